Source: an optimization exercise on an open RTL-to-GDS flow (aim: small area). Production flows keep margins and buffers that such runs may drop. Where RTL was checked, it was by simulation tests only, not by an equivalence proof against the original. Order is by start time. A run may have started before the one above it ended, and the first run may already hold edits. The series may have gaps, and a smaller design here may also do less where the tests do not look. The RTL of run 3 was laid out without a check of its function. Power and IR drop assume default switching activity.

### config.mk
export PLATFORM = sky130hd
export DESIGN_NAME = ram_top
export DESIGN_NICKNAME = ram_top
export VERILOG_FILES = /design/flow/design.v
export SDC_FILE = /design/flow/constraint.sdc
export NUM_CORES = 4
export LEC_CHECK = 0
export CAP_MARGIN = 20
export CORE_MARGIN = 2
export CORE_UTILIZATION = 40
export SLEW_MARGIN = 20
### constraint.sdc
create_clock -name core_clock -period 5.0 [get_ports {clk}]
set_input_delay 1.0000 -clock core_clock [delete_from_list [all_inputs] [get_ports {clk}]]
set_output_delay 1.0000 -clock core_clock [all_outputs]
set_load 0.01 [all_outputs]
### design.v
module dual_port_ram #(
	parameter ADDR_WIDTH = 3,
	parameter DATA_WIDTH = 8
)(
	input  logic 		      clk,
	input  logic 		      rsta,
	input  logic 		      ena,
	input  logic 		      wea,
	input  logic [ADDR_WIDTH-1:0] addra,
	input  logic [DATA_WIDTH-1:0] dina,
	output logic [DATA_WIDTH-1:0] douta,
	input  logic 		      rstb,
	input  logic 		      enb,
	input  logic 		      web,
	input  logic [ADDR_WIDTH-1:0] addrb,
	input  logic [DATA_WIDTH-1:0] dinb,
	output logic [DATA_WIDTH-1:0] doutb
);
	logic [DATA_WIDTH-1:0] mem [(2**ADDR_WIDTH)-1:0];
	integer i;
	always_ff @(posedge clk) begin
		if(rsta || rstb) begin
			for(i = 0; i < (2**ADDR_WIDTH); i++) begin
				mem[i] <= '0;
			end
		end
		else begin
			if(ena && wea) begin
				mem[addra] <= dina;
			end
			if(enb && web) begin
				mem[addrb] <= dinb;
			end
		end
	end
	always_ff @(posedge clk) begin
		if(rsta) begin
			douta <= '0;
		end
		else begin
			if(ena && !wea) begin
				douta <= mem[addra];
			end
			else
				douta <= douta;
		end
	end
	always_ff @(posedge clk) begin
		if(rstb) begin
			doutb <= '0;
		end
		else begin
			if(enb && !web) begin
				doutb <= mem[addrb];
			end
			else
				doutb <= doutb;
		end
	end
endmodule
module ram_top(
	input  logic 	   clk,
	input  logic 	   rsta,
	input  logic 	   ena,
	input  logic       wea,
	input  logic [4:0] addra,
	input  logic [7:0] dina,
	output logic [7:0] douta,
	input  logic 	   rstb,
	input  logic 	   enb,
	input  logic 	   web,
	input  logic [4:0] addrb,
	input  logic [7:0] dinb,
	output logic [7:0] doutb
);
	logic [1:0] bank_a;
	logic [2:0] row_a;
	logic [1:0] bank_b;
	logic [2:0] row_b;
	assign bank_a = addra[4:3];	 
	assign row_a  = addra[2:0];	 
	assign bank_b = addrb[4:3];
	assign row_b  = addrb[2:0];
	logic [7:0] douta_bank[3:0];
	logic [7:0] doutb_bank[3:0];
	logic [1:0] rd_bank_a;
	logic [1:0] rd_bank_b;
	genvar i;
	generate
	for( i = 0; i < 4; i++) begin : banks
		dual_port_ram #(
			.ADDR_WIDTH(3),		 
			.DATA_WIDTH(8)		 
		)u_bank (
			.clk(clk),
			.rsta(rsta),
			.ena(ena && (bank_a == i)),
			.wea(wea),
			.addra(row_a),
			.dina(dina),
			.douta(douta_bank[i]),
			.rstb(rstb),
			.enb(enb && bank_b == i),
			.web(web),
			.addrb(row_b),
			.dinb(dinb),
			.doutb(doutb_bank[i])
		);
	end
	endgenerate
	always_ff @(posedge clk) begin
		if(rsta)
			rd_bank_a <= 2'd0;
		else if(ena && !wea)
			rd_bank_a <= bank_a;
	end
	always_ff @(posedge clk) begin
		if(rstb)
			rd_bank_b <= 2'd0;
		else if(enb && !web)
			rd_bank_b <= bank_b;
	end
	assign douta = douta_bank[rd_bank_a];
	assign doutb = doutb_bank[rd_bank_b];
endmodule
### run.sh
#!/bin/bash
# synth_recipe.tcl (not shown) runs the flow's synth.tcl, then flattens the netlist and writes it again
# the make line also repeats each setting of config.mk as NAME=value (left out here)
make -C /OpenROAD-flow-scripts/flow DESIGN_CONFIG=/design/flow/config.mk WORK_HOME=/design/flow/orfs CLKGATE_MAP_FILE= SYNTH_SCRIPT=/design/flow/synth_recipe.tcl finish
==> run notes, run 1 <==
status=no timing/DRC/antenna violations; Worst Tran Pin Value=1.30 ns; number of global-route vias before repair=15.2k; Seq/Total Area, Yosys=0.471; reg2reg setup slack=2.94 ns; slowest CP cell=nor3_1; Syn Inst Count=between 1.5k and 2k; Die Area=49800 µm²; cells along the critical path=clkdlybuf4s50_1, nand4bb_4, buf_4, nor3_1, nand2b_1, o21ai_1; Clk Latency, worst-skew pair=about 0.58 ns; 1st-iter DRT viols=roughly 3.5k; Tmin final=between 3 and 4 ns; largest net degree at the start of global routing=65; postcts setup bufs=0; number of synthesized flops with an enable pin=around 260; Synth async-reset ratio=0; clk slew on worst S/H paths=around 0.06 ns; Critical Path Max Stage Delay=between 0.8 and 0.9 ns; CP required=5.32 ns; wire length per cell=~37 µm; Cell Pwr Density=roughly 320 nW/µm²; Most used DFF post-synth=edfxtp_1; RSZ-0062 raised after global routing=false; cts hold-fix bufs=0; dpl hpwl=approximately 67000 µm; Placeable Area=47500 µm²; Clock Tree Buf Depth=3; Congestion Overflow GR=0; count of pins over their slew limit=0; first-pass GRT wire length=126000 µm; Root Buffer=clkbuf_16; headroom to the max-slew limit=0.134; Port-buffer cells=48; row count=80; top-count cell post-synth=nand2_1; Worst setup SP type=primary input; synth cell count leaders=nand2_1, edfxtp_1, o31ai_1; Layout Cells excl Fill=2463; placed cells=2390; all-layer global routing usage=0.366; Peak Freq=roughly 270 MHz; Lkg Pwr=between 7 and 8 nW; crit path kind=primary input to register; endpoint class of the critical path=register; Setup Skew=between 0.02 and 0.03 ns; crit-path max FO=15; GPL Wtd Cong=~1; max cap viols=0; final period utilization=0.729; crit path DAT=between 3 and 4 ns; vias=~17k; post-synth top area share=0.400; die width=223 µm; TritonCTS clock tree=yes; setup TNS=0 ns; worst vdd rail ir drop=0.000223 V; initial antenna violation count=4; drc violations=0; IO Pins=slightly below 50; layout cell share with drive strength beyond 1=0.133; synthesized area per cell=between 10 and 15 µm²; Tightest Hold Check Type=register to register; Final ANT Viol Nets=0; Avg Vias per Cell=approximately 7; Post-Syn Area=around 19000 µm²; initial core utilization=0.404; Pre-Repair DR Iteration Count=10; Final Hold Vio Count=0; Final #Nets=approximately 1.8k; top cells by area, synth=edfxtp_1, nand2_1, dfxtp_1; synthesis-stage register bit count=~320; H-Tree Depth=2; Synth Warn #=4; # setup viols final=0; chip height=between 200 and 250 µm; Yosys cell types=73; Syn-to-layout area delta=10.2%; Post-Syn Nets=about 1.9k; Sink Count=324; CTS Buf Count=39; post-CTS resize count=0; area leader, netlist=edfxtp_1; drt total wl=roughly 92000 µm
[report_power, final]
group | switching, W | internal, W | total (W) | leakage, nW
logic | 0.000577 | 0.000239 | 0.000816 | 3.23
clock network | 0.00122 | 0.00163 | 0.00285 | 0.611
registers | 0.000170 | 0.00304 | 0.00321 | 3.34
[critical path: cells and delay by family]
kind | cells | cell delay (ns)
buf+inv | 2 | 0.95
simple gates | 3 | 1.86
compound gates | 1 | 0.12
[cell usage in the layout (no fill, tap or decap), types with 40 or more instances in the layout]
cell type        synthesis  routed
clkbuf_16                0      40
mux2i_1                 96      96
o31ai_1                164     164
mux2_2                  46      46
nand2_1                368     368
o21ai_1                 49      49
edfxtp_1               256     256
o21ai_0                 70      70
nor2_1                  80      79
buf_4                   37      60
a221oi_1                41      41
a21oi_1                 59      59
dfxtp_1                 68      68
clkdlybuf4s50_1          0      42
[final cells by class]
class | instances | area (µm²)
antenna | 1 | 2.50
clock buffer | 48 | 1070
clock inverter | 24 | 184
fill | 4467 | 26400
inverter | 7 | 26.3
multi-input combinational | 1339 | 9180
sequential | 324 | 9050
tap | 615 | 769
timing repair buffer | 105 | 901
[logic make-up after synthesis]
logic type,after synthesis,share of synthesized area
AOI/OAI and AO/OA,566,0.211
buffers and inverters,205,0.0538
DFF,324,0.471
muxes,170,0.109
and+or+nand+nor,603,0.156
[routing by layer]
metal,track usage,vias up,wire length (µm),share of wire
met5,0,-,25,0.00027
met4,0.166,4,4910,0.053
met3,0.127,204,14200,0.15
met2,0.508,1538,36900,0.40
met1,0.512,8296,36100,0.39
li1,-,7069,-,-
[path summary, 6_finish.rpt]
kind                                           startpoint  cells after the start                         to
worst min register to register   banks[0].u_bank.doutb[2]                      2   banks[0].u_bank.doutb[2]
worst max-delay path                                 rstb                      6  banks[1].u_bank.mem[1][7]
worst min-delay path             banks[0].u_bank.doutb[2]                      2   banks[0].u_bank.doutb[2]
worst max register to register  banks[3].u_bank.mem[5][1]                      4   banks[3].u_bank.douta[1]
[stage by stage]
step | setup slack, ns | util | hold slack, ns | power [W] | area (µm²)
5_1_grt | 1.29 | 0.446 | 0.478 | 0.00699 | 21200
3_5_place_dp | 0.777 | 0.419 | 0.451 | 0.00402 | 19900
6_report | 1.36 | 0.446 | 0.462 | 0.00688 | 21200
3_3_place_gp | 0.824 | 0.419 | 0.452 | 0.00402 | 19900
4_1_cts | 1.37 | 0.445 | 0.459 | 0.00681 | 21200
2_1_floorplan | 2.24 | - | 0.433 | 0.00360 | 19200
[registers in the layout, indices dropped and copies added (netlist names)]
| register | count |
|---|---|
| banks.u_bank.douta | 32 |
| banks.u_bank.doutb | 32 |
| banks.u_bank.mem | 256 |
| rd_bank_a | 2 |
| rd_bank_b | 2 |
==> inputs of run 2 (changes only) <==
==> design.v (replaced) <==
module dual_port_ram (
	input  logic       clk,
	input  logic       wb,
	input  logic       sa,
	input  logic       hold,
	input  logic [7:0] nda,
	input  logic [7:0] ndb,
	output logic [7:0] q
);
	always_ff @(posedge clk)
		q <= ~(({8{wb}} & ndb) | ({8{sa}} & nda) | ({8{hold}} & ~q));
endmodule
module ram_read_bit (
	input  logic        clk,
	input  logic [31:0] sel,
	input  logic        hold,
	input  logic [31:0] d,
	output logic        q
);
	always_ff @(posedge clk)
		q <= (|(sel & d)) | (hold & q);
endmodule
module ram_top(
	input  logic 	   clk,
	input  logic 	   rsta,
	input  logic 	   ena,
	input  logic       wea,
	input  logic [4:0] addra,
	input  logic [7:0] dina,
	output logic [7:0] douta,
	input  logic 	   rstb,
	input  logic 	   enb,
	input  logic 	   web,
	input  logic [4:0] addrb,
	input  logic [7:0] dinb,
	output logic [7:0] doutb
);
	logic        rst;
	logic [7:0]  nda, ndb;      
	logic [31:0] wb;            
	logic [31:0] xa;            
	logic [31:0] sa;            
	logic [31:0] hold;          
	logic [7:0]  mem [31:0];
	assign rst = rsta | rstb;
	assign nda = ~(dina & {8{~rst}});
	assign ndb = ~(dinb & {8{~rst}});
	always_comb begin
		for (int k = 0; k < 32; k++) begin
			wb[k]   = enb & web & (addrb == k[4:0]);
			xa[k]   = rst | (ena & wea & (addra == k[4:0]));
			sa[k]   = xa[k] & ~wb[k];
			hold[k] = ~xa[k] & ~wb[k];
		end
	end
	genvar k, j;
	generate
	for (k = 0; k < 32; k++) begin : words
		dual_port_ram u_word (
			.clk(clk), .wb(wb[k]), .sa(sa[k]), .hold(hold[k]),
			.nda(nda), .ndb(ndb), .q(mem[k])
		);
	end
	endgenerate
	logic [31:0] ra, rb;
	logic        ha, hb;
	logic [31:0] col [7:0];
	always_comb begin
		ha = ~rsta & ~(ena & ~wea);
		hb = ~rstb & ~(enb & ~web);
		for (int i = 0; i < 32; i++) begin
			ra[i] = ~rsta & ena & ~wea & (addra == i[4:0]);
			rb[i] = ~rstb & enb & ~web & (addrb == i[4:0]);
		end
		for (int b = 0; b < 8; b++)
			for (int i = 0; i < 32; i++)
				col[b][i] = mem[i][b];
	end
	generate
	for (j = 0; j < 8; j++) begin : bits
		ram_read_bit u_ra (.clk(clk), .sel(ra), .hold(ha), .d(col[j]), .q(douta[j]));
		ram_read_bit u_rb (.clk(clk), .sel(rb), .hold(hb), .d(col[j]), .q(doutb[j]));
	end
	endgenerate
endmodule
--- a/config.mk
+++ b/config.mk
@@ -11 +11,2 @@
 export SLEW_MARGIN = 20
+export SYNTH_HIERARCHICAL = 1
==> run notes, run 2 <==
status=no timing/DRC/antenna violations; Die Area=between 30000 and 40000 µm²; largest net degree at the start of global routing=roughly 50; CP required=roughly 5.4 ns; Setup Skew=0.0233 ns; fillers=about 3.3k; Congestion Overflow GR=0; synthesized area per cell=9.13 µm²; crit path DAT=3.97 ns; Synth Warn #=12; endpoint class of the critical path=register; final period utilization=0.718; setup TNS=0 ns; Largest Register=words.u_word.q; Worst Tran Pin Value=roughly 0.98 ns; synth cell count leaders=a222oi_1, dfxtp_1, inv_1; Reg power frac=0.459; Critical Path Max Stage Delay=~0.8 ns; initial core utilization=0.409; chip height=190 µm; dpl hpwl=a little over 40000 µm; Post-Syn Nets=~1.5k; Hold Path Sink=words[19].u_word.q[4]; hold path cells=2; H-Tree Depth=2; Root Buffer=clkbuf_16; Syn-to-layout area delta=13.0%; die width=roughly 190 µm; Logic pwr share=0.103; reg2reg path depth=4; RSZ-0062 raised after global routing=false; headroom to the max-slew limit=0.344; internal power=a little over 0.004 W; Clk Latency, worst-skew pair=between 0.5 and 0.6 ns; Synth async-reset ratio=0; Seq/Total Area, Yosys=0.395; crit-path max FO=16; layout cell share with drive strength beyond 1=0.0940; post-synth top area share=0.395; reg2reg setup slack=approximately 3.4 ns; ANT cells=0; Largest register FFs=around 260; cts hold-fix bufs=0; first-pass GRT wire length=89500 µm; Pre-Repair DR Iteration Count=14; post-layout instance area=approximately 16000 µm²; synthesis-stage register bit count=272; post-CTS resize count=0; hold_sp=words[19].u_word.q[4]; Clock Tree Buf Depth=3; GPL Wtd Cong=~1; count of pins over their slew limit=0; # setup viols final=0; row count=67; Top Registers=words.u_word.q (256), bits.u_ra.q (8), bits.u_rb.q (8); clk slew on worst S/H paths=roughly 0.06 ns; TritonCTS clock tree=yes; Tightest Hold Check Type=register to register; Port-buffer cells=between 40 and 50; Clock power frac=0.438; Final Hold Vio Count=0; slowest CP cell=or4b_1; Post-DP Area=14500 µm²; Syn Inst Count=1508; top cells by area, synth=dfxtp_1, a222oi_1, a22oi_1; worst vdd rail ir drop=between 0.0002 and 0.00025 V; drc violations=0; Worst setup SP type=primary input; Placeable Area=around 34000 µm²; Tmin final=around 3.6 ns; Critical R2R Capture=bits[0].u_ra.q; Sink Count=between 200 and 300; Peak Freq=around 280 MHz; postcts setup bufs=0; CTS Buf Count=34; R2R Path Start=words[20].u_word.q[0]; area leader, netlist=dfxtp_1; Final ANT Viol Nets=0; initial antenna violation count=0; NetSw=between 0.0015 and 0.002 W; most frequent cells in the layout=a222oi_1, dfxtp_1, inv_1, a22oi_1, nor2_1; IO Pins=slightly below 50; crit path kind=primary input to register; Lkg Pwr=5.81 nW; crit path from=rsta; number of synthesized flops with an enable pin=0; number of global-route vias before repair=between 10k and 15k; max cap viols=0; Avg Vias per Cell=7.22; vias=between 10k and 15k; Cell Pwr Density=361 nW/µm²; drt total wl=around 63000 µm; 1st-iter DRT viols=4196; Yosys cell types=29; Sw Share=0.277; all-layer global routing usage=0.335; Post-Syn Area=about 14000 µm²; wire length per cell=31.3 µm; cells along the critical path=clkdlybuf4s50_1, or4b_1, nor2_1, a22oi_2, nand4_1, nor4_1, nand2_1; Final #Nets=~1.6k; Most used DFF post-synth=dfxtp_1
==> run 2: worst max-delay path by stage <==
stage	endpoint	slack, ns
4_1_cts	bits[0].u_ra.q	1.58
3_3_place_gp	bits[0].u_ra.q	1.03
6_report	bits[0].u_ra.q	1.41
5_1_grt	bits[6].u_ra.q	1.39
2_1_floorplan	bits[0].u_ra.q	2.26
3_5_place_dp	bits[0].u_ra.q	1.04
==> run 2: logic make-up (layout without fill, tap and decap cells) <==
| group | count (synthesis) | count (layout) | synth area share |
|---|---|---|---|
| simple gates | 313 | 313 | 0.124 |
| compound gates | 546 | 546 | 0.353 |
| flops | 272 | 272 | 0.395 |
| buf+inv | 377 | 423 | 0.128 |
==> run 2: area by class of cell <==
class / instances / area, µm² / share of cell area
Multi-Input combinational cell: 859 / 6570 / 0.422
Sequential cell: 272 / 5450 / 0.350
Clock buffer: 50 / 992 / 0.0638
Inverter: 258 / 968 / 0.0622
Timing Repair Buffer: 106 / 916 / 0.0589
Tap cell: 448 / 561 / 0.0360
Clock inverter: 9 / 109 / 0.00700
==> run 2: metal layers <==
metal / global-route usage / vias to the layer above / wire length, µm
li1: - / 6083 / -
met1: 0.454 / 6895 / 24500
met2: 0.504 / 1245 / 26500
met3: 0.0845 / 224 / 8410
met4: 0.146 / 2 / 3100
met5: 0.0124 / - / 40
==> run 2: per-module statistics from Yosys (local to each module, per instance) <==
module / cells inside / copies in the design / flops+latches / cell area [µm²]
ram_top: 276 / 1 / 0 / 1540
dual_port_ram: 27 / 32 / 8 / 292
ram_read_bit: 23 / 16 / 1 / 181
==> run 2: power by group through the flow <==
stage               logic (W)  clock network [W]  registers [W]
floorplan            0.000377                  0        0.00252
global placement     0.000542                  0        0.00262
detailed placement   0.000556                  0        0.00261
CTS                  0.000559            0.00247        0.00257
global route         0.000617            0.00257        0.00259
finish               0.000578            0.00246        0.00258
==> run 2: critical path, delay by kind of cell <==
kind                   cells  cell delay [ns]
AND/OR/NAND/NOR            5             2.07
buffers and inverters      1             0.57
AO/OA/AOI/OAI              1             0.32
==> run 2: metrics by stage <==
| stage | util | hold slack [ns] | cells | worst slack [ns] | total power, W |
|---|---|---|---|---|---|
| after floorplan | - | 0.445 | 1508 | 2.26 | 0.00290 |
| after global placement | 0.429 | 0.457 | 1943 | 1.03 | 0.00316 |
| after CTS | 0.462 | 0.474 | 2002 | 1.58 | 0.00560 |
| after detailed placement | 0.429 | 0.463 | 1943 | 1.04 | 0.00317 |
| after global routing | 0.462 | 0.490 | 2002 | 1.39 | 0.00578 |
| final | 0.462 | 0.479 | 2002 | 1.41 | 0.00562 |
==> inputs of run 3 (changes only) <==
--- a/design.v
+++ b/design.v
@@ -12,2 +12,9 @@
 endmodule
+module ram_aoi3 (
+	input  logic [2:0] s,
+	input  logic [2:0] d,
+	output logic       y
+);
+	assign y = ~|(s & d);
+endmodule
 module ram_read_bit (
@@ -19,4 +26,14 @@
 );
+	logic [32:0] s, dd;
+	logic [10:0] y;
+	assign s  = {hold, sel};
+	assign dd = {q, d};
+	genvar g;
+	generate
+	for (g = 0; g < 11; g++) begin : aoi
+		ram_aoi3 u_aoi (.s(s[3*g+2:3*g]), .d(dd[3*g+2:3*g]), .y(y[g]));
+	end
+	endgenerate
 	always_ff @(posedge clk)
-		q <= (|(sel & d)) | (hold & q);
+		q <= ~&y;
 endmodule
--- a/config.mk
+++ b/config.mk
@@ -10,2 +10,3 @@
 export CORE_UTILIZATION = 40
+export GPL_TIMING_DRIVEN = 0
 export SLEW_MARGIN = 20
==> run notes, run 3 <==
met3 wire len=around 7600 µm; highest routed layer=met4; Clock Tree Buf Depth=3; initial core utilization=0.408; most common library cell in the layout ignoring fill and taps=a222oi_1; Setup Skew=slightly below 0.009 ns; Most used DFF post-synth=dfxtp_1; layout cell share with drive strength beyond 1=0.136; Lkg Pwr=between 6 and 7 nW; Syn-to-layout area delta=18.2%; delay-heaviest family, CP=simple AND/OR/NAND/NOR gates; Peak Freq=roughly 260 MHz; RSZ-0062 raised after global routing=false; Largest Register=words.u_word.q; synth cell count leaders=a222oi_1, dfxtp_1, inv_1; max cap viols=0; status=no timing/DRC/antenna violations; critical path depth=8; Layout Cells excl Fill=roughly 2.0k; Post-Syn Area=between 10000 and 15000 µm²; Synth Warn #=12; dpl hpwl=40500 µm; H-Tree Depth=1; Port-buffer cells=between 40 and 50; Worst Tran Pin Value=roughly 1.1 ns; Final Hold Vio Count=0; Clk Latency, worst-skew pair=roughly 0.57 ns; Top Registers=words.u_word.q (256), bits.u_ra.q (8), bits.u_rb.q (8); Syn Inst Count=approximately 1.4k; clk slew on worst S/H paths=approximately 0.060 ns; Post-Syn Nets=about 1.4k; headroom to the max-slew limit=0.282; drt total wl=~57000 µm; routed wl met2=about 25000 µm; slowest CP cell=a222oi_1; postcts setup bufs=0; worst vdd rail ir drop=between 0.0002 and 0.0003 V; CTS Buf Count=31; Yosys cell types=27; hold path cells=2; crit-path max FO=10; Final #Nets=~1.5k; wire length per cell=around 29 µm; Tightest Hold Check Type=register to register; Tmin final=3.88 ns; GPL Wtd Cong=~1.0; row count=between 60 and 70; count of pins over their slew limit=0; Critical Path Max Stage Delay=between 0.7 and 0.8 ns; Final ANT Viol Nets=0; cts hold-fix bufs=0; chip height=approximately 190 µm; Seq/Total Area, Yosys=0.408; crit path DAT=between 4 and 5 ns; Cell Pwr Density=roughly 340 nW/µm²; area leader, netlist=dfxtp_1; Die Area=about 35000 µm²; cells along the critical path=clkdlybuf4s50_1, inv_1, nand4b_1, clkbuf_1, nor2_1, a222oi_1, nand4_1, or3_1; CP required=~5.5 ns; Largest register FFs=around 260; IO Pins=49; synthesized area per cell=approximately 9.5 µm²; top-count cell post-synth=a222oi_1; most frequent cells in the layout=a222oi_1, dfxtp_1, inv_1, nor2_1, clkbuf_2; synthesis-stage register bit count=272; Placeable Area=about 33000 µm²; post-CTS resize count=0; Synth async-reset ratio=0; TritonCTS clock tree=yes; number of synthesized flops with an enable pin=0; WL met1=between 20000 and 25000 µm; Worst setup SP type=primary input; die width=about 190 µm; Pre-Repair DR Iteration Count=13; post-synth top area share=0.408; crit path buf inv count=3; number of global-route vias before repair=~13k; reg2reg path depth=3; crit path kind=primary input to register; Avg Vias per Cell=7.21; vias=about 14k; endpoint class of the critical path=register; initial antenna violation count=2; top cells by area, synth=dfxtp_1, a222oi_1, inv_1; # setup viols final=0; final period utilization=0.776; Congestion Overflow GR=0; largest net degree at the start of global routing=23; 1st-iter DRT viols=4263; Sink Count=between 200 and 300; setup TNS=0 ns; first-pass GRT wire length=82600 µm; all-layer global routing usage=0.309; Root Buffer=clkbuf_16; placed cells=1902; drc violations=0
## run 3: cell types whose count changed in the layout (fill, tap and decap cells not counted), moves of 32 or more
cell	delta
a222oi_1	+160
a22oi_1	-224
buf_4	-57
buf_6	+34
clkbuf_2	+64
nand2_1	-32
## run 3: worst min-delay path, stage by stage, from the launching register on
cell,delay [ns]
dfxtp_1,0.32
inv_1,0.05
a222oi_1,0.05
## run 3: per-module statistics from Yosys (local to each module, per instance)
| module | cell area [µm²] | copies in the design | flip-flops and latches | cells |
|---|---|---|---|---|
| dual_port_ram | 292 | 32 | 8 | 27 |
| ram_aoi3 | 10.0 | 176 | 0 | 1 |
| ram_top | 1540 | 1 | 0 | 276 |
| ram_read_bit | 43.8 | 16 | 1 | 5 |
## run 3: final timing paths
path	startpoint	to	slack [ns]
setup / recovery	web	bits[0].u_rb.q	1.12
hold / removal	words[4].u_word.q[4]	words[4].u_word.q[4]	0.48
setup reg to reg	words[21].u_word.q[0]	bits[0].u_rb.q	3.01
hold reg to reg	words[4].u_word.q[4]	words[4].u_word.q[4]	0.48
## run 3: stage by stage
| stage | hold WS, ns | setup WS, ns | power (W) | instance area [µm²] | util |
|---|---|---|---|---|---|
| 2_1_floorplan | 0.445 | 2.33 | 0.00289 | 13300 | - |
| 3_3_place_gp | 0.455 | 0.350 | 0.00313 | 14400 | 0.439 |
| 3_5_place_dp | 0.460 | 0.807 | 0.00318 | 14800 | 0.452 |
| 4_1_cts | 0.474 | 1.41 | 0.00539 | 15800 | 0.482 |
| 5_1_grt | 0.485 | 1.10 | 0.00556 | 15800 | 0.482 |
| 6_report | 0.476 | 1.12 | 0.00541 | 15800 | 0.482 |
## run 3: layout make-up
| class | count | area, µm² |
|---|---|---|
| Inverter | 258 | 968 |
| Sequential cell | 272 | 5450 |
| Antenna cell | 1 | 2.50 |
| Clock inverter | 9 | 95.1 |
| Fill cell | 3127 | 16900 |
| Multi-Input combinational cell | 747 | 6160 |
| Buffer | 119 | 797 |
| Timing Repair Buffer | 64 | 853 |
| Tap cell | 442 | 553 |
| Clock buffer | 47 | 886 |
## run 3: power breakdown
group	internal, W	switching [W]	leakage, nW	total [W]
Combinational	0.000260	0.000355	3.34	0.000614
Sequential	0.00237	0.000185	2.27	0.00255
Clock	0.00131	0.000932	0.487	0.00224
Total	0.00394	0.00147	6.10	0.00541
## run 3: cells by family after synthesis
kind of cell    synth area share
compound gates             0.344
buf+inv                    0.132
simple gates               0.116
flops                      0.408
## run 3: layer usage
metal,GRT usage,vias to the layer above
met5,0,-
met4,0.162,0
met3,0.0574,201
met2,0.475,1139
met1,0.411,6756
li1,-,6036
==> inputs of run 4 (changes only) <==
--- a/design.v
+++ b/design.v
@@ -9,4 +9,43 @@
 );
+	genvar j;
+	generate
+	for (j = 0; j < 8; j++) begin : bits
+		ram_bit u_bit (
+			.clk(clk), .wb(wb), .sa(sa), .hold(hold),
+			.nda(nda[j]), .ndb(ndb[j]), .q(q[j])
+		);
+	end
+	endgenerate
+endmodule
+module ram_bit (
+	input  logic clk,
+	input  logic wb,
+	input  logic sa,
+	input  logic hold,
+	input  logic nda,
+	input  logic ndb,
+	output logic q
+);
 	always_ff @(posedge clk)
-		q <= ~(({8{wb}} & ndb) | ({8{sa}} & nda) | ({8{hold}} & ~q));
+		q <= ~((wb & ndb) | (sa & nda) | (hold & ~q));
+endmodule
+module ram_word_ctl (
+	input  logic nwbh,
+	input  logic nwbl,
+	input  logic nxah,
+	input  logic nxal,
+	output logic wb,
+	output logic xa,
+	output logic hold
+);
+	assign wb   = ~(nwbh | nwbl);
+	assign xa   = ~(nxah | nxal);
+	ram_nor2 u_hold (.a(wb), .b(xa), .y(hold));
+endmodule
+module ram_nor2 (
+	input  logic a,
+	input  logic b,
+	output logic y
+);
+	assign y = ~(a | b);
 endmodule
@@ -56,17 +95,36 @@
 	logic [7:0]  nda, ndb;      
-	logic [31:0] wb;            
-	logic [31:0] xa;            
-	logic [31:0] sa;            
-	logic [31:0] hold;          
+	logic        coll;          
+	logic [3:0]  nwbh, nxah, rah, rbh;
+	logic [7:0]  nwbl, nxal, ral, rbl;
+	logic [31:0] wb, xa, hold;  
+	logic [31:0] ra, rb;        
+	logic        ha, hb;        
 	logic [7:0]  mem [31:0];
+	logic [31:0] col [7:0];
 	assign rst = rsta | rstb;
-	assign nda = ~(dina & {8{~rst}});
+	assign coll = ena & wea & enb & web & (addra == addrb);
+	assign nda = ~((coll ? dinb : dina) & {8{~rst}});
 	assign ndb = ~(dinb & {8{~rst}});
+	assign ha  = ~rsta & ~(ena & ~wea);
+	assign hb  = ~rstb & ~(enb & ~web);
 	always_comb begin
+		for (int i = 0; i < 4; i++) begin
+			nwbh[i] = ~(enb & web & (addrb[4:3] == i[1:0]));
+			nxah[i] = ~(rst | (ena & wea & (addra[4:3] == i[1:0])));
+			rah[i]  = ~rsta & ena & ~wea & (addra[4:3] == i[1:0]);
+			rbh[i]  = ~rstb & enb & ~web & (addrb[4:3] == i[1:0]);
+		end
+		for (int j = 0; j < 8; j++) begin
+			nwbl[j] = ~(addrb[2:0] == j[2:0]);
+			nxal[j] = ~(rst | (addra[2:0] == j[2:0]));
+			ral[j]  = (addra[2:0] == j[2:0]);
+			rbl[j]  = (addrb[2:0] == j[2:0]);
+		end
 		for (int k = 0; k < 32; k++) begin
-			wb[k]   = enb & web & (addrb == k[4:0]);
-			xa[k]   = rst | (ena & wea & (addra == k[4:0]));
-			sa[k]   = xa[k] & ~wb[k];
-			hold[k] = ~xa[k] & ~wb[k];
+			ra[k] = rah[k / 8] & ral[k % 8];
+			rb[k] = rbh[k / 8] & rbl[k % 8];
 		end
+		for (int b = 0; b < 8; b++)
+			for (int k = 0; k < 32; k++)
+				col[b][k] = mem[k][b];
 	end
@@ -75,4 +133,8 @@
 	for (k = 0; k < 32; k++) begin : words
+		ram_word_ctl u_ctl (
+			.nwbh(nwbh[k / 8]), .nwbl(nwbl[k % 8]), .nxah(nxah[k / 8]), .nxal(nxal[k % 8]),
+			.wb(wb[k]), .xa(xa[k]), .hold(hold[k])
+		);
 		dual_port_ram u_word (
-			.clk(clk), .wb(wb[k]), .sa(sa[k]), .hold(hold[k]),
+			.clk(clk), .wb(wb[k]), .sa(xa[k]), .hold(hold[k]),
 			.nda(nda), .ndb(ndb), .q(mem[k])
@@ -80,18 +142,2 @@
 	end
-	endgenerate
-	logic [31:0] ra, rb;
-	logic        ha, hb;
-	logic [31:0] col [7:0];
-	always_comb begin
-		ha = ~rsta & ~(ena & ~wea);
-		hb = ~rstb & ~(enb & ~web);
-		for (int i = 0; i < 32; i++) begin
-			ra[i] = ~rsta & ena & ~wea & (addra == i[4:0]);
-			rb[i] = ~rstb & enb & ~web & (addrb == i[4:0]);
-		end
-		for (int b = 0; b < 8; b++)
-			for (int i = 0; i < 32; i++)
-				col[b][i] = mem[i][b];
-	end
-	generate
 	for (j = 0; j < 8; j++) begin : bits
--- a/config.mk
+++ b/config.mk
@@ -10,2 +10,5 @@
 export CORE_UTILIZATION = 40
+export CTS_BUF_LIST = sky130_fd_sc_hd__clkbuf_16
+export CTS_CLUSTER_DIAMETER = 60
+export CTS_CLUSTER_SIZE = 20
 export GPL_TIMING_DRIVEN = 0
==> run notes, run 4 <==
Syn-to-layout area delta=17.4%; count of pins over their slew limit=0; 1st-iter DRT viols=4177; Tightest Hold Check Type=register to register; wire length per cell=between 30 and 40 µm; status=no timing/DRC/antenna violations; Die Area=~32000 µm²; Top Registers=words.u_word.bits.u_bit.q (256), bits.u_ra.q (8), bits.u_rb.q (8); CTS Buf Count=28; CP dominant cell by count=nor2_1; reg2reg path depth=3; synthesis-stage register bit count=approximately 270; top-count cell post-synth=a222oi_1; Post-Syn Nets=roughly 1.3k; Setup Skew=0.0120 ns; RSZ-0062 raised after global routing=false; Worst setup SP type=primary input; postcts setup bufs=0; Lkg Pwr=roughly 6 nW; synth cell count leaders=a222oi_1, dfxtp_1, inv_1; max cap viols=0; Clock Tree Buf Depth=3; drc violations=0; Largest Register=words.u_word.bits.u_bit.q; ANT cells=0; Clk Latency, worst-skew pair=0.56 ns; Final #Nets=1395; number of global-route vias before repair=roughly 12k; Placeable Area=30500 µm²; die width=approximately 180 µm; Pre-Repair DR Iteration Count=11; Syn Inst Count=1283; most frequent cells in the layout=a222oi_1, dfxtp_1, inv_1, nor2_1, clkdlybuf4s50_1; Final Hold Vio Count=0; crit path DAT=approximately 4.1 ns; first-pass GRT wire length=around 78000 µm; all-layer global routing usage=0.317; Reg power frac=0.474; Final ANT Viol Nets=0; Cell Pwr Density=just under 400 nW/µm²; NetSw=roughly 0.0018 W; internal power=0.00393 W; final period utilization=0.741; Sink Count=roughly 270; dpl hpwl=between 30000 and 40000 µm; Root Buffer=clkbuf_16; crit-path max FO=10; vias=approximately 13k; cts hold-fix bufs=0; Synth Warn #=12; setup TNS=0 ns; clk slew on worst S/H paths=approximately 0.08 ns; GPL Wtd Cong=between 0.9 and 1; Yosys cell types=27; critical path depth=7; crit path kind=primary input to register; layout cell share with drive strength beyond 1=0.0679; Post-Syn Area=around 12000 µm²; drt total wl=about 55000 µm; TritonCTS clock tree=yes; Logic pwr share=0.123; Largest register FFs=around 260; hold path cells=2; Power, Total=around 0.0057 W; chip height=between 150 and 200 µm; slowest CP cell=nor2_1; post-synth top area share=0.441; Peak Freq=~270 MHz; synthesized area per cell=around 9.6 µm²; most common library cell in the layout ignoring fill and taps=a222oi_1; row count=64; number of synthesized flops with an enable pin=0; # setup viols final=0; Tmin final=around 3.7 ns; Avg Vias per Cell=roughly 7.5; largest net degree at the start of global routing=33; Worst Tran Pin Value=1.11 ns; Sw Share=0.311; Seq/Total Area, Yosys=0.441; Synth async-reset ratio=0; headroom to the max-slew limit=0.259; delay-heaviest family, CP=simple AND/OR/NAND/NOR gates; Hold Worst Slack=~0.5 ns; worst vdd rail ir drop=approximately 0.00027 V; cells along the critical path=clkdlybuf4s50_1, nor2_1, clkbuf_1, and2_1, nor2_1, nor2_1, a222oi_1; post-CTS resize count=0; endpoint class of the critical path=register; crit path buf inv count=2; CP required=roughly 5.4 ns; Most used DFF post-synth=dfxtp_1; IO Pins=around 50; Congestion Overflow GR=0; Critical Path Max Stage Delay=roughly 0.55 ns; top cells by area, synth=dfxtp_1, a222oi_1, inv_1; area leader, netlist=dfxtp_1; Port-buffer cells=41; H-Tree Depth=1; initial antenna violation count=0; Clock power frac=0.403; initial core utilization=0.404
[run 4: cell count changes after synthesis, sizes merged, moves of 7 or more]
| cell | delta |
|---|---|
| and2 | +7 |
| nand4bb | -12 |
| or4b | -10 |
| nor2b | -29 |
| clkbuf | -70 |
| o21ai | -10 |
| nand2 | +7 |
| o21a | -22 |
| mux2 | +8 |
| nand4b | -9 |
| buf | -37 |
| nor2 | +36 |
[run 4: power groups by stage]
stage / clock [W] / combinational, W / sequential, W
floorplan: 0 / 0.000455 / 0.00264
global placement: 0 / 0.000648 / 0.00273
detailed placement: 0 / 0.000679 / 0.00274
CTS: 0.00231 / 0.000682 / 0.00269
global route: 0.00240 / 0.000765 / 0.00272
finish: 0.00230 / 0.000703 / 0.00270
[run 4: metal layers]
layer / global-route usage / wire length [µm]
met2: 0.477 / 23600
met3: 0.0687 / 7550
met5: 0 / 0
met4: 0.134 / 2340
met1: 0.439 / 21100
[run 4: worst paths after layout]
kind | from | end | slack [ns]
worst max-delay path | rstb | words[14].u_word.bits[7].u_bit.q | 1.29
worst min-delay path | words[1].u_word.bits[5].u_bit.q | words[1].u_word.bits[5].u_bit.q | 0.50
worst max register to register | words[27].u_word.bits[4].u_bit.q | bits[4].u_rb.q | 3.03
worst min register to register | words[1].u_word.bits[5].u_bit.q | words[1].u_word.bits[5].u_bit.q | 0.50
[run 4: cells by family after synthesis]
family / Yosys count / share of synthesized area
xor+xnor: 5 / 0.00355
mux: 8 / 0.00730
flops: 272 / 0.441
compound gates: 439 / 0.354
simple gates: 289 / 0.109
buf+inv: 270 / 0.0850
[run 4: layout make-up]
type / count / area [µm²]
repair buffers: 49 / 586
well taps: 396 / 495
plain buffers: 12 / 80.1
clock buffers: 29 / 726
clock inverters: 23 / 295
flip-flops and latches: 272 / 5450
multi-input cells: 741 / 5880
inverters: 258 / 968
fillers: 2959 / 16000
[run 4: Yosys stat by module (local to each module, per instance), excerpt]
module | copies in the design | cells inside
ram_nor2 | 32 | 1
ram_read_bit | 16 | 5
ram_word_ctl | 32 | 2
ram_top | 1 | 163
ram_bit | 256 | 3
ram_aoi3 | 176 | 1
[run 4: worst register-to-register path: cells and delay by family (launching register included)]
| kind | cells | cell delay [ns] |
|---|---|---|
| and+or+nand+nor | 2 | 0.91 |
| AOI/OAI and AO/OA | 1 | 0.60 |
| DFF | 1 | 0.33 |
[run 4: metrics by stage]
| step | cells | worst slack (ns) | instance area (µm²) | util |
|---|---|---|---|---|
| CTS | 1780 | 1.47 | 14500 | 0.475 |
| floorplan | 1283 | 2.21 | 12300 | - |
| detailed placement | 1728 | 0.890 | 13500 | 0.441 |
| global route | 1780 | 1.22 | 14500 | 0.475 |
| finish | 1780 | 1.29 | 14500 | 0.475 |
| global placement | 1720 | 0.130 | 13200 | 0.434 |
==> inputs of run 5 (changes only) <==
--- a/config.mk
+++ b/config.mk
@@ -10,6 +10,5 @@
 export CORE_UTILIZATION = 40
-export CTS_BUF_LIST = sky130_fd_sc_hd__clkbuf_16
-export CTS_CLUSTER_DIAMETER = 60
-export CTS_CLUSTER_SIZE = 20
-export GPL_TIMING_DRIVEN = 0
+export CTS_BUF_LIST = sky130_fd_sc_hd__clkbuf_8
+export CTS_CLUSTER_DIAMETER = 50
+export CTS_CLUSTER_SIZE = 12
 export SLEW_MARGIN = 20
==> run notes, run 5 <==
layout cell share with drive strength beyond 1=0.0665; setup TNS=0 ns; crit-path max FO=8; Cell Pwr Density=between 300 and 400 nW/µm²; GPL Wtd Cong=1.02; worst vdd rail ir drop=just under 0.0002 V; crit path buf inv count=1; RSZ-0062 raised after global routing=false; IO Pins=just under 50; Tightest Hold Check Type=register to register; Congestion Overflow GR=0; largest net degree at the start of global routing=34; Worst Tran Pin Value=1.17 ns; Peak Freq=approximately 280 MHz; wire length per cell=31.0 µm; CP required=~5.5 ns; Die Area=roughly 32000 µm²; TritonCTS clock tree=yes; postcts setup bufs=0; Top Registers=words.u_word.bits.u_bit.q (256), bits.u_ra.q (8), bits.u_rb.q (8); Tmin final=3.53 ns; initial antenna violation count=2; Clock power frac=0.341; Seq/Total Area, Yosys=0.441; Clock Tree Buf Depth=3; CTS Buf Count=34; first-pass GRT wire length=slightly above 80000 µm; Root Buffer=clkbuf_8; most frequent cells in the layout=a222oi_1, dfxtp_1, inv_1, nor2_1, clkdlybuf4s50_1; headroom to the max-slew limit=0.219; Final Hold Vio Count=0; delay-heaviest family, CP=simple AND/OR/NAND/NOR gates; status=no timing/DRC/antenna violations; row count=64; Clk Latency, worst-skew pair=between 0.5 and 0.6 ns; Largest Register=words.u_word.bits.u_bit.q; cells along the critical path=clkdlybuf4s50_1, nor3b_1, nand2_1, nor2_1, a222oi_1, nand4_1, or3_1; Lkg Pwr=roughly 5.9 nW; chip height=~180 µm; clk slew on worst S/H paths=0.09 ns; Synth async-reset ratio=0; top cells by area, synth=dfxtp_1, a222oi_1, inv_1; Power, Total=about 0.0052 W; Placeable Area=30500 µm²; Syn-to-layout area delta=14.6%; endpoint class of the critical path=register; number of synthesized flops with an enable pin=0; # setup viols final=0; Avg Vias per Cell=7.54; NetSw=~0.0016 W; Final WS setup=1.47 ns; post-synth top area share=0.441; cts hold-fix bufs=0; Largest register FFs=roughly 260; synthesis-stage register bit count=272; Syn Inst Count=1283; Pre-Repair DR Iteration Count=22; Final ANT Viol Nets=0; crit path kind=primary input to register; post-layout util=0.464; final period utilization=0.706; Port-buffer cells=between 40 and 50; initial core utilization=0.404; die width=between 150 and 200 µm; synth cell count leaders=a222oi_1, dfxtp_1, inv_1; Post-Syn Nets=approximately 1.3k; H-Tree Depth=2; Final #Nets=around 1.4k; Yosys cell types=27; drt total wl=55700 µm; synthesized area per cell=roughly 9.6 µm²; most common library cell in the layout ignoring fill and taps=a222oi_1; Logic pwr share=0.135; Worst setup SP type=primary input; Synth Warn #=12; top-count cell post-synth=a222oi_1; Setup WS pre-CTS=1.11 ns; Setup Skew=0.0250 ns; max cap viols=0; area leader, netlist=dfxtp_1; Post-Syn Area=~12000 µm²; Sink Count=about 270; crit path DAT=around 4 ns; slowest CP cell=nor2_1; Reg power frac=0.525; count of pins over their slew limit=0; post-CTS resize count=0; Sw Share=0.305; 1st-iter DRT viols=4280; all-layer global routing usage=0.329; drc violations=0; vias=about 14k; Most used DFF post-synth=dfxtp_1; number of global-route vias before repair=12.4k; Critical Path Max Stage Delay=about 0.7 ns; dpl hpwl=about 36000 µm; internal power=between 0.003 and 0.004 W
run 5: cell families after synthesis:
kind of cell / share of synthesized area
compound gates: 0.354
xor+xnor: 0.00355
buf+inv: 0.0850
flops: 0.441
mux: 0.00730
simple gates: 0.109
run 5: modules after synthesis (local to each module, per instance), excerpt:
module / flip-flops and latches / copies in the design / area (µm²)
ram_bit: 1 / 256 / 33.8
ram_nor2: 0 / 32 / 3.75
ram_word_ctl: 0 / 32 / 7.51
ram_read_bit: 1 / 16 / 43.8
ram_top: 0 / 1 / 867
ram_aoi3: 0 / 176 / 10.0
run 5: path summary, 6_finish.rpt:
| kind | to | cells after the start | from | slack (ns) |
|---|---|---|---|---|
| max | bits[6].u_ra.q | 7 | ena | 1.47 |
| min reg2reg | words[13].u_word.bits[2].u_bit.q | 2 | words[13].u_word.bits[2].u_bit.q | 0.50 |
| max reg2reg | bits[6].u_ra.q | 3 | words[27].u_word.bits[6].u_bit.q | 3.20 |
| min | words[13].u_word.bits[2].u_bit.q | 2 | words[13].u_word.bits[2].u_bit.q | 0.50 |
run 5: layout make-up:
| type | instances | area (µm²) |
|---|---|---|
| antenna | 2 | 5.00 |
| timing repair buffer | 74 | 676 |
| clock inverter | 16 | 181 |
| tap | 396 | 495 |
| fill | 2972 | 16400 |
| multi-input combinational | 741 | 5850 |
| clock buffer | 38 | 523 |
| inverter | 258 | 968 |
| sequential | 272 | 5450 |
run 5: tightest hold or removal path, cell delays in order (launching register included):
cell and delay [ns]:
dfxtp_1 0.33, inv_1 0.05, a222oi_1 0.08
run 5: layer usage:
layer  routed length, µm  global-route usage  vias to the layer above  share of wire
li1                    -                   -                     5718              -
met3                7610              0.0697                      183           0.14
met2               23300               0.485                     1185           0.42
met4                2840               0.155                        0          0.051
met5                   0                   0                        -              0
met1               21900               0.459                     6471           0.39
run 5: power by group through the flow:
stage / sequential, W / clock, W / combinational (W)
global route: 0.00274 / 0.00186 / 0.000759
finish: 0.00272 / 0.00176 / 0.000697
global placement: 0.00274 / 0 / 0.000662
floorplan: 0.00264 / 0 / 0.000455
detailed placement: 0.00275 / 0 / 0.000676
CTS: 0.00270 / 0.00177 / 0.000679
run 5: metrics by stage:
| step | instance area (µm²) | hold slack (ns) | std cells |
|---|---|---|---|
| after floorplan | 12300 | 0.480 | 1283 |
| after global placement | 13400 | 0.486 | 1741 |
| after detailed placement | 13400 | 0.492 | 1741 |
| after CTS | 14100 | 0.503 | 1795 |
| after global routing | 14100 | 0.527 | 1796 |
| final | 14100 | 0.504 | 1797 |
==> inputs of run 6 (changes only) <==
==> flow/run.sh (new file) <==
#!/bin/bash
set -euo pipefail
export BUFFER_PORTS_ARGS="-buffer_cell sky130_fd_sc_hd__buf_1"
export CTS_ARGS="-sink_clustering_enable -repair_clock_nets -dont_use_dummy_load -buf_list sky130_fd_sc_hd__clkbuf_16 -sink_clustering_size 20 -sink_clustering_max_diameter 150"
bash standard.sh > standard.log 2>&1
==> standard.sh (new file) <==
#!/bin/bash
# synth_recipe.tcl (not shown) runs the flow's synth.tcl, then flattens the netlist and writes it again
# the make line also repeats each setting of config.mk as NAME=value (left out here)
make -C /OpenROAD-flow-scripts/flow DESIGN_CONFIG=/design/flow/config.mk WORK_HOME=/design/flow/orfs CLKGATE_MAP_FILE= SYNTH_SCRIPT=/design/flow/synth_recipe.tcl "${@:-finish}"
--- a/config.mk
+++ b/config.mk
@@ -10,5 +10,3 @@
 export CORE_UTILIZATION = 40
-export CTS_BUF_LIST = sky130_fd_sc_hd__clkbuf_8
-export CTS_CLUSTER_DIAMETER = 50
-export CTS_CLUSTER_SIZE = 12
+export GPL_TIMING_DRIVEN = 0
 export SLEW_MARGIN = 20
removed: run.sh
==> run notes, run 6 <==
Synth Warn #=12; Syn-to-layout area delta=10.6%; crit path DAT=between 3 and 4 ns; Largest Register=words.u_word.bits.u_bit.q; Worst Tran Pin Value=~1.1 ns; Root Buffer=clkbuf_16; GR Layer Usage met2=0.467; drt total wl=about 53000 µm; RSZ-0062 raised after global routing=false; crit path kind=primary input to register; Port-buffer cells=41; Sink Count=about 270; Post-Syn Area=~12000 µm²; area leader, netlist=dfxtp_1; Setup Skew=between 0.03 and 0.04 ns; Largest register FFs=~260; gr busiest metal=met2; TritonCTS clock tree=yes; Top Registers=words.u_word.bits.u_bit.q (256), bits.u_ra.q (8), bits.u_rb.q (8); Worst setup SP type=primary input; headroom to the max-slew limit=0.291; Layout Cells excl Fill=1745; post-synth top area share=0.441; Placeable Area=between 30000 and 40000 µm²; Syn Inst Count=between 1k and 1.5k; IO Pins=49; Synth Area in Simple Gates=0.109; Yosys cell types=27; met1 Use GR=0.448; 1st-iter DRT viols=between 4k and 5k; Synth Area in Compound Gates=0.354; Lkg Pwr=about 5.6 nW; Congestion Overflow GR=0; post-CTS resize count=0; setup TNS=0 ns; Seq/Total Area, Yosys=0.441; GR Util met3=0.0470; fillers=3044; # setup viols final=0; Power, Total=between 0.004 and 0.005 W; Die Area=around 32000 µm²; most common library cell in the layout ignoring fill and taps=a222oi_1; synth cell count leaders=a222oi_1, dfxtp_1, inv_1; number of synthesized flops with an enable pin=0; mux cell area share after synthesis=0.00730; Synth async-reset ratio=0; postcts setup bufs=0; max cap viols=0; status=no timing/DRC/antenna violations; Clock Tree Buf Depth=3; CP required=about 5.3 ns; synthesis-stage register bit count=about 270; Avg Vias per Cell=7.52; dpl hpwl=about 37000 µm; final period utilization=0.656; reg2reg setup slack=about 3.2 ns; count of pins over their slew limit=0; chip height=approximately 180 µm; vias=about 13k; top-count cell post-synth=a222oi_1; main combinational cell family by area after synthesis=compound AO/OA/AOI/OAI gates; Most used DFF post-synth=dfxtp_1; largest net degree at the start of global routing=33; H-Tree Depth=1; Tightest Hold Check Type=register to register; clk slew on worst S/H paths=roughly 0.09 ns; top cells by area, synth=dfxtp_1, a222oi_1, inv_1; die width=between 150 and 200 µm; GPL Wtd Cong=~1.0; drc violations=0; XOR/XNOR share of the synthesized area=0.00355; row count=between 60 and 70; cts hold-fix bufs=0; first-pass GRT wire length=between 70000 and 80000 µm; Final Hold Vio Count=0; Cell Pwr Density=347 nW/µm²; Final #Nets=~1.4k; most frequent cells in the layout=a222oi_1, dfxtp_1, inv_1, nor2_1, buf_1; CTS Buf Count=17; Post-Syn Nets=approximately 1.3k; all-layer global routing usage=0.311; endpoint class of the critical path=register; post-layout util=0.447; Peak Freq=between 300 and 400 MHz; crit-path max FO=10; placed cells=about 1.7k; synthesized area per cell=around 9.6 µm²; Clk Latency, worst-skew pair=0.51 ns; worst vdd rail ir drop=~0.00021 V; initial antenna violation count=1; Adder-Cell Fraction of Synth Area=0; Final ANT Viol Nets=0; number of global-route vias before repair=between 10k and 15k; ANT cells=0; Pre-Repair DR Iteration Count=13; layout cell share with drive strength beyond 1=0.0437; Hold Worst Slack=just over 0.5 ns; Tmin final=3.28 ns; initial core utilization=0.404; wire length per cell=~30 µm
==> run 6: cell counts after synthesis <==
No cell type changed its count.
==> run 6: power breakdown <==
group	internal (W)	switching [W]	leakage, nW
logic	0.000260	0.000411	3.12
clock network	0.000609	0.000746	0.209
registers	0.00245	0.000257	2.28
==> run 6: Yosys stat by module (local to each module, per instance), a selection <==
| module | cells | area [µm²] | copies in the design | flops+latches |
|---|---|---|---|---|
| ram_aoi3 | 1 | 10.0 | 176 | 0 |
| ram_bit | 3 | 33.8 | 256 | 1 |
| ram_nor2 | 1 | 3.75 | 32 | 0 |
| ram_read_bit | 5 | 43.8 | 16 | 1 |
| ram_top | 163 | 867 | 1 | 0 |
| ram_word_ctl | 2 | 7.51 | 32 | 0 |
==> run 6: critical path, stage by stage <==
cell and delay (ns):
buf_1 0.15, nor2_1 0.54, clkbuf_1 0.43, and2_1 0.47, nor2_1 0.27, nor2_1 0.53
a222oi_1 0.20
==> run 6: worst paths after layout <==
| kind | start | endpoint | cells after the start |
|---|---|---|---|
| setup reg to reg | words[27].u_word.bits[2].u_bit.q | bits[2].u_ra.q | 3 |
| hold / removal | words[1].u_word.bits[5].u_bit.q | words[1].u_word.bits[5].u_bit.q | 2 |
| setup / recovery | rstb | words[7].u_word.bits[5].u_bit.q | 7 |
| hold reg to reg | words[1].u_word.bits[5].u_bit.q | words[1].u_word.bits[5].u_bit.q | 2 |
==> run 6: kinds of logic (layout without fill, tap and decap cells) <==
kind of cell | count (synthesis) | after routing
buffers and inverters | 270 | 336
AOI/OAI and AO/OA | 439 | 439
DFF | 272 | 272
muxes | 8 | 8
xor gates and xnor gates | 5 | 5
and+or+nand+nor | 289 | 289
==> run 6: through the flow <==
stage | cell area, µm² | setup slack, ns
6_report | 13600 | 1.72
5_1_grt | 13600 | 1.64
4_1_cts | 13600 | 1.86
3_5_place_dp | 13200 | 1.32
3_3_place_gp | 13000 | 0.510
2_1_floorplan | 12300 | 2.21
==> run 6: routing by layer <==
layer | part of all wire | up-vias
met3 | 0.13 | 135
li1 | - | 5634
met5 | 0.00021 | -
met4 | 0.045 | 2
met1 | 0.40 | 6306
met2 | 0.43 | 1052
==> run 6: final cells by class <==
cell class,instances,area (µm²),share of cell area
sequential,272,5450,0.399
timing repair buffer,49,344,0.0252
tap,396,495,0.0363
buffer,12,80.1,0.00587
multi-input combinational,741,5880,0.431
inverter,258,968,0.0710
clock buffer,17,425,0.0312
==> inputs of run 7 (changes only) <==
==> flow/run.sh (replaced) <==
#!/bin/bash
set -euo pipefail
export BUFFER_PORTS_ARGS="-buffer_cell sky130_fd_sc_hd__buf_1"
export CTS_ARGS="-sink_clustering_enable -repair_clock_nets -dont_use_dummy_load -buf_list sky130_fd_sc_hd__clkbuf_8 -sink_clustering_size 14 -sink_clustering_max_diameter 80"
bash standard.sh > standard.log 2>&1
==> run notes, run 7 <==
# setup viols final=0; hold path cells=2; final period utilization=0.636; clk slew on worst S/H paths=~0.09 ns; post-CTS resize count=0; Syn-to-layout area delta=9.69%; Die Area=32300 µm²; cells along the critical path=buf_1, nor2_1, clkbuf_1, and2_1, nor2_1, nor2_1, a222oi_1; Largest register FFs=between 200 and 300; Port-buffer cells=41; Hold Worst Slack=about 0.51 ns; die width=approximately 180 µm; footprint of the multi-input gates=a little under 6000 µm²; Tightest Hold Check Type=register to register; status=no timing/DRC/antenna violations; reg2reg path depth=3; XOR/XNOR share of the synthesized area=0.00355; Worst setup SP type=primary input; most frequent cells in the layout=a222oi_1, dfxtp_1, inv_1, nor2_1, buf_1; Congestion Overflow GR=0; worst vdd rail ir drop=between 0.0002 and 0.00025 V; Synth Warn #=12; ANT cells=0; Largest Register=words.u_word.bits.u_bit.q; Sink Count=between 200 and 300; crit path kind=primary input to register; synthesis-stage register bit count=272; Clock Tree Buf Depth=3; Adder-Cell Fraction of Synth Area=0; headroom to the max-slew limit=0.302; dpl hpwl=36600 µm; Top Registers=words.u_word.bits.u_bit.q (256), bits.u_ra.q (8), bits.u_rb.q (8); Seq/Total Area, Yosys=0.441; Post-Syn Nets=1316; Placeable Area=a little over 30000 µm²; Critical Path Max Stage Delay=0.53 ns; drc violations=0; Root Buffer=clkbuf_8; Power, Total=0.00453 W; postcts setup bufs=0; post-synth top area share=0.441; mux cell area share after synthesis=0.00730; Final Hold Vio Count=0; vias=around 13k; top cells by area, synth=dfxtp_1, a222oi_1, inv_1; TritonCTS clock tree=yes; slowest CP cell=nor2_1; Peak Freq=~310 MHz; number of synthesized flops with an enable pin=0; Worst Tran Pin Value=1.05 ns; reg2reg setup slack=about 3.2 ns; crit-path max FO=10; RSZ-0062 raised after global routing=false; Hold Path Sink=words[1].u_word.bits[5].u_bit.q; initial core utilization=0.404; top-count cell post-synth=a222oi_1; max cap viols=0; Pre-Repair DR Iteration Count=15; Tmin final=~3.2 ns; hold_sp=words[1].u_word.bits[5].u_bit.q; drt total wl=around 53000 µm; count of pins over their slew limit=0; setup TNS=0 ns; first-pass GRT wire length=77100 µm; R2R Path Start=words[27].u_word.bits[5].u_bit.q; fillers=between 3k and 4k; IO Pins=49; most common library cell in the layout ignoring fill and taps=a222oi_1; GPL Wtd Cong=between 1 and 1.5; FF/Latch Area=approximately 5400 µm²; layout cell share with drive strength beyond 1=0.0480; CP required=5.40 ns; CTS Buf Count=23; Synth async-reset ratio=0; Cell Pwr Density=334 nW/µm²; row count=64; largest net degree at the start of global routing=33; Yosys cell types=27; Setup Skew=between 0.04 and 0.05 ns; main combinational cell family by area after synthesis=compound AO/OA/AOI/OAI gates; all-layer global routing usage=0.312; Syn Inst Count=between 1k and 1.5k; Avg Vias per Cell=around 7.5; Final ANT Viol Nets=0; post-layout util=0.444; cts hold-fix bufs=0; wire length per cell=30.5 µm; Post-Syn Area=between 10000 and 15000 µm²; Most used DFF post-synth=dfxtp_1; chip height=between 150 and 200 µm; endpoint class of the critical path=register; synth cell count leaders=a222oi_1, dfxtp_1, inv_1; 1st-iter DRT viols=4382; H-Tree Depth=1; Synth Area in Simple Gates=0.109; area leader, netlist=dfxtp_1; Final #Nets=approximately 1.4k; Critical R2R Capture=bits[5].u_ra.q; Synth Area in Compound Gates=0.354; crit path DAT=between 3 and 4 ns; number of global-route vias before repair=11.7k; Lkg Pwr=roughly 5.6 nW; initial antenna violation count=1; CP dominant cell by count=nor2_1; synthesized area per cell=9.62 µm²; Clk Latency, worst-skew pair=0.58 ns
## run 7: cell types whose count changed in the layout (fill, tap and decap cells not counted), sizes merged
cell,change
clkbuf,+6
## run 7: cell type report
cell class | count | share of cell area
well taps | 396 | 0.0366
repair buffers | 49 | 0.0254
clock buffers | 23 | 0.0234
plain buffers | 12 | 0.00592
inverters | 258 | 0.0716
multi-input cells | 741 | 0.435
flip-flops and latches | 272 | 0.402
## run 7: worst max path at each step
stage                                            end  slack (ns)  cells past startpoint     start
finish               words[7].u_word.bits[2].u_bit.q        1.82                      7      rstb
floorplan           words[26].u_word.bits[0].u_bit.q        2.21                      6  addra[0]
global placement     words[7].u_word.bits[3].u_bit.q        0.51                      6      rstb
CTS                 words[12].u_word.bits[6].u_bit.q        1.93                      7      rstb
global route        words[23].u_word.bits[3].u_bit.q        1.75                      7      rstb
detailed placement  words[12].u_word.bits[6].u_bit.q        1.32                      7      rstb
## run 7: critical path: cells and delay by family
family / cells / cell delay [ns]
AO/OA/AOI/OAI: 1 / 0.20
buffers and inverters: 2 / 0.57
AND/OR/NAND/NOR: 4 / 1.79
## run 7: power breakdown
group / total [W] / internal, W / switching [W]
Sequential: 0.00270 / 0.00245 / 0.000257
Combinational: 0.000670 / 0.000260 / 0.000410
Clock: 0.00115 / 0.000412 / 0.000742
Total: 0.00453 / 0.00312 / 0.00141
## run 7: cell families (layout without fill, tap and decap cells)
logic type	Yosys count	in the layout
compound gates	439	439
xor+xnor	5	5
buf+inv	270	342
flops	272	272
mux	8	8
simple gates	289	289
## run 7: metrics by stage
stage	instance area, µm²	setup WS, ns	std cells
after floorplan	12300	2.21	1283
after global placement	13000	0.510	1720
after detailed placement	13200	1.32	1728
final	13500	1.82	1751
after CTS	13500	1.93	1751
after global routing	13500	1.75	1751
## run 7: Yosys stat by module, one instance, submodules excluded, excerpt
module,times used,cells inside,area (µm²)
ram_word_ctl,32,2,7.51
ram_aoi3,176,1,10.0
ram_read_bit,16,5,43.8
ram_bit,256,3,33.8
ram_top,1,163,867
ram_nor2,32,1,3.75
## run 7: routing by layer
metal	up-vias	global-route usage	part of all wire
met2	1062	0.467	0.42
met4	2	0.132	0.049
met5	-	0	0.00017
li1	5637	-	-
met3	157	0.0496	0.14
met1	6304	0.446	0.39
==> inputs of run 8 (changes only) <==
--- a/config.mk
+++ b/config.mk
@@ -9,4 +9,4 @@
 export CORE_MARGIN = 2
-export CORE_UTILIZATION = 40
-export GPL_TIMING_DRIVEN = 0
+export CORE_UTILIZATION = 55
+export GPL_TIMING_DRIVEN = 1
 export SLEW_MARGIN = 20
==> run notes, run 8 <==
met1 Use GR=0.630; crit path from=addra[0]; 1st-iter DRT viols=4914; drc violations=0; worst vdd rail ir drop=approximately 0.00024 V; number of global-route vias before repair=approximately 12k; first-pass GRT wire length=80500 µm; Final Hold Vio Count=0; Placeable Area=21900 µm²; Critical Path Max Stage Delay=~0.88 ns; initial core utilization=0.564; chip height=154 µm; row count=54; headroom to the max-slew limit=0.215; Sink Count=~270; Congestion Overflow GR=0; H-Tree Depth=1; Top Registers=words.u_word.bits.u_bit.q (256), bits.u_ra.q (8), bits.u_rb.q (8); Clk Latency, worst-skew pair=~0.6 ns; drt total wl=between 50000 and 60000 µm; Pre-Repair DR Iteration Count=14; TritonCTS clock tree=yes; delay-heaviest family, CP=compound AO/OA/AOI/OAI gates; R2R Path Start=words[27].u_word.bits[5].u_bit.q; GR Util met3=0.128; final period utilization=0.628; # setup viols final=0; footprint of the multi-input gates=slightly below 6000 µm²; largest net degree at the start of global routing=34; reg2reg setup slack=between 3 and 4 ns; cells along the critical path=buf_1, nor2_1, a21oi_1, nor2_1, nor2_1, a222oi_1; postcts setup bufs=0; Die Area=23600 µm²; CP dominant cell by count=nor2_1; synth cell count leaders=a222oi_1, dfxtp_1, inv_1; RSZ-0062 raised after global routing=false; Cell Pwr Density=approximately 340 nW/µm²; Synth Warn #=12; top cells by area, synth=dfxtp_1, a222oi_1, inv_1; wire length per cell=between 30 and 40 µm; endpoint class of the critical path=register; all-layer global routing usage=0.452; crit-path max FO=9; slowest CP cell=a21oi_1; Synth async-reset ratio=0; clk slew on worst S/H paths=approximately 0.090 ns; Tmin final=3.14 ns; Critical R2R Capture=bits[5].u_ra.q; area leader, netlist=dfxtp_1; Seq/Total Area, Yosys=0.441; die width=roughly 150 µm; Clock Tree Buf Depth=3; crit path kind=primary input to register; cts hold-fix bufs=0; Final #Nets=approximately 1.4k; count of pins over their slew limit=0; reg2reg path depth=3; Syn-to-layout area delta=7.04%; vias=between 10k and 15k; Avg Vias per Cell=a little over 8; post-CTS resize count=0; Largest register FFs=256; dpl hpwl=roughly 36000 µm; most common library cell in the layout ignoring fill and taps=a222oi_1; synthesized area per cell=around 9.6 µm²; Most used DFF post-synth=dfxtp_1; layout cell share with drive strength beyond 1=0.0377; GPL Wtd Cong=1.08; synthesis-stage register bit count=approximately 270; initial antenna violation count=1; setup TNS=0 ns; CTS Buf Count=23; Peak Freq=318 MHz; IO Pins=49; Setup Skew=approximately 0.06 ns; post-layout instance area=13200 µm²; number of synthesized flops with an enable pin=0; most frequent cells in the layout=a222oi_1, dfxtp_1, inv_1, nor2_1, buf_1; Post-DP Area=approximately 13000 µm²; Post-Syn Area=12300 µm²; top-count cell post-synth=a222oi_1; gr busiest metal=met2; hold_sp=words[5].u_word.bits[2].u_bit.q; Yosys cell types=27; Hold Path Sink=words[5].u_word.bits[2].u_bit.q; crit path DAT=about 3.5 ns; Worst Tran Pin Value=~1.2 ns; max cap viols=0; status=no timing/DRC/antenna violations; Worst setup SP type=primary input; Lkg Pwr=between 5 and 6 nW; Largest Register=words.u_word.bits.u_bit.q; Syn Inst Count=roughly 1.3k; CP required=roughly 5.4 ns; Post-Syn Nets=approximately 1.3k; fillers=just over 2k; Final ANT Viol Nets=0; FF/Latch Area=between 5000 and 6000 µm²; Root Buffer=clkbuf_8; crit path buf inv count=1; post-synth top area share=0.441; Port-buffer cells=48; hold path cells=2; GR Layer Usage met2=0.651; Tightest Hold Check Type=register to register
run 8: through the flow:
| step | setup slack, ns | utilization | power, W | cells | hold WS, ns |
|---|---|---|---|---|---|
| 6_report | 1.86 | 0.603 | 0.00455 | 1636 | 0.510 |
| 5_1_grt | 1.83 | 0.603 | 0.00470 | 1634 | 0.528 |
| 4_1_cts | 1.98 | 0.603 | 0.00449 | 1634 | 0.510 |
| 3_5_place_dp | 1.42 | 0.588 | 0.00340 | 1611 | 0.496 |
| 3_3_place_gp | 1.49 | 0.588 | 0.00338 | 1611 | 0.486 |
| 2_1_floorplan | 2.21 | - | 0.00310 | 1283 | 0.480 |
run 8: worst max-delay path by stage:
| stage | end | cells after the start | slack [ns] |
|---|---|---|---|
| 6_report | words[20].u_word.bits[5].u_bit.q | 6 | 1.86 |
| 4_1_cts | words[20].u_word.bits[5].u_bit.q | 6 | 1.98 |
| 5_1_grt | bits[2].u_rb.q | 7 | 1.83 |
| 2_1_floorplan | words[26].u_word.bits[0].u_bit.q | 6 | 2.21 |
| 3_5_place_dp | words[20].u_word.bits[5].u_bit.q | 6 | 1.42 |
| 3_3_place_gp | words[18].u_word.bits[3].u_bit.q | 6 | 1.49 |
run 8: layer usage:
| metal | routed length (µm) | share of wire | vias to the layer above |
|---|---|---|---|
| met5 | 0 | 0 | - |
| met3 | 9790 | 0.18 | 224 |
| met2 | 22600 | 0.41 | 1367 |
| li1 | - | - | 5647 |
| met4 | 3220 | 0.058 | 0 |
| met1 | 19900 | 0.36 | 6310 |
run 8: cell families after synthesis:
logic type,share of synthesized area
multiplexers,0.00730
AO/OA/AOI/OAI,0.354
XOR/XNOR,0.00355
AND/OR/NAND/NOR,0.109
buffers and inverters,0.0850
flip-flops,0.441
run 8: cell type report:
cell class                 count  share of cell area
inverter                     258              0.0733
tap                          280              0.0265
clock buffer                  23              0.0240
sequential                   272               0.412
multi-input combinational    741               0.443
timing repair buffer          60              0.0205
antenna                        2            0.000379
run 8: power breakdown:
part | switching [W] | internal [W] | leakage (nW)
Sequential | 0.000291 | 0.00245 | 2.28
Clock | 0.000739 | 0.000412 | 0.165
Combinational | 0.000415 | 0.000249 | 3.04
Total | 0.00144 | 0.00311 | 5.48
run 8: Yosys stat by module, one instance, submodules excluded, excerpt:
module / area (µm²) / cells / copies in the design / flops+latches
ram_aoi3: 10.0 / 1 / 176 / 0
ram_bit: 33.8 / 3 / 256 / 1
ram_nor2: 3.75 / 1 / 32 / 0
ram_read_bit: 43.8 / 5 / 16 / 1
ram_top: 867 / 163 / 1 / 0
ram_word_ctl: 7.51 / 2 / 32 / 0
run 8: worst reg2reg max path: stages (launching register included):
cell and delay [ns]:
dfxtp_1 0.35, a222oi_1 0.71, nand4_1 0.31, or3_1 0.44
==> inputs of run 9 (changes only) <==
--- a/config.mk
+++ b/config.mk
@@ -9,3 +9,3 @@
 export CORE_MARGIN = 2
-export CORE_UTILIZATION = 55
+export CORE_UTILIZATION = 40
 export GPL_TIMING_DRIVEN = 1
==> run notes, run 9 <==
status=no timing/DRC/antenna violations; NetSw=0.00144 W; cells along the critical path=buf_1, or2_2, a31oi_1, nor2_1, nor2_1, a222oi_1; Seq/Total Area, Yosys=0.441; post-layout instance area=13400 µm²; all-layer global routing usage=0.329; Clock Tree Buf Depth=3; top-count cell post-synth=a222oi_1; synth cell count leaders=a222oi_1, dfxtp_1, inv_1; number of global-route vias before repair=between 10k and 15k; Syn-to-layout area delta=8.51%; Synth async-reset ratio=0; crit path kind=primary input to register; GR Layer Usage met2=0.480; chip height=180 µm; Post-DP Area=around 13000 µm²; 1st-iter DRT viols=4178; Setup Skew=about 0.048 ns; FF/Latch Area=about 5400 µm²; synthesized area per cell=between 9 and 10 µm²; Placeable Area=30500 µm²; Pre-Repair DR Iteration Count=15; clk slew on worst S/H paths=0.09 ns; most common library cell in the layout ignoring fill and taps=a222oi_1; CP dominant cell by count=nor2_1; Lkg Pwr=about 5.5 nW; met1 Use GR=0.466; Largest Register=words.u_word.bits.u_bit.q; RSZ-0062 raised after global routing=false; drc violations=0; die width=~180 µm; cts hold-fix bufs=0; Tmin final=3.23 ns; Peak Freq=309 MHz; Top Registers=words.u_word.bits.u_bit.q (256), bits.u_ra.q (8), bits.u_rb.q (8); largest net degree at the start of global routing=34; Yosys cell types=27; Synth Warn #=12; Syn Inst Count=~1.3k; drt total wl=about 56000 µm; count of pins over their slew limit=0; number of synthesized flops with an enable pin=0; TritonCTS clock tree=yes; Sw Share=0.316; Final ANT Viol Nets=0; dpl hpwl=36400 µm; Largest register FFs=roughly 260; final period utilization=0.647; endpoint class of the critical path=register; H-Tree Depth=1; internal power=slightly above 0.003 W; IO Pins=49; Die Area=between 30000 and 40000 µm²; post-CTS resize count=0; Post-Syn Nets=1316; layout cell share with drive strength beyond 1=0.0412; initial core utilization=0.404; Congestion Overflow GR=0; # setup viols final=0; Port-buffer cells=48; wire length per cell=31.7 µm; area leader, netlist=dfxtp_1; gr busiest metal=met2; initial antenna violation count=2; footprint of the multi-input gates=approximately 5800 µm²; postcts setup bufs=0; row count=64; Critical Path Max Stage Delay=0.87 ns; post-synth top area share=0.441; worst vdd rail ir drop=0.000225 V; crit-path max FO=9; headroom to the max-slew limit=0.205; GR Util met3=0.0750; delay-heaviest family, CP=simple AND/OR/NAND/NOR gates; Clk Latency, worst-skew pair=0.61 ns; synthesis-stage register bit count=roughly 270; crit path buf inv count=1; Root Buffer=clkbuf_8; Clock power frac=0.256; Post-Syn Area=between 10000 and 15000 µm²; crit path DAT=around 3.6 ns; Final Hold Vio Count=0; Worst Tran Pin Value=around 1.2 ns; slowest CP cell=a31oi_1; setup TNS=0 ns; Logic pwr share=0.146; vias=13.3k; CTS Buf Count=23; Worst setup SP type=primary input; most frequent cells in the layout=a222oi_1, dfxtp_1, inv_1, nor2_1, buf_1; Most used DFF post-synth=dfxtp_1; Sink Count=about 270; fillers=~3.0k; GPL Wtd Cong=roughly 1.1; first-pass GRT wire length=80700 µm; Final #Nets=approximately 1.4k; Cell Pwr Density=roughly 340 nW/µm²; Avg Vias per Cell=between 7 and 8; max cap viols=0; Tightest Hold Check Type=register to register; top cells by area, synth=dfxtp_1, a222oi_1, inv_1; CP required=between 5 and 6 ns; Reg power frac=0.598
run 9: cell counts after synthesis:
Identical to the previous run, type by type.
run 9: worst register-to-register path: cells and delay by family (launching register included):
kind | cells | cell delay, ns
simple gates | 2 | 0.82
compound gates | 1 | 0.55
flops | 1 | 0.37
run 9: worst paths after layout:
check / end / cells past startpoint / slack, ns / from
max: words[18].u_word.bits[4].u_bit.q / 6 / 1.77 / rstb
min reg2reg: words[29].u_word.bits[0].u_bit.q / 2 / 0.51 / words[29].u_word.bits[0].u_bit.q
max reg2reg: bits[2].u_ra.q / 3 / 3.10 / words[15].u_word.bits[2].u_bit.q
min: words[29].u_word.bits[0].u_bit.q / 2 / 0.51 / words[29].u_word.bits[0].u_bit.q
run 9: area by class of cell:
| class | instances | area share |
|---|---|---|
| antenna | 1 | 0.000187 |
| clock buffer | 23 | 0.0236 |
| inverter | 258 | 0.0723 |
| multi-input combinational | 741 | 0.437 |
| sequential | 272 | 0.407 |
| tap | 396 | 0.0370 |
| timing repair buffer | 66 | 0.0236 |
run 9: cell families (layout without fill, tap and decap cells):
group,Yosys count,in the layout,share of synthesized area
xor+xnor,5,5,0.00355
flops,272,272,0.441
compound gates,439,439,0.354
other cells,0,1,0
simple gates,289,289,0.109
buf+inv,270,347,0.0850
mux,8,8,0.00730
run 9: power by group through the flow:
stage | sequential [W] | clock, W | combinational [W]
floorplan | 0.00264 | 0 | 0.000455
global placement | 0.00274 | 0 | 0.000628
detailed placement | 0.00275 | 0 | 0.000642
CTS | 0.00270 | 0.00117 | 0.000644
global route | 0.00274 | 0.00125 | 0.000729
finish | 0.00272 | 0.00116 | 0.000664
run 9: per-module statistics from Yosys (local to each module, per instance), a selection:
module	copies in the design	cells inside	area [µm²]
ram_read_bit	16	5	43.8
ram_word_ctl	32	2	7.51
ram_bit	256	3	33.8
ram_top	1	163	867
ram_aoi3	176	1	10.0
ram_nor2	32	1	3.75
run 9: layer usage:
layer  vias to the layer above  wire, µm
met5                         -         0
met4                         0      2660
met3                       159      7960
met2                      1110     23100
met1                      6344     22000
li1                       5659         -
run 9: metrics by stage:
step | power [W] | hold WS [ns] | std cells | worst slack [ns] | utilization
finish | 0.00454 | 0.508 | 1757 | 1.77 | 0.439
global route | 0.00472 | 0.521 | 1756 | 1.78 | 0.439
CTS | 0.00451 | 0.507 | 1756 | 1.99 | 0.439
detailed placement | 0.00339 | 0.493 | 1733 | 1.40 | 0.428
global placement | 0.00337 | 0.489 | 1733 | 1.43 | 0.428
floorplan | 0.00310 | 0.480 | 1283 | 2.21 | -
==> inputs of run 10 (changes only) <==
==> flow/run.sh (replaced) <==
#!/bin/bash
set -euo pipefail
export BUFFER_PORTS_ARGS="-buffer_cell sky130_fd_sc_hd__buf_1"
export CTS_ARGS="-sink_clustering_enable -repair_clock_nets -dont_use_dummy_load -buf_list sky130_fd_sc_hd__clkbuf_8 -sink_clustering_size 16 -sink_clustering_max_diameter 40"
bash standard.sh > standard.log 2>&1
==> run notes, run 10 <==
largest net degree at the start of global routing=34; Final WS setup=roughly 1.7 ns; top cells by area, synth=dfxtp_1, a222oi_1, inv_1; Most used DFF post-synth=dfxtp_1; Port-buffer cells=48; RSZ-0062 raised after global routing=false; synth cell count leaders=a222oi_1, dfxtp_1, inv_1; drt total wl=between 50000 and 60000 µm; area leader, netlist=dfxtp_1; setup TNS=0 ns; Lkg Pwr=about 5.6 nW; crit path kind=primary input to register; Tightest Hold Check Type=register to register; Root Buffer=clkbuf_8; number of global-route vias before repair=around 12k; Placeable Area=30500 µm²; Tmin final=3.34 ns; R2R Path Start=words[27].u_word.bits[6].u_bit.q; first-pass GRT wire length=a little over 80000 µm; Yosys cell types=27; # setup viols final=0; synthesized area per cell=between 9 and 10 µm²; number of synthesized flops with an enable pin=0; dpl hpwl=36400 µm; top-count cell post-synth=a222oi_1; CTS Buf Count=41; Clock Tree Buf Depth=3; Worst setup SP type=primary input; status=no timing/DRC/antenna violations; chip height=roughly 180 µm; row count=between 60 and 70; crit path DAT=around 3.7 ns; Synth Warn #=12; Avg Vias per Cell=around 7.5; most frequent cells in the layout=a222oi_1, dfxtp_1, inv_1, nor2_1, buf_1; GPL Wtd Cong=between 1 and 1.5; count of pins over their slew limit=0; Post-Syn Area=12300 µm²; headroom to the max-slew limit=0.152; CP required=approximately 5.3 ns; Die Area=approximately 32000 µm²; Clk Latency, worst-skew pair=around 0.56 ns; TritonCTS clock tree=yes; post-synth top area share=0.441; IO Pins=a little under 50; crit-path max FO=9; fillers=about 3k; Final #Nets=roughly 1.4k; Pre-Repair DR Iteration Count=17; hold_sp=words[13].u_word.bits[3].u_bit.q; 1st-iter DRT viols=~4.2k; Setup WS pre-CTS=between 1 and 1.5 ns; die width=180 µm; Largest Register=words.u_word.bits.u_bit.q; Cell Pwr Density=360 nW/µm²; FF/Latch Area=about 5400 µm²; Synth async-reset ratio=0; Seq/Total Area, Yosys=0.441; Setup Skew=slightly below 0.04 ns; max cap viols=0; post-CTS resize count=0; Sink Count=approximately 270; final period utilization=0.668; Peak Freq=300 MHz; initial antenna violation count=2; wire length per cell=between 30 and 40 µm; cts hold-fix bufs=0; Final ANT Viol Nets=0; Syn-to-layout area delta=10.5%; Top Registers=words.u_word.bits.u_bit.q (256), bits.u_ra.q (8), bits.u_rb.q (8); endpoint class of the critical path=register; crit path from=rstb; H-Tree Depth=2; Post-Syn Nets=between 1k and 1.5k; vias=approximately 13k; all-layer global routing usage=0.330; synthesis-stage register bit count=approximately 270; Largest register FFs=between 200 and 300; drc violations=0; initial core utilization=0.404; postcts setup bufs=0; layout cell share with drive strength beyond 1=0.0537; Congestion Overflow GR=0; footprint of the multi-input gates=approximately 6000 µm²; worst vdd rail ir drop=0.000186 V; Syn Inst Count=~1.3k; Final Hold Vio Count=0; clk slew on worst S/H paths=0.06 ns; Worst Tran Pin Value=roughly 1.3 ns; most common library cell in the layout ignoring fill and taps=a222oi_1
[run 10: layer usage]
| layer | vias up | part of all wire | global-route usage |
|---|---|---|---|
| li1 | 5715 | - | - |
| met1 | 6398 | 0.40 | 0.464 |
| met2 | 1096 | 0.42 | 0.482 |
| met3 | 152 | 0.14 | 0.0752 |
| met4 | 0 | 0.046 | 0.143 |
| met5 | - | 0 | 0 |
[run 10: critical path, stage by stage]
cell and delay, ns:
buf_1 0.15, or2_2 0.37, a31oi_1 0.93, nor2_1 0.43, nor2_1 0.57, a222oi_1 0.21
[run 10: worst paths after layout]
path | to | slack [ns] | cells after the start
worst min-delay path | words[13].u_word.bits[3].u_bit.q | 0.50 | 2
worst min register to register | words[13].u_word.bits[3].u_bit.q | 0.50 | 2
worst max register to register | bits[6].u_ra.q | 3.20 | 3
worst max-delay path | words[18].u_word.bits[7].u_bit.q | 1.66 | 6
[run 10: Yosys stat by module, one instance, submodules excluded, excerpt]
| module | copies in the design | flip-flops and latches | area (µm²) |
|---|---|---|---|
| ram_aoi3 | 176 | 0 | 10.0 |
| ram_word_ctl | 32 | 0 | 7.51 |
| ram_top | 1 | 0 | 867 |
| ram_nor2 | 32 | 0 | 3.75 |
| ram_bit | 256 | 1 | 33.8 |
| ram_read_bit | 16 | 1 | 43.8 |
[run 10: layout make-up]
cell class,count,area share
antenna,1,0.000184
timing repair buffer,66,0.0231
tap,396,0.0363
inverter,258,0.0710
multi-input combinational,741,0.429
sequential,272,0.399
clock buffer,41,0.0414
[run 10: cells by family after synthesis]
logic type                after synthesis  share of synthesized area
AOI/OAI and AO/OA                     439                      0.354
xor gates and xnor gates                5                    0.00355
buffers and inverters                 270                     0.0850
DFF                                   272                      0.441
muxes                                   8                    0.00730
and+or+nand+nor                       289                      0.109
[run 10: where the power goes]
part	internal (W)	leakage, nW	switching, W
clock	0.000724	0.295	0.000798
sequential	0.00245	2.28	0.000271
combinational	0.000250	3.07	0.000414
[run 10: metrics by stage]
step	total power, W	area [µm²]	std cells	hold slack (ns)	util
6_report	0.00491	13600	1775	0.502	0.447
2_1_floorplan	0.00310	12300	1283	0.480	-
4_1_cts	0.00489	13600	1774	0.502	0.447
3_3_place_gp	0.00337	13100	1733	0.489	0.428
5_1_grt	0.00509	13600	1774	0.517	0.447
3_5_place_dp	0.00339	13100	1733	0.493	0.428
==> inputs of run 11 (changes only) <==
--- a/design.v
+++ b/design.v
@@ -105,3 +105,3 @@
 	assign coll = ena & wea & enb & web & (addra == addrb);
-	assign nda = ~((coll ? dinb : dina) & {8{~rst}});
+	assign nda = ~(dina & {8{~rst}});
 	assign ndb = ~(dinb & {8{~rst}});
@@ -112,3 +112,3 @@
 			nwbh[i] = ~(enb & web & (addrb[4:3] == i[1:0]));
-			nxah[i] = ~(rst | (ena & wea & (addra[4:3] == i[1:0])));
+			nxah[i] = ~(rst | (ena & wea & ~coll & (addra[4:3] == i[1:0])));
 			rah[i]  = ~rsta & ena & ~wea & (addra[4:3] == i[1:0]);
==> flow/run.sh (replaced) <==
#!/bin/bash
set -euo pipefail
export BUFFER_PORTS_ARGS="-buffer_cell sky130_fd_sc_hd__buf_1"
export CTS_ARGS="-sink_clustering_enable -repair_clock_nets -dont_use_dummy_load -buf_list sky130_fd_sc_hd__clkbuf_8 -sink_clustering_size 14 -sink_clustering_max_diameter 80"
bash standard.sh > standard.log 2>&1
==> run notes, run 11 <==
Most used DFF post-synth=dfxtp_1; crit-path max FO=9; Tmin final=approximately 3.1 ns; crit path kind=primary input to register; gr busiest metal=met2; largest net degree at the start of global routing=33; 1st-iter DRT viols=4726; top-count cell post-synth=a222oi_1; fillers=roughly 3.1k; Peak Freq=322 MHz; cts hold-fix bufs=0; Worst Tran Pin Value=roughly 1.2 ns; area leader, netlist=dfxtp_1; post-CTS resize count=0; chip height=roughly 180 µm; synthesized area per cell=approximately 9.6 µm²; headroom to the max-slew limit=0.174; Synth async-reset ratio=0; Lkg Pwr=around 5.5 nW; Clk Latency, worst-skew pair=approximately 0.60 ns; wire length per cell=~32 µm; Root Buffer=clkbuf_8; first-pass GRT wire length=about 82000 µm; endpoint class of the critical path=register; Final Hold Vio Count=0; initial core utilization=0.403; setup TNS=0 ns; GR Util met3=0.0791; Setup Skew=between 0.05 and 0.06 ns; GPL Wtd Cong=approximately 1.1; Synth Warn #=12; post-layout util=0.440; RSZ-0062 raised after global routing=false; number of synthesized flops with an enable pin=0; slowest CP cell=a222oi_1; Seq/Total Area, Yosys=0.444; CTS Buf Count=23; most frequent cells in the layout=a222oi_1, dfxtp_1, inv_1, nor2_1, buf_1; FF/Latch Area=5450 µm²; synthesis-stage register bit count=approximately 270; Top Registers=words.u_word.bits.u_bit.q (256), bits.u_ra.q (8), bits.u_rb.q (8); Post-Syn Nets=approximately 1.3k; clk slew on worst S/H paths=0.12 ns; layout cell share with drive strength beyond 1=0.0389; crit path DAT=3.59 ns; Cell Pwr Density=343 nW/µm²; CP dominant cell by count=or3_1; Placeable Area=30400 µm²; die width=between 150 and 200 µm; initial antenna violation count=3; synth cell count leaders=a222oi_1, dfxtp_1, inv_1; top cells by area, synth=dfxtp_1, a222oi_1, inv_1; # setup viols final=0; critical path depth=6; reg2reg path depth=3; GR Layer Usage met2=0.500; worst vdd rail ir drop=slightly above 0.0002 V; all-layer global routing usage=0.347; max cap viols=0; Pre-Repair DR Iteration Count=13; Die Area=32100 µm²; Tightest Hold Check Type=register to register; TritonCTS clock tree=yes; Largest register FFs=approximately 260; Avg Vias per Cell=between 7 and 8; H-Tree Depth=1; Syn Inst Count=roughly 1.3k; crit path buf inv count=1; delay-heaviest family, CP=simple AND/OR/NAND/NOR gates; Largest Register=words.u_word.bits.u_bit.q; Clock Tree Buf Depth=3; Worst setup SP type=primary input; status=no timing/DRC/antenna violations; Post-Syn Area=roughly 12000 µm²; Yosys cell types=25; Final ANT Viol Nets=0; cells along the critical path=buf_1, or3_1, nor2_1, a222oi_1, nand4_1, or3_1; most common library cell in the layout ignoring fill and taps=a222oi_1; final period utilization=0.620; CP required=between 5 and 6 ns; postcts setup bufs=0; dpl hpwl=38000 µm; met1 Use GR=0.498; post-synth top area share=0.444; number of global-route vias before repair=approximately 12k; Syn-to-layout area delta=9.02%; Port-buffer cells=48; vias=approximately 13k; Critical Path Max Stage Delay=~0.58 ns; footprint of the multi-input gates=5790 µm²; hold path cells=2; Congestion Overflow GR=0; Sink Count=about 270; IO Pins=49; count of pins over their slew limit=0; drt total wl=between 50000 and 60000 µm; row count=between 60 and 70; Final #Nets=1398; drc violations=0
-- run 11: cell types whose count changed in the layout (fill, tap and decap cells not counted), moves of 4 or more --
cell,change
mux2_2,-8
clkbuf_8,-18
o21ai_0,+6
or3b_2,-4
buf_4,+6
or3b_1,+5
-- run 11: report_power, final --
part,total [W],switching (W),internal (W)
Combinational,0.000682,0.000425,0.000256
Clock,0.00117,0.000759,0.000411
Sequential,0.00274,0.000286,0.00245
Total,0.00459,0.00147,0.00312
-- run 11: layout make-up --
class                   instances  area share
diodes                          1    0.000187
clock buffers                  23      0.0237
inverters                     258      0.0724
multi-input cells             738       0.433
flip-flops and latches        272       0.407
well taps                     396      0.0370
repair buffers                 72      0.0269
-- run 11: per-module statistics from Yosys (local to each module, per instance), a selection --
module	cell area, µm²	cells inside	times used
ram_top	805	161	1
ram_aoi3	10.0	1	176
ram_word_ctl	7.51	2	32
ram_read_bit	43.8	5	16
ram_nor2	3.75	1	32
ram_bit	33.8	3	256
-- run 11: per-stage QoR --
stage,power [W],std cells,worst slack [ns],hold WS [ns],instance area (µm²)
2_1_floorplan,0.00311,1281,2.17,0.480,12300
3_3_place_gp,0.00341,1736,1.46,0.486,13100
3_5_place_dp,0.00342,1736,1.40,0.496,13100
4_1_cts,0.00454,1759,2.03,0.509,13400
5_1_grt,0.00473,1759,1.79,0.527,13400
6_report,0.00459,1760,1.90,0.512,13400
-- run 11: routing by layer --
metal,wire length (µm),up-vias,part of all wire
li1,-,5640,-
met1,22600,6492,0.40
met2,23500,1202,0.41
met3,8630,155,0.15
met4,2360,2,0.041
met5,11,-,0.00019
-- run 11: cells by family after synthesis --
kind of cell | share of synthesized area
and+or+nand+nor | 0.112
xor gates and xnor gates | 0.00357
DFF | 0.444
buffers and inverters | 0.0847
AOI/OAI and AO/OA | 0.357
-- run 11: tightest hold or removal path, delay by kind of cell (launching register included) --
| kind | cells | cell delay (ns) |
|---|---|---|
| AOI/OAI and AO/OA | 1 | 0.08 |
| buffers and inverters | 1 | 0.05 |
| DFF | 1 | 0.33 |
-- run 11: final timing paths --
kind	from	end	slack (ns)
min reg2reg	words[2].u_word.bits[1].u_bit.q	words[2].u_word.bits[1].u_bit.q	0.51
max reg2reg	words[24].u_word.bits[0].u_bit.q	bits[0].u_rb.q	3.19
max	addrb[0]	bits[0].u_rb.q	1.90
min	words[2].u_word.bits[1].u_bit.q	words[2].u_word.bits[1].u_bit.q	0.51
==> inputs of run 12 (changes only) <==
--- a/config.mk
+++ b/config.mk
@@ -9,3 +9,3 @@
 export CORE_MARGIN = 2
-export CORE_UTILIZATION = 40
+export CORE_UTILIZATION = 50
 export GPL_TIMING_DRIVEN = 1
==> run notes, run 12 <==
Logic pwr share=0.148; Largest register FFs=between 200 and 300; Root Buffer=clkbuf_8; reg2reg path depth=3; vias=approximately 13k; Post-Syn Nets=1314; post-synth top area share=0.444; Tmin final=3.19 ns; GPL Wtd Cong=1.02; top cells by area, synth=dfxtp_1, a222oi_1, inv_1; initial antenna violation count=2; Largest Register=words.u_word.bits.u_bit.q; Tightest Hold Check Type=register to register; Top Registers=words.u_word.bits.u_bit.q (256), bits.u_ra.q (8), bits.u_rb.q (8); dpl hpwl=between 30000 and 40000 µm; row count=57; clk slew on worst S/H paths=around 0.09 ns; crit-path max FO=9; initial core utilization=0.508; # setup viols final=0; Layout Cells excl Fill=roughly 1.7k; post-layout instance area=13300 µm²; Sw Share=0.314; first-pass GRT wire length=78600 µm; placed cells=about 1.7k; final period utilization=0.637; Final #Nets=approximately 1.4k; reg2reg setup slack=about 3.1 ns; Yosys cell types=25; TritonCTS clock tree=yes; drt total wl=54300 µm; top-count cell post-synth=a222oi_1; Peak Freq=between 300 and 400 MHz; Clk Latency, worst-skew pair=0.58 ns; postcts setup bufs=0; hold_sp=words[29].u_word.bits[4].u_bit.q; chip height=around 160 µm; synthesized area per cell=about 9.6 µm²; Congestion Overflow GR=0; area leader, netlist=dfxtp_1; synthesis-stage register bit count=approximately 270; worst vdd rail ir drop=around 0.00021 V; Synth Warn #=12; layout cell share with drive strength beyond 1=0.0431; max cap viols=0; cts hold-fix bufs=0; Final ANT Viol Nets=0; Port-buffer cells=between 40 and 50; Seq/Total Area, Yosys=0.444; largest net degree at the start of global routing=33; headroom to the max-slew limit=0.288; Cell Pwr Density=around 340 nW/µm²; H-Tree Depth=1; Pre-Repair DR Iteration Count=15; Die Area=about 26000 µm²; Hold Path Sink=words[29].u_word.bits[4].u_bit.q; wire length per cell=~32 µm; Setup Skew=0.0363 ns; Clock power frac=0.252; R2R Path Start=words[27].u_word.bits[6].u_bit.q; die width=about 160 µm; NetSw=0.00143 W; count of pins over their slew limit=0; hold path cells=2; Placeable Area=about 24000 µm²; Worst setup SP type=primary input; post-CTS resize count=0; endpoint class of the critical path=register; number of global-route vias before repair=12.2k; Syn Inst Count=between 1k and 1.5k; most common library cell in the layout ignoring fill and taps=a222oi_1; drc violations=0; status=no timing/DRC/antenna violations; 1st-iter DRT viols=4893; Avg Vias per Cell=just under 8; Final Hold Vio Count=0; internal power=between 0.003 and 0.004 W; Syn-to-layout area delta=8.68%; IO Pins=49; Synth async-reset ratio=0; Sink Count=272; crit path DAT=~3.6 ns; synth cell count leaders=a222oi_1, dfxtp_1, inv_1; Clock Tree Buf Depth=3; RSZ-0062 raised after global routing=false; Most used DFF post-synth=dfxtp_1; crit path kind=primary input to register; Reg power frac=0.600; number of synthesized flops with an enable pin=0; CTS Buf Count=23; most frequent cells in the layout=a222oi_1, dfxtp_1, inv_1, nor2_1, buf_1; Critical R2R Capture=bits[6].u_rb.q; Worst Tran Pin Value=1.07 ns; Post-Syn Area=12300 µm²; all-layer global routing usage=0.404; Lkg Pwr=between 5 and 6 nW; CP required=5.42 ns; setup TNS=0 ns; Post-DP Area=roughly 13000 µm²
==> run 12: worst max-delay path, stage by stage <==
cell	delay, ns
buf_1	0.24
and4bb_2	0.29
nand4_1	0.13
o21ai_1	0.79
nor2_1	0.42
nor2_1	0.53
a222oi_1	0.20
==> run 12: worst max path at each step <==
| stage | cells after the start | from | end | slack, ns |
|---|---|---|---|---|
| 2_1_floorplan | 7 | addra[4] | words[0].u_word.bits[0].u_bit.q | 2.17 |
| 6_report | 7 | web | words[8].u_word.bits[1].u_bit.q | 1.81 |
| 3_3_place_gp | 7 | rsta | words[8].u_word.bits[1].u_bit.q | 1.52 |
| 5_1_grt | 7 | addra[4] | words[11].u_word.bits[4].u_bit.q | 1.62 |
| 3_5_place_dp | 7 | web | words[8].u_word.bits[1].u_bit.q | 1.37 |
| 4_1_cts | 7 | web | words[8].u_word.bits[1].u_bit.q | 1.97 |
==> run 12: layout make-up <==
cell class | count | area (µm²)
clock buffer | 23 | 317
sequential | 272 | 5450
inverter | 258 | 968
tap | 324 | 405
fill | 2344 | 10800
multi-input combinational | 738 | 5790
antenna | 1 | 2.50
timing repair buffer | 79 | 413
==> run 12: power by group through the flow <==
stage          clock network [W]  logic [W]  registers (W)
3_3_place_gp                   0   0.000636        0.00275
6_report                 0.00115   0.000673        0.00273
3_5_place_dp                   0   0.000650        0.00276
2_1_floorplan                  0   0.000459        0.00265
5_1_grt                  0.00122   0.000741        0.00275
4_1_cts                  0.00115   0.000651        0.00271
==> run 12: routing by layer <==
layer / track usage / up-vias / share of wire
met4: 0.163 / 4 / 0.047
met2: 0.581 / 1182 / 0.41
met3: 0.108 / 179 / 0.16
li1: - / 5661 / -
met1: 0.573 / 6368 / 0.38
met5: 0 / - / 0.00050
==> run 12: metrics by stage <==
step / hold slack, ns / utilization / worst slack, ns / total power (W)
floorplan: 0.480 / - / 2.17 / 0.00311
global placement: 0.485 / 0.539 / 1.52 / 0.00339
detailed placement: 0.493 / 0.539 / 1.37 / 0.00341
CTS: 0.506 / 0.552 / 1.97 / 0.00451
global route: 0.526 / 0.552 / 1.62 / 0.00471
finish: 0.506 / 0.552 / 1.81 / 0.00455
==> run 12: logic make-up (layout without fill, tap and decap cells) <==
| logic type | after synthesis | in the layout | synth area share |
|---|---|---|---|
| compound gates | 442 | 442 | 0.357 |
| other cells | 0 | 1 | 0 |
| buf+inv | 271 | 360 | 0.0847 |
| xor+xnor | 5 | 5 | 0.00357 |
| flops | 272 | 272 | 0.444 |
| simple gates | 291 | 291 | 0.112 |
==> run 12: per-module statistics from Yosys (local to each module, per instance), excerpt <==
module	times used	cell area [µm²]
ram_read_bit	16	43.8
ram_nor2	32	3.75
ram_bit	256	33.8
ram_top	1	805
ram_aoi3	176	10.0
ram_word_ctl	32	7.51
==> inputs of run 13 (changes only) <==
==> flow/run.sh (replaced) <==
#!/bin/bash
set -euo pipefail
export BUFFER_PORTS_ARGS="-buffer_cell sky130_fd_sc_hd__buf_1"
export CTS_ARGS="-sink_clustering_enable -repair_clock_nets -dont_use_dummy_load -buf_list sky130_fd_sc_hd__clkbuf_8 -sink_clustering_size 12 -sink_clustering_max_diameter 80"
bash standard.sh > standard.log 2>&1
--- a/config.mk
+++ b/config.mk
@@ -7,7 +7,7 @@
 export LEC_CHECK = 0
-export CAP_MARGIN = 20
+export CAP_MARGIN = 0
 export CORE_MARGIN = 2
-export CORE_UTILIZATION = 50
+export CORE_UTILIZATION = 40
 export GPL_TIMING_DRIVEN = 1
-export SLEW_MARGIN = 20
+export SLEW_MARGIN = 0
 export SYNTH_HIERARCHICAL = 1
==> run notes, run 13 <==
status=no timing/DRC/antenna violations; initial antenna violation count=3; most frequent cells in the layout=a222oi_1, dfxtp_1, inv_1, nor2_1, buf_1; synthesis-stage register bit count=272; Worst setup SP type=primary input; Final Hold Vio Count=0; fillers=approximately 3.1k; top-count cell post-synth=a222oi_1; Tmin final=3.11 ns; Clk Latency, worst-skew pair=around 0.60 ns; Largest Register=words.u_word.bits.u_bit.q; most common library cell in the layout ignoring fill and taps=a222oi_1; first-pass GRT wire length=just over 80000 µm; vias=approximately 14k; wire length per cell=~32 µm; Tightest Hold Check Type=register to register; post-CTS resize count=0; post-synth top area share=0.444; crit path DAT=about 3.6 ns; count of pins over their slew limit=0; chip height=between 150 and 200 µm; RSZ-0062 raised after global routing=false; area leader, netlist=dfxtp_1; Pre-Repair DR Iteration Count=17; all-layer global routing usage=0.347; Cell Pwr Density=346 nW/µm²; headroom to the max-slew limit=0.164; clk slew on worst S/H paths=around 0.080 ns; TritonCTS clock tree=yes; Worst Tran Pin Value=1.25 ns; Port-buffer cells=48; Top Registers=words.u_word.bits.u_bit.q (256), bits.u_ra.q (8), bits.u_rb.q (8); synth cell count leaders=a222oi_1, dfxtp_1, inv_1; Yosys cell types=25; drc violations=0; Synth Warn #=12; layout cell share with drive strength beyond 1=0.0403; Placeable Area=30400 µm²; Seq/Total Area, Yosys=0.444; # setup viols final=0; Clock Tree Buf Depth=3; Congestion Overflow GR=0; postcts setup bufs=0; die width=roughly 180 µm; crit path kind=primary input to register; largest net degree at the start of global routing=33; row count=64; setup TNS=0 ns; Largest register FFs=around 260; 1st-iter DRT viols=approximately 4.8k; final period utilization=0.622; cts hold-fix bufs=0; Final #Nets=1401; initial core utilization=0.403; Syn-to-layout area delta=9.33%; crit-path max FO=9; H-Tree Depth=1; Syn Inst Count=about 1.3k; drt total wl=~57000 µm; CP required=roughly 5.5 ns; Post-Syn Nets=between 1k and 1.5k; number of global-route vias before repair=between 10k and 15k; endpoint class of the critical path=register; top cells by area, synth=dfxtp_1, a222oi_1, inv_1; Final ANT Viol Nets=0; post-layout util=0.441; CTS Buf Count=26; Root Buffer=clkbuf_8; Avg Vias per Cell=~7.7; dpl hpwl=approximately 38000 µm; number of synthesized flops with an enable pin=0; Most used DFF post-synth=dfxtp_1; Peak Freq=about 320 MHz; synthesized area per cell=around 9.6 µm²; Lkg Pwr=roughly 5.5 nW; Die Area=~32000 µm²; IO Pins=a little under 50; worst vdd rail ir drop=between 0.00015 and 0.0002 V; Post-Syn Area=12300 µm²; Sink Count=~270; max cap viols=0; GPL Wtd Cong=~1.1; Setup Skew=0.0297 ns; Synth async-reset ratio=0
==> run 13: kinds of logic (layout without fill, tap and decap cells) <==
group	Yosys count	count (layout)	synth area share
xor+xnor	5	5	0.00357
buf+inv	271	356	0.0847
flops	272	272	0.444
compound gates	442	442	0.357
other cells	0	1	0
simple gates	291	291	0.112
==> run 13: cell type report <==
class	instances	area, µm²	share of cell area
inverters	258	968	0.0722
repair buffers	72	360	0.0269
diodes	1	2.50	0.000186
flip-flops and latches	272	5450	0.406
multi-input cells	738	5790	0.431
clock buffers	26	358	0.0267
well taps	396	495	0.0369
==> run 13: where the power goes <==
group	internal, W	switching (W)	total [W]
Clock	0.000461	0.000770	0.00123
Combinational	0.000256	0.000424	0.000681
Sequential	0.00245	0.000286	0.00274
Total	0.00317	0.00148	0.00465
==> run 13: per-module statistics from Yosys, one instance, submodules excluded, a selection <==
| module | copies in the design | flip-flops and latches | cell area (µm²) |
|---|---|---|---|
| ram_nor2 | 32 | 0 | 3.75 |
| ram_aoi3 | 176 | 0 | 10.0 |
| ram_word_ctl | 32 | 0 | 7.51 |
| ram_top | 1 | 0 | 805 |
| ram_read_bit | 16 | 1 | 43.8 |
| ram_bit | 256 | 1 | 33.8 |
==> run 13: metrics by stage <==
stage | cells | hold WS, ns | setup slack [ns] | total power, W | area (µm²)
5_1_grt | 1762 | 0.525 | 1.81 | 0.00480 | 13400
4_1_cts | 1762 | 0.509 | 2.04 | 0.00461 | 13400
6_report | 1763 | 0.513 | 1.89 | 0.00465 | 13400
2_1_floorplan | 1281 | 0.480 | 2.17 | 0.00311 | 12300
3_5_place_dp | 1736 | 0.496 | 1.40 | 0.00342 | 13100
3_3_place_gp | 1736 | 0.486 | 1.46 | 0.00341 | 13100
==> run 13: worst max-delay path: stages <==
cell,delay (ns)
buf_1,0.34
or3b_1,0.52
and2_1,0.27
nor2_1,0.72
nor2_1,0.34
a222oi_1,0.40
==> run 13: path summary, 6_finish.rpt <==
check	slack [ns]	cells past startpoint	end	start
max reg2reg	3.20	3	bits[0].u_rb.q	words[24].u_word.bits[0].u_bit.q
min	0.51	2	words[26].u_word.bits[7].u_bit.q	words[26].u_word.bits[7].u_bit.q
max	1.89	6	words[1].u_word.bits[1].u_bit.q	addra[0]
min reg2reg	0.51	2	words[26].u_word.bits[7].u_bit.q	words[26].u_word.bits[7].u_bit.q
==> run 13: metal layers <==
| metal | track usage | vias to the layer above | wire [µm] |
|---|---|---|---|
| met2 | 0.504 | 1265 | 23400 |
| met3 | 0.0704 | 194 | 8940 |
| met5 | 0 | - | 24 |
| li1 | - | 5651 | - |
| met4 | 0.131 | 4 | 2580 |
| met1 | 0.504 | 6390 | 22200 |
==> inputs of run 14 (changes only) <==
==> flow/run.sh (replaced) <==
#!/bin/bash
set -euo pipefail
export BUFFER_PORTS_ARGS="-buffer_cell sky130_fd_sc_hd__buf_1"
export CTS_ARGS="-sink_clustering_enable -repair_clock_nets -dont_use_dummy_load -buf_list sky130_fd_sc_hd__clkbuf_8 -sink_clustering_size 13 -sink_clustering_max_diameter 80"
bash standard.sh > standard.log 2>&1
--- a/config.mk
+++ b/config.mk
@@ -7,3 +7,3 @@
 export LEC_CHECK = 0
-export CAP_MARGIN = 0
+export CAP_MARGIN = 20
 export CORE_MARGIN = 2
@@ -11,3 +11,3 @@
 export GPL_TIMING_DRIVEN = 1
-export SLEW_MARGIN = 0
+export SLEW_MARGIN = 20
 export SYNTH_HIERARCHICAL = 1
==> run notes, run 14 <==
Worst Tran Pin Value=1.34 ns; TritonCTS clock tree=yes; setup TNS=0 ns; ANT cells=0; Setup Skew=about 0.027 ns; Die Area=~32000 µm²; H-Tree Depth=1; fillers=a little over 3k; Power, Total=0.00461 W; status=no timing/DRC/antenna violations; crit path buf inv count=1; Logic pwr share=0.148; worst vdd rail ir drop=0.000200 V; Worst setup SP type=primary input; all-layer global routing usage=0.348; dpl hpwl=approximately 38000 µm; cts hold-fix bufs=0; Tmin final=between 3 and 4 ns; Congestion Overflow GR=0; Placeable Area=30400 µm²; area leader, netlist=dfxtp_1; drc violations=0; layout cell share with drive strength beyond 1=0.0396; row count=64; GPL Wtd Cong=between 1 and 1.5; largest net degree at the start of global routing=33; first-pass GRT wire length=approximately 82000 µm; number of synthesized flops with an enable pin=0; internal power=roughly 0.0031 W; drt total wl=roughly 57000 µm; Sink Count=~270; slowest CP cell=a222oi_1; Largest Register=words.u_word.bits.u_bit.q; Final ANT Viol Nets=0; initial core utilization=0.403; Synth async-reset ratio=0; final period utilization=0.616; synth cell count leaders=a222oi_1, dfxtp_1, inv_1; postcts setup bufs=0; post-layout util=0.440; synthesized area per cell=9.58 µm²; NetSw=0.00148 W; Tightest Hold Check Type=register to register; Final WS setup=between 1.5 and 2 ns; crit path kind=primary input to register; RSZ-0062 raised after global routing=false; post-CTS resize count=0; endpoint class of the critical path=register; Top Registers=words.u_word.bits.u_bit.q (256), bits.u_ra.q (8), bits.u_rb.q (8); max cap viols=0; headroom to the max-slew limit=0.105; Yosys cell types=25; Most used DFF post-synth=dfxtp_1; crit path from=addrb[0]; vias=13.6k; Syn Inst Count=1281; most frequent cells in the layout=a222oi_1, dfxtp_1, inv_1, nor2_1, buf_1; 1st-iter DRT viols=just under 5k; CP dominant cell by count=or3_1; Largest register FFs=roughly 260; Setup WS pre-CTS=between 1 and 1.5 ns; Post-Syn Nets=about 1.3k; Synth Warn #=12; synthesis-stage register bit count=272; clk slew on worst S/H paths=0.12 ns; post-synth top area share=0.444; R2R Path Start=words[27].u_word.bits[0].u_bit.q; Syn-to-layout area delta=9.11%; count of pins over their slew limit=0; Post-Syn Area=between 10000 and 15000 µm²; crit-path max FO=9; crit path DAT=3.58 ns; Final Hold Vio Count=0; Sw Share=0.321; IO Pins=slightly below 50; chip height=179 µm; Reg power frac=0.593; Clock Tree Buf Depth=3; top-count cell post-synth=a222oi_1; Final #Nets=1399; Lkg Pwr=5.52 nW; most common library cell in the layout ignoring fill and taps=a222oi_1; Pre-Repair DR Iteration Count=14; hold_sp=words[30].u_word.bits[3].u_bit.q; Critical Path Max Stage Delay=around 0.6 ns; CP required=roughly 5.5 ns; CTS Buf Count=24; wire length per cell=32.6 µm; cells along the critical path=buf_1, or3_1, nor2_1, a222oi_1, nand4_1, or3_1; Peak Freq=between 300 and 400 MHz; die width=179 µm; number of global-route vias before repair=between 10k and 15k; Avg Vias per Cell=7.71; Clk Latency, worst-skew pair=0.61 ns; delay-heaviest family, CP=simple AND/OR/NAND/NOR gates; Port-buffer cells=48; Seq/Total Area, Yosys=0.444; Clock power frac=0.259; # setup viols final=0; Cell Pwr Density=~340 nW/µm²; Root Buffer=clkbuf_8; initial antenna violation count=2; top cells by area, synth=dfxtp_1, a222oi_1, inv_1
run 14: cell counts after synthesis:
Identical to the previous run, type by type.
run 14: kinds of logic after synthesis:
family,after synthesis,share of synthesized area
buffers and inverters,271,0.0847
XOR/XNOR,5,0.00357
flip-flops,272,0.444
AO/OA/AOI/OAI,442,0.357
AND/OR/NAND/NOR,291,0.112
run 14: layout make-up:
class,count,area (µm²),share of cell area
tap,396,495,0.0370
timing repair buffer,72,360,0.0269
sequential,272,5450,0.407
inverter,258,968,0.0723
multi-input combinational,738,5790,0.433
clock buffer,24,330,0.0247
run 14: worst min-delay path, delay by kind of cell (launching register included):
| kind | cells | cell delay, ns |
|---|---|---|
| flip-flops | 1 | 0.33 |
| AO/OA/AOI/OAI | 1 | 0.08 |
| buffers and inverters | 1 | 0.05 |
run 14: power by group through the flow:
| stage | clock [W] | sequential (W) | combinational (W) |
|---|---|---|---|
| global route | 0.00127 | 0.00276 | 0.000741 |
| finish | 0.00119 | 0.00274 | 0.000682 |
| floorplan | 0 | 0.00265 | 0.000459 |
| global placement | 0 | 0.00276 | 0.000644 |
| detailed placement | 0 | 0.00277 | 0.000657 |
| CTS | 0.00119 | 0.00272 | 0.000659 |
run 14: Yosys stat by module (local to each module, per instance), a selection:
| module | cell area, µm² | flip-flops and latches | cells inside |
|---|---|---|---|
| ram_read_bit | 43.8 | 1 | 5 |
| ram_word_ctl | 7.51 | 0 | 2 |
| ram_aoi3 | 10.0 | 0 | 1 |
| ram_bit | 33.8 | 1 | 3 |
| ram_top | 805 | 0 | 161 |
| ram_nor2 | 3.75 | 0 | 1 |
run 14: final timing paths:
path	slack, ns	to	depth (start not counted)
min	0.51	words[30].u_word.bits[3].u_bit.q	2
min reg2reg	0.51	words[30].u_word.bits[3].u_bit.q	2
max	1.92	bits[0].u_rb.q	6
max reg2reg	3.15	bits[0].u_ra.q	3
run 14: metrics by stage:
stage	area (µm²)	hold WS [ns]	instances
2_1_floorplan	12300	0.480	1281
3_3_place_gp	13100	0.486	1736
5_1_grt	13400	0.530	1760
4_1_cts	13400	0.510	1760
3_5_place_dp	13100	0.496	1736
6_report	13400	0.514	1760
run 14: layer usage:
metal,GRT usage,routed length [µm],part of all wire
met2,0.506,23500,0.41
met5,0,11,0.00019
met3,0.0696,9040,0.16
met1,0.505,22300,0.39
met4,0.130,2440,0.043

## what the ideal ports hide
No port has a modelled driver above. Below, the same layouts with a new extraction and two added sets of constraints.
Step 1 assumes that a clkbuf_16 drives the clock port and a buf_2 every other input.
Step 2 times the ports against the registers' clock, not the clock port: input delays grow and output delays shrink by t, the midpoint of the rising clock arrivals with the driver on.
a / b / c = ideal ports / drivers / drivers and shift; a / b = the first two.
run	t, ns	setup slack, ns	clock arrival spread, ns	slew at the worst register clock pin (ns)	worst slew at a driven data input, ns
run 1	0.621	1.355 / 1.392 / 0.771	0.031 / 0.031	0.07 / 0.07	0.04
run 2	0.573	1.410 / 1.432 / 0.860	0.023 / 0.023	0.06 / 0.06	0.05
run 3	0.619	1.119 / 1.148 / 0.530	0.011 / 0.011	0.06 / 0.06	0.04
run 4	0.605	1.295 / 1.321 / 0.715	0.013 / 0.013	0.08 / 0.08	0.04
run 5	0.591	1.469 / 1.491 / 0.901	0.035 / 0.035	0.09 / 0.09	0.07
run 6	0.550	1.718 / 1.749 / 1.198	0.035 / 0.035	0.09 / 0.09	0.04
run 7	0.608	1.822 / 1.848 / 1.240	0.044 / 0.044	0.11 / 0.11	0.04
run 8	0.621	1.858 / 1.830 / 1.208	0.063 / 0.063	0.10 / 0.10	0.07
run 9	0.631	1.766 / 1.797 / 1.167	0.050 / 0.049	0.11 / 0.11	0.07
run 10	0.591	1.662 / 1.691 / 1.100	0.042 / 0.042	0.08 / 0.08	0.07
run 11	0.618	1.898 / 1.921 / 1.303	0.058 / 0.058	0.12 / 0.12	0.04
run 12	0.611	1.813 / 1.801 / 1.190	0.039 / 0.039	0.10 / 0.10	0.07
run 13	0.633	1.891 / 1.913 / 1.280	0.030 / 0.030	0.10 / 0.10	0.04
run 14	0.641	1.920 / 1.931 / 1.289	0.028 / 0.027	0.12 / 0.12	0.04
After both steps setup and hold are still met in every run listed. The setup slack of run 8, which loses most, moves by -0.028 ns with the drivers and by -0.650 ns with both steps.
